Context: an optimization exercise on an open-source flow, tuned for small area and a short achievable clock period. The choices shown serve that exercise and are no tape-out recipe.
In this exercise RTL edits were held to simulation tests only and were not proved equivalent to the original.
Order is by start time. A run may have started before the one above it ended, and the first run may already hold edits.
Some runs may be left out. An edit can pass the tests and still lose a function that they never use.

==> run.sh <==
#!/bin/bash
# synth_recipe.tcl (not shown) runs the flow's synth.tcl, then flattens the netlist and writes it again
# the make line also repeats each setting of config.mk as NAME=value (left out here)
make -C /OpenROAD-flow-scripts/flow DESIGN_CONFIG=/design/flow/config.mk WORK_HOME=/design/flow/orfs CLKGATE_MAP_FILE= SYNTH_SCRIPT=/design/flow/synth_recipe.tcl finish
==> config.mk <==
export PLATFORM = sky130hd
export DESIGN_NAME = float_alu
export DESIGN_NICKNAME = float_alu
export VERILOG_FILES = /design/flow/design.v
export SDC_FILE = /design/flow/constraint.sdc
export NUM_CORES = 4
export LEC_CHECK = 0
export CAP_MARGIN = 20
export CORE_MARGIN = 2
export CORE_UTILIZATION = 40
export SLEW_MARGIN = 20
==> constraint.sdc <==
create_clock -name core_clock -period 300.0 [get_ports {clk}]
set_input_delay 60.0000 -clock core_clock [delete_from_list [all_inputs] [get_ports {clk}]]
set_output_delay 60.0000 -clock core_clock [all_outputs]
set_load 0.01 [all_outputs]
==> design.v <==
`timescale 1ns / 1ps
module float_alu(op,a,b,clk,out);
input [31:0] a,b; 
input [2:0] op;
input clk;
output reg [31:0] out;
reg signed [7:0] exp_a,exp_b,expo;
reg signed [22:0] integ_a,integ_b,float_a,float_b,a_s,b_s,intega_s,integb_s,floata_s,floatb_s,intego,floato,intego_s,floato_s,intego_so,floato_so,mano;
reg signed [45:0] arg_a,arg_b,res_md;
reg [2:0] op_s;
reg [5:0] ia,ib,ja,jb,io,jo,fla,flb,fla_s,flb_s;
integer neg_flag,neg_flag_s;
always@(posedge clk) begin
	exp_a=a[30:23]-127;
	if(exp_a==0) begin
		integ_a=1;
		float_a=0; end
	else begin
		a_s=a[22:0];
		if(exp_a<0) begin
			exp_a=exp_a*-1;
			a_s={1'b1,a_s}>>exp_a; 
			integ_a=0;
		end
		else
			integ_a={1'b1,a_s}>>(23-exp_a);
		float_a=a_s<<exp_a; 
	end
	if(a[31]) begin
		integ_a=-integ_a;
		float_a=-float_a;
	end
	ja=23;
	for(ia=0;ia<23;ia=ia+1)
		if((float_a[ia]==1)&&(ja>ia))
			ja=ia;
	fla=23-ja;
end
always@(posedge clk) begin
	exp_b=b[30:23]-127;
	if(exp_b==0) begin
		integ_b=1;
		float_b=0; end
	else begin
		b_s=b[22:0];
		if(exp_b<0) begin
			exp_b=exp_b*-1;
			b_s={1'b1,b_s}>>exp_b; 
			integ_b=0;
		end
		else
			integ_b={1'b1,b_s}>>(23-exp_b);
		float_b=b_s<<exp_b; 
	end
	if(b[31]) begin
		integ_b=-integ_b;
		float_b=-float_b;
	end
	jb=23;
	for(ib=0;ib<23;ib=ib+1)
		if((float_b[ib]==1)&&(jb>ib))	
			jb=ib;
	flb=23-jb;
end
always@(negedge clk) begin
	intega_s=integ_a;
	floata_s=float_a;
	integb_s=integ_b;
	floatb_s=float_b;
	op_s=op;
	fla_s=fla;
	flb_s=flb;
end
always@(posedge clk) begin
case(op_s)
3'b00:begin
	{intego,floato}={intega_s,floata_s}+{integb_s,floatb_s};
	if(intego<0) begin
		{intego,floato}=-{intego,floato};
		neg_flag=1; 
		end
	else
		neg_flag=0;	
	end
3'b001:begin
	{intego,floato}={intega_s,floata_s}-{integb_s,floatb_s}; 
	end
3'b010:begin
	arg_a={intega_s,floata_s};
	arg_b={integb_s,floatb_s};
	arg_a=arg_a>>(23-fla_s);
	arg_b=arg_b>>(23-flb_s);
	res_md=arg_a*arg_b;
	res_md=res_md<<23-(fla_s+flb_s);
	{intego,floato}=res_md;
	end
3'b011:begin
	arg_a={intega_s,floata_s};
	arg_b={integb_s,floatb_s};
	arg_a=arg_a>>(23-fla_s);
	arg_b=arg_b>>(23-flb_s);
	if(arg_b==0) res_md=0;
	else res_md=arg_a/arg_b;
	res_md=res_md<<23-(fla_s-flb_s);
	{intego,floato}=res_md;
	end
3'b100:{intego,floato}={intega_s,floata_s};
3'b101:{intego,floato}=-{intega_s,floata_s};
3'b110:{intego,floato}={intega_s,floata_s}>>>integb_s;
3'b111:{intego,floato}={intega_s,floata_s}<<<integb_s;
endcase
if(intego<0) begin 
		{intego,floato}=-{intego,floato};
		neg_flag=1; 
		end
	else
		neg_flag=0;
end
always@(negedge clk) begin
	neg_flag_s=neg_flag;
	intego_s=intego;
	floato_s=floato;
end
always@(posedge clk) begin
	if({intego_s,floato_s}) begin
		if(intego_s) begin
			jo=0;
			for(io=22;io>0;io=io-1)
				if((intego_s[io]==1) && (jo<io))
					jo=io;
			expo=jo+127;
			if(jo) mano={intego_s,floato_s}>>jo;
			else
				mano=floato_s;
		end
		else begin
			io=23;
			{intego_so,floato_so}={intego_s,floato_s}<<1;
			expo=io+125;
			mano=floato_so;
		end
		out={neg_flag_s,expo,mano};
	end
	else
		out=0;
end
endmodule
==> metrics.cfg, run 1 <==
[critical_path]
required_ps = 300450
path_depth = 641
max_stage_delay_ps = 980
slowest_stage = a2111oi_1
crit_end = intego[21]$_DFF_P_
worst-r2r-cell-count = 641
critPathTopFamily = compound AO/OA/AOI/OAI gates
cpMostUsedCell = a21oi_1
path_class = flop to flop
reg2reg_setup_slack_ps = 6720
end_kind = flop
regToRegStartpoint = flb_s[4]$_DFF_N_
worstPathMaxFanout = 28
cp-startpoint = flb_s[4]$_DFF_N_
r2r-end = intego[21]$_DFF_P_
cp-start-kind = flop
crit_arrival_ps = 293730
critPathBufInv = 63

[grt]
grt_pass1_wl_mm = 1100
grt_overflow_total = 0
grt_max_degree = 70
gr-usage-all-layers_pct = 41.3
grt_pass1_vias = 152928
antenna_found_initial = 57

[die]
die_w_um = 602
fp-row-count = 219
die_h_um = 602
start_util_pct = 40.2
fp.coreArea_um2 = 356000
ios = 100
dieArea_um2 = 362000

[sta]
worst_slew_pin_slew_ps = 1370
holdWs_ps = 60040
maxSlewHeadroom_pct = 7.21
slew_viol_final = 0
final_hold_viol_count = 0
setup-violations-final = 0
fin_skew_ps = 86.8
setup_tns_ps = 0

[hold_path]
worst_hold_path_type = input port to flop
holdPathEnd = integ_a[17]$_DFF_P_
min_from = a[31]
hold_depth = 3

[layout]
layout_common_cells = nand2_1 (2,514), nor2_1 (2,002), inv_1 (1,469), ha_1 (1,455), a21oi_1 (1,344)
fin_nets = 22498
nFillCells = 37417
final_layout_size_suffix_gt1_share_pct = 9.82
area_growth_pct = 9.84
final_common_cell = nand2_1
fin_cells = 24869
postLayoutCellArea_um2 = 157000

[route]
post-route-drc-count = 0
initialDrtViolationCount = 21321
routedWlPerCell_um = 31.4
dr.pass1.iters = 7
routed_via_density = 6.56
wl_mm = 782
vias = 163052
antenna_left = 0

[placed_design]
io_buffer_count = 99
place.gp.congestion = 1.10
place_area_um2 = 153000
dpl.hpwl_mm = 622
dp.cells = 24550

[job]
drv_cap = 0

[clock_network]
clkLatencyLatePin_ps = 660
clock_sinks = 337
cts_tree = yes
h-tree-depth = 2
hold_buffers = 0
path_clk_slew_ps = 100
clock-root-buffer = clkbuf_16
clk_path_buf_depth = 3
cts_buffers = 37

[yosys]
yosys_most_used_dff = dfxtp_1
netlist.area_leader.share_pct = 12.8
synth_edf_count = 0
synthArstFlopShare_pct = 0
yosysTopAreaCell = ha_1
synth_cell_types = 115
yosys_warnings = 1
netlist_area_um2 = 143000
synthCells = 20032
yosys-top-cells-area = ha_1 (13%), fa_1 (13%), nand2_1 (6.6%)
syn_avg_cell_area_um2 = 7.13
ys_seq_elements = 337
ys_seq_area_share_pct = 4.72

[run_status]
status = no timing/DRC/antenna violations

Yosys cell counts, types with 262 or more instances:
cell type	count
a21o_1	452
nor2b_1	262
a21oi_1	1372
mux2i_1	375
nand3_1	452
o21a_1	299
nor2_1	2039
o21ai_0	1122
nor3_1	580
a31oi_1	272
clkbuf_1	856
nand2_1	2530
ha_1	1457
xor2_1	420
fa_1	909
xnor2_1	805
dfxtp_1	337
inv_1	1321
timing repair:
item | 4_1_cts | 5_1_grt
pin swaps | 8 | 32
buffers inserted | 15 | 54
setup endpoints to repair | 47 | 47
gates resized for setup | 48 | 309
cloned | 0 | 1
kinds of logic after synthesis:
logic type | count (synthesis) | synth area share [%]
AOI/OAI and AO/OA | 5508 | 25.2
xor gates and xnor gates | 1227 | 7.54
adders and majority gates | 2366 | 25.5
buffers and inverters | 2452 | 6.55
DFF | 337 | 4.72
muxes | 754 | 6.68
and+or+nand+nor | 7388 | 23.8
metal layers:
layer	up-vias	global-route usage [%]	wire length (µm)
met4	22	25.8	60100
met2	10081	61.6	325000
met3	2426	10.0	86700
met1	78960	53.3	310000
li1	71563	-	-
met5	-	0	243
state kept, by name, indices dropped and copies added (netlist names):
signal      flops
floato_s       23
flb             6
floatb_s       23
float_a        23
floato         23
intego_s       23
fla_s           6
intego         23
integ_a        23
integ_b        23
out            32
op_s            3
floata_s       23
integb_s       23
neg_flag_s      1
intega_s       23
neg_flag        1
float_b        23
flb_s           6
fla             6
stage by stage:
step                worst slack, ps  util (%)
floorplan                       189         -
global placement              -4250      42.9
detailed placement            -4670      42.9
CTS                             113      43.5
global route                   -332      44.1
finish                         6720      44.1
area by class of cell:
class	instances	area [µm²]	share of cell area, %
Multi-Input combinational cell	17244	130000	82.5
Antenna cell	28	70.1	0.0447
Sequential cell	337	6780	4.32
Clock buffer	45	1030	0.656
Inverter	1339	5030	3.21
Tap cell	4751	5940	3.79
Timing Repair Buffer	951	7720	4.92
Clock inverter	174	800	0.510
Power of run 1 is not shown: the default activity estimate is doubtful for this run.
==> inputs of run 2 (changes only) <==
==> design.v (replaced) <==
module float_alu(op,a,b,clk,out);
input [31:0] a,b;
input [2:0] op;
input clk;
output reg [31:0] out;
localparam CUT = 11;    
function [45:0] xpos;
  input [31:0] x;
  reg [7:0] e8, k; reg [22:0] m;
  begin
    m = x[22:0]; e8 = x[30:23] - 8'd127;
    if (e8 == 8'd0) xpos = 46'd1 << 23;
    else if (e8[7]) begin
      k = -e8;
      xpos = (k >= 8'd23) ? 46'd0 : {23'd0, m & ~((23'd1 << k) - 23'd1)};
    end
    else if (e8 <= 8'd23) xpos = {22'd0, 1'b1, m} << e8[4:0];
    else xpos = 46'd0;
  end
endfunction
function [5:0] ctz23;
  input [22:0] f; integer i;
  begin ctz23 = 6'd23; for (i = 22; i >= 0; i = i - 1) if (f[i]) ctz23 = i; end
endfunction
function [5:0] clz46;
  input [45:0] x; integer i;
  begin clz46 = 6'd46; for (i = 0; i <= 45; i = i + 1) if (x[i]) clz46 = 45 - i; end
endfunction
function [45:0] rev46;
  input [45:0] x; integer i;
  begin for (i = 0; i < 46; i = i + 1) rev46[i] = x[45-i]; end
endfunction
reg [31:0] ar, br; reg [2:0] opr;
always @(posedge clk) begin ar <= a; br <= b; opr <= op; end
wire [45:0] xpa = xpos(ar), xpb = xpos(br);
wire [45:0] Xa = ar[31] ? {-xpa[45:23], -xpa[22:0]} : xpa;
wire [45:0] Xb = br[31] ? {-xpb[45:23], -xpb[22:0]} : xpb;
wire [5:0] ja = ctz23(xpa[22:0]), jb = ctz23(xpb[22:0]);
wire [5:0] La = clz46(Xa), Lb = clz46(Xb);
wire is_mul = (opr == 3'd2), is_div = (opr == 3'd3);
wire [22:0] Ib = Xb[45:23];
wire [5:0] Ibs = (|Ib[22:6]) ? 6'd63 : Ib[5:0];
reg [5:0] sha; reg ra;
always @(*) begin
  ra = 1'b0; sha = 6'd0;
  case (opr)
    3'd2: begin ra = 1'b1; sha = ja; end
    3'd3: begin ra = 1'b0; sha = La; end
    3'd6: begin ra = 1'b1; sha = Ibs; end
    3'd7: begin ra = 1'b0; sha = Ibs; end
    default: ;
  endcase
end
wire [45:0] xa_in = ra ? rev46(Xa) : Xa;
wire [45:0] xa_sh = xa_in << sha;
wire [45:0] Xa_s = ra ? rev46(xa_sh) : xa_sh;
wire [5:0] shb = is_mul ? (6'd23 - ja) : Lb;
wire [45:0] xb_in = is_mul ? rev46(Xb) : Xb;
wire [45:0] xb_sh = xb_in << shb;
wire [45:0] V = is_mul ? rev46(xb_sh) : {1'b0, xb_sh[45:1]};
wire [45:0] add1 = (opr == 3'd5) ? 46'd0 : Xa_s;
wire [45:0] add2 = (opr == 3'd0) ? Xb : (opr == 3'd1) ? ~Xb : (opr == 3'd5) ? ~Xa : 46'd0;
wire addc = (opr == 3'd1) || (opr == 3'd5);
wire [45:0] SR = add1 + add2 + addc;
wire [44:0] An = Xa_s[45:1];                    
wire [46:0] Ab = {2'b00, Xa_s[44:0]};           
wire [47:0] S [0:23];
wire [47:0] C [0:23];
wire [2:0] pd [0:22];    
reg [47:0] S_r, C_r; reg [45:0] V_r; reg [23:0] Ab_r;
reg [2*CUT*2-1:0] dg_r;
reg div_r, mul_r, mval_r, dz_r; reg [2:0] op_r2; reg [45:0] SR_r;
reg [6:0] dsh_r; reg [5:0] s_r;
wire [45:0] Vrow [0:22];
wire divrow [0:22];
wire [47:0] Ain;
genvar gi;
generate
  for (gi = 22; gi >= 0; gi = gi - 1) begin : rows
    wire [47:0] sin, cin_;
    wire [45:0] vv;
    wire dv;
    wire [2:0] bb;   
    if (gi == 22) begin
      assign sin = is_div ? {5'b00000, An[44:2]} : 48'd0;   
      assign cin_ = 48'd0;
    end else if (gi == 22 - CUT) begin
      assign sin = S_r; assign cin_ = C_r;
    end else begin
      assign sin = S[gi+1]; assign cin_ = C[gi+1];
    end
    if (gi > 22 - CUT) begin
      assign vv = V; assign dv = is_div;
      assign bb = {Xa_s[2*gi+1], Xa_s[2*gi], (gi == 0) ? 1'b0 : Xa_s[2*gi-1]};
    end else begin
      assign vv = V_r; assign dv = div_r;
      assign bb = {Ab_r[2*gi+1], Ab_r[2*gi], (gi == 0) ? 1'b0 : Ab_r[2*gi-1]};
    end
    wire [1:0] nn = (gi == 22 && 1) ? (is_div ? An[1:0] : 2'b00) : 2'b00;
    srt_row r (.s(sin), .c(cin_), .v(vv), .n(nn), .div(dv), .bb(bb),
               .so(S[gi]), .co(C[gi]), .dig(pd[gi]));
  end
endgenerate
wire [6:0] dsh = {1'b0, La} - {1'b0, Lb} + 7'd45;
wire [5:0] sdiv = 6'd23 + ja - jb;
wire [6:0] jsum = {1'b0, ja} + {1'b0, jb};
integer k;
always @(posedge clk) begin
  S_r <= S[23-CUT]; C_r <= C[23-CUT]; V_r <= V; Ab_r <= Xa_s[23:0];
  for (k = 0; k < CUT; k = k + 1) begin
    dg_r[4*k +: 4] <= {pd[22-k][2], pd[22-k][1:0]};
  end
  div_r <= is_div; mul_r <= is_mul; op_r2 <= opr;
  mval_r <= (jsum >= 7'd23);
  dz_r <= (Xa == 46'd0) || (Xb == 46'd0);
  SR_r <= SR; dsh_r <= dsh; s_r <= sdiv;
end
wire [47:0] T = S[0] + C[0];
wire rneg = T[47];
reg [45:0] Pq, Mq;
integer j;
always @(*) begin
  Pq = 0; Mq = 0;
  for (j = 0; j < 23; j = j + 1) begin
    if (j > 22 - CUT) begin
      if (dg_r[4*(22-j)+2]) Mq[2*j +: 2] = dg_r[4*(22-j) +: 2];
      else Pq[2*j +: 2] = dg_r[4*(22-j) +: 2];
    end else begin
      if (pd[j][2]) Mq[2*j +: 2] = pd[j][1:0];
      else Pq[2*j +: 2] = pd[j][1:0];
    end
  end
end
wire [45:0] qv = Pq - Mq - rneg;
wire [68:0] qx = {qv[44:0], 24'd0};
wire [68:0] qs = qx >> dsh_r;
wire [45:0] dmask = ~((46'd1 << s_r) - 46'd1);
wire [45:0] divres = dz_r ? 46'd0 : (qs[45:0] & dmask);
wire [45:0] mulres = mval_r ? T[45:0] : 46'd0;
wire [45:0] R = mul_r ? mulres : div_r ? divres : SR_r;
wire nf = (op_r2 == 3'd0) ? (R == 46'h200000000000) : R[45];
wire [45:0] X = R[45] ? -R : R;
reg [4:0] jo; integer i;
always @(*) begin
  jo = 0;
  for (i = 1; i <= 22; i = i + 1) if (X[23+i]) jo = i;
end
wire [45:0] Xsh = X >> jo;
always @(posedge clk) begin
  if (X == 0) out <= 32'd0;
  else if (X[45:23] != 0) out <= {nf, 8'd127 + {3'd0, jo}, Xsh[22:0]};
  else out <= {nf, 8'd148, X[21:0], 1'b0};
end
endmodule
module srt_row(input [47:0] s, input [47:0] c, input [45:0] v, input [1:0] n,
               input div, input [2:0] bb,
               output [47:0] so, output [47:0] co, output [2:0] dig);
  wire [47:0] ys = {s[45:0], n};
  wire [47:0] yc = {c[45:0], 2'b00};
  wire [6:0] est = ys[47:41] + yc[47:41];
  wire [2:0] d3 = v[43:41];
  reg signed [6:0] m2, m1, m0, mm1;
  always @(*) begin
    case (d3)
      3'd0: begin m2 = 12; m1 = 4; m0 = -4; mm1 = -13; end
      3'd1: begin m2 = 14; m1 = 4; m0 = -6; mm1 = -15; end
      3'd2: begin m2 = 15; m1 = 4; m0 = -6; mm1 = -16; end
      3'd3: begin m2 = 16; m1 = 4; m0 = -6; mm1 = -18; end
      3'd4: begin m2 = 18; m1 = 6; m0 = -6; mm1 = -20; end
      3'd5: begin m2 = 20; m1 = 6; m0 = -8; mm1 = -20; end
      3'd6: begin m2 = 20; m1 = 8; m0 = -8; mm1 = -22; end
      default: begin m2 = 24; m1 = 8; m0 = -8; mm1 = -24; end
    endcase
  end
  wire signed [6:0] se = est;
  reg [2:0] qd;    
  always @(*) begin
    if (se >= m2) qd = 3'b010;
    else if (se >= m1) qd = 3'b001;
    else if (se >= m0) qd = 3'b000;
    else if (se >= mm1) qd = 3'b101;
    else qd = 3'b110;
  end
  reg [2:0] bd;
  always @(*) begin
    case (bb)
      3'b000, 3'b111: bd = 3'b000;
      3'b001, 3'b010: bd = 3'b101;    
      3'b011: bd = 3'b110;            
      3'b100: bd = 3'b010;            
      default: bd = 3'b001;           
    endcase
  end
  wire [2:0] e = div ? qd : bd;
  wire inv = ~e[2] & (e[1] | e[0]);           
  wire [47:0] vx = {2'b00, v};
  wire [47:0] mg = ({48{e[0]}} & vx) | ({48{e[1]}} & {vx[46:0], 1'b0});
  wire [47:0] o = mg ^ {48{inv}};
  assign so = ys ^ yc ^ o;
  wire [47:0] cy = (ys & yc) | (ys & o) | (yc & o);
  assign co = {cy[46:0], inv};
  assign dig = e;
endmodule
==> run 2 against run 1 <==
  * Final area fell by 24%
  * Synthesized cell count fell by 25%
  * Sequential share of layout area rose by 1.7 points
  * Setup slack improved by 230000 ps
  * Flip-flop and latch count rose by 19
  * Utilization fell by 2.4 points
  * Critical path type unchanged
  * Highest routed layer unchanged
==> metrics.cfg, run 2 <==
[run_status]
status = no timing/DRC/antenna violations

[hold_path]
holdPathEnd = op_r2[2]$_DFF_P_
worst_hold_path_type = flop to flop
hold_depth = 0
min_from = opr[2]$_DFF_P_

[die]
ios = 100
dieArea_um2 = 290000
start_util_pct = 40.1
die_h_um = 538
fp-row-count = 196
fp.coreArea_um2 = 284000
die_w_um = 538

[sta]
slew_viol_final = 0
rsz0062_at_grt = no
post-route-min-period_ps = 66610
maxSlewHeadroom_pct = 15.6
worst_slew_pin_slew_ps = 1260
fin_skew_ps = 65.7
setup_tns_ps = 0
fin_crit_sh_pct = 22.2
final_hold_viol_count = 0
setup-violations-final = 0
fmax_ghz = 0.0150

[grt]
met1_usage_pct = 46.7
gr-usage-all-layers_pct = 34.7
grt_overflow_total = 0
antenna_found_initial = 32
grt_max_degree = 92
grt_pass1_vias = 110913
busiest_layer = met2
grt_pass1_wl_mm = 761
use_met2_pct = 51.4
gr-usage-met3_pct = 9.22

[critical_path]
worstPathMaxFanout = 62
end_kind = flop
required_ps = 300570
worst-r2r-cell-count = 220
cpMostUsedCell = inv_1
crit_arrival_ps = 67180
reg2reg_setup_slack_ps = 233390
slowest_stage = a2111oi_0
cp-start-kind = flop
max_stage_delay_ps = 920
r2r-end = S_r[44]$_DFF_P_
regToRegStartpoint = br[23]$_DFF_P_
path_class = flop to flop

[yosys]
syn_avg_cell_area_um2 = 7.63
ys_seq_elements = 356
synth_edf_count = 0
synthArstFlopShare_pct = 0
yosysMostFrequentCell = o21ai_0
yosys_most_used_dff = dfxtp_1
netlist.area_leader.share_pct = 16.0
yosys-top-cells-area = fa_1 (16%), ha_1 (8.0%), dfxtp_1 (6.2%)
netlist_area_um2 = 114000
yosysTopAreaCell = fa_1
synth_cell_types = 193
synth_common_cells = o21ai_0 (1,197), inv_1 (1,113), nor2_1 (1,104), nand2_1 (1,037), a21oi_1 (1,024)
synthCells = 14953
yosys_warnings = 2
ys_seq_area_share_pct = 6.25

[layout]
ff_latch_area_um2 = 7180
final_common_cell = o21ai_0
area_growth_pct = 3.95
multi_input_area_um2 = 96700
reg_top3 = SR_r (46), S_r (46), V_r (46)
fin_nets = 15948
nFillCells = 29450
fin_util_pct = 41.7
layout_common_cells = o21ai_0 (1,185), inv_1 (1,109), nor2_1 (1,089), nand2_1 (1,032), a21oi_1 (1,011)
final_layout_size_suffix_gt1_share_pct = 8.48

[placed_design]
dpl.hpwl_mm = 403
place.gp.congestion = 1.08
io_buffer_count = 99

[clock_network]
path_clk_slew_ps = 70
h-tree-depth = 2
clock-root-buffer = clkbuf_16
clkLatencyLatePin_ps = 710
cts_tree = yes
hold_buffers = 0
clock_sinks = 356
cts-resized-gates = 0
cts_buffers = 48
cts_setup_buffers = 0
clk_path_buf_depth = 3

[route]
vias = 119900
wl_mm = 521
routed_via_density = 6.64
post-route-drc-count = 0
dr.pass1.iters = 7
antenna_left = 0
initialDrtViolationCount = 17258
routedWlPerCell_um = 28.8

[job]
drv_cap = 0

-- run 2: cell types whose count changed in the layout (fill, tap and decap cells not counted), sizes merged, moves of 220 or more --
cell,delta
nor3,-289
o22a,+220
nor2,-924
a21oi,-334
nand2,-1480
inv,-339
o22ai,+401
buf,-479
ha,-729
-- run 2: worst max path at each step --
stage,start,end,slack (ps),depth (start not counted)
after floorplan,out[0]$_SDFF_PP0_,out[0],239670,0
after global placement,br[23]$_DFF_P_,S_r[44]$_DFF_P_,235940,224
after detailed placement,V_r[42]$_DFF_P_,out[20]$_SDFF_PP0_,235550,245
after CTS,V_r[42]$_DFF_P_,out[20]$_SDFF_PP0_,235380,243
after global routing,V_r[42]$_DFF_P_,out[20]$_SDFF_PP0_,229810,239
final,br[23]$_DFF_P_,S_r[44]$_DFF_P_,233390,220
-- run 2: layout make-up --
type                    instances  share of cell area, %
clock buffers                  54                   1.05
multi-input cells           12197                   81.5
clock inverters                35                  0.423
well taps                    3762                   3.97
flip-flops and latches        356                   6.05
diodes                         11                 0.0232
inverters                    1162                   3.74
repair buffers                473                   3.20
-- run 2: cells by family after synthesis --
logic type | count (synthesis) | synth area share, %
xor gates and xnor gates | 911 | 7.13
adders and majority gates | 1642 | 24.0
muxes | 439 | 4.63
AOI/OAI and AO/OA | 5463 | 32.5
DFF | 356 | 6.25
buffers and inverters | 2400 | 9.55
and+or+nand+nor | 3742 | 15.9
-- run 2: worst max-delay path: cells and delay by family, from the launching register on --
kind | cells | cell delay, ps
buf+inv | 47 | 12520
fa+ha+maj | 43 | 16190
mux | 7 | 2530
compound gates | 70 | 19460
flops | 1 | 310
xor+xnor | 11 | 5100
simple gates | 42 | 9820
-- run 2: metrics by stage --
| step | cells | setup WS [ps] | cell area, µm² | hold WS [ps] |
|---|---|---|---|---|
| 2_1_floorplan | 14953 | 239670 | 114000 | 329 |
| 3_3_place_gp | 17948 | 235940 | 117000 | 529 |
| 3_5_place_dp | 17948 | 235550 | 117000 | 526 |
| 4_1_cts | 18037 | 235380 | 119000 | 532 |
| 5_1_grt | 18040 | 229810 | 119000 | 556 |
| 6_report | 18050 | 233390 | 119000 | 558 |
-- run 2: per-layer routing --
| layer | up-vias | wire length, µm |
|---|---|---|
| met2 | 7429 | 218000 |
| met4 | 42 | 28500 |
| met5 | - | 279 |
| li1 | 53003 | - |
| met1 | 58059 | 212000 |
| met3 | 1367 | 62300 |
Power of run 2 is not shown: default switching activity piles up to over one toggle a cycle in this logic, so the estimate is an artifact.
==> inputs of run 3 (changes only) <==
--- a/design.v
+++ b/design.v
@@ -3,7 +3,7 @@
 input [2:0] op;
 input clk;
 output reg [31:0] out;
-localparam CUT = 11;    
+localparam CUT = 12;    
 function [45:0] xpos;
   input [31:0] x;
   reg [7:0] e8, k; reg [22:0] m;
@@ -64,26 +64,23 @@
 wire [45:0] SR = add1 + add2 + addc;
 wire [44:0] An = Xa_s[45:1];                    
 wire [46:0] Ab = {2'b00, Xa_s[44:0]};           
-wire [47:0] S [0:23];
-wire [47:0] C [0:23];
+wire [45:0] S [0:23];
+wire [45:0] C [0:23];
 wire [2:0] pd [0:22];    
-reg [47:0] S_r, C_r; reg [45:0] V_r; reg [23:0] Ab_r;
-reg [2*CUT*2-1:0] dg_r;
+reg [45:0] S_r, C_r; reg [45:0] V_r; reg [23:0] Ab_r;
+reg [4*CUT-1:0] dg_r;
 reg div_r, mul_r, mval_r, dz_r; reg [2:0] op_r2; reg [45:0] SR_r;
 reg [6:0] dsh_r; reg [5:0] s_r;
-wire [45:0] Vrow [0:22];
-wire divrow [0:22];
-wire [47:0] Ain;
 genvar gi;
 generate
   for (gi = 22; gi >= 0; gi = gi - 1) begin : rows
-    wire [47:0] sin, cin_;
+    wire [45:0] sin, cin_;
     wire [45:0] vv;
     wire dv;
     wire [2:0] bb;   
     if (gi == 22) begin
-      assign sin = is_div ? {5'b00000, An[44:2]} : 48'd0;   
-      assign cin_ = 48'd0;
+      assign sin = is_div ? {3'b000, An[44:2]} : 46'd0;   
+      assign cin_ = 46'd0;
     end else if (gi == 22 - CUT) begin
       assign sin = S_r; assign cin_ = C_r;
     end else begin
@@ -96,9 +93,61 @@
       assign vv = V_r; assign dv = div_r;
       assign bb = {Ab_r[2*gi+1], Ab_r[2*gi], (gi == 0) ? 1'b0 : Ab_r[2*gi-1]};
     end
-    wire [1:0] nn = (gi == 22 && 1) ? (is_div ? An[1:0] : 2'b00) : 2'b00;
-    srt_row r (.s(sin), .c(cin_), .v(vv), .n(nn), .div(dv), .bb(bb),
-               .so(S[gi]), .co(C[gi]), .dig(pd[gi]));
+    wire [1:0] nn = (gi == 22) ? (is_div ? An[1:0] : 2'b00) : 2'b00;
+    wire [6:0] est = sin[45:39] + cin_[45:39];
+    wire [2:0] d3 = vv[43:41];
+    reg signed [6:0] m2, m1, m0, mm1;
+    always @(*) begin
+      case (d3)
+        3'd0: begin m2 = 12; m1 = 4; m0 = -4; mm1 = -13; end
+        3'd1: begin m2 = 14; m1 = 4; m0 = -6; mm1 = -15; end
+        3'd2: begin m2 = 15; m1 = 4; m0 = -6; mm1 = -16; end
+        3'd3: begin m2 = 16; m1 = 4; m0 = -6; mm1 = -18; end
+        3'd4: begin m2 = 18; m1 = 6; m0 = -6; mm1 = -20; end
+        3'd5: begin m2 = 20; m1 = 6; m0 = -8; mm1 = -20; end
+        3'd6: begin m2 = 20; m1 = 8; m0 = -8; mm1 = -22; end
+        default: begin m2 = 24; m1 = 8; m0 = -8; mm1 = -24; end
+      endcase
+    end
+    wire signed [6:0] se = est;
+    reg [2:0] qd;    
+    always @(*) begin
+      if (se >= m2) qd = 3'b010;
+      else if (se >= m1) qd = 3'b001;
+      else if (se >= m0) qd = 3'b000;
+      else if (se >= mm1) qd = 3'b101;
+      else qd = 3'b110;
+    end
+    reg [2:0] bd;
+    always @(*) begin
+      case (bb)
+        3'b000, 3'b111: bd = 3'b000;
+        3'b001, 3'b010: bd = 3'b101;
+        3'b011: bd = 3'b110;
+        3'b100: bd = 3'b010;
+        default: bd = 3'b001;
+      endcase
+    end
+    wire [2:0] e = dv ? qd : bd;
+    wire inv = ~e[2] & (e[1] | e[0]);
+    wire [45:0] mg = e[1] ? {vv[44:0], 1'b0} : (e[0] ? vv : 46'd0);
+    wire [45:0] o = mg ^ {46{inv}};
+    wire [45:0] ys = {sin[43:0], nn};
+    wire [45:0] yc = {cin_[43:0], 1'b0, inv};
+    wire [45:0] so, cy;
+    if (gi == 22) begin
+      assign so = ys ^ yc ^ o;
+      assign cy = (ys & yc) | (ys & o) | (yc & o);
+    end else begin
+      assign so[1:0] = {o[1], yc[0] ^ o[0]};
+      assign cy[1:0] = {1'b0, yc[0] & o[0]};
+      csa #(.W(43)) u (.a(ys[44:2]), .b(yc[44:2]), .c(o[44:2]), .s(so[44:2]), .cy(cy[44:2]));
+      assign so[45] = ys[45] ^ yc[45] ^ o[45];
+      assign cy[45] = 1'b0;
+    end
+    assign S[gi] = so;
+    assign C[gi] = {cy[44:0], 1'b0};
+    assign pd[gi] = e;
   end
 endgenerate
 wire [6:0] dsh = {1'b0, La} - {1'b0, Lb} + 7'd45;
@@ -115,8 +164,8 @@
   dz_r <= (Xa == 46'd0) || (Xb == 46'd0);
   SR_r <= SR; dsh_r <= dsh; s_r <= sdiv;
 end
-wire [47:0] T = S[0] + C[0];
-wire rneg = T[47];
+wire [45:0] T = S[0] + C[0];
+wire rneg = T[45];
 reg [45:0] Pq, Mq;
 integer j;
 always @(*) begin
@@ -152,52 +201,8 @@
   else out <= {nf, 8'd148, X[21:0], 1'b0};
 end
 endmodule
-module srt_row(input [47:0] s, input [47:0] c, input [45:0] v, input [1:0] n,
-               input div, input [2:0] bb,
-               output [47:0] so, output [47:0] co, output [2:0] dig);
-  wire [47:0] ys = {s[45:0], n};
-  wire [47:0] yc = {c[45:0], 2'b00};
-  wire [6:0] est = ys[47:41] + yc[47:41];
-  wire [2:0] d3 = v[43:41];
-  reg signed [6:0] m2, m1, m0, mm1;
-  always @(*) begin
-    case (d3)
-      3'd0: begin m2 = 12; m1 = 4; m0 = -4; mm1 = -13; end
-      3'd1: begin m2 = 14; m1 = 4; m0 = -6; mm1 = -15; end
-      3'd2: begin m2 = 15; m1 = 4; m0 = -6; mm1 = -16; end
-      3'd3: begin m2 = 16; m1 = 4; m0 = -6; mm1 = -18; end
-      3'd4: begin m2 = 18; m1 = 6; m0 = -6; mm1 = -20; end
-      3'd5: begin m2 = 20; m1 = 6; m0 = -8; mm1 = -20; end
-      3'd6: begin m2 = 20; m1 = 8; m0 = -8; mm1 = -22; end
-      default: begin m2 = 24; m1 = 8; m0 = -8; mm1 = -24; end
-    endcase
-  end
-  wire signed [6:0] se = est;
-  reg [2:0] qd;    
-  always @(*) begin
-    if (se >= m2) qd = 3'b010;
-    else if (se >= m1) qd = 3'b001;
-    else if (se >= m0) qd = 3'b000;
-    else if (se >= mm1) qd = 3'b101;
-    else qd = 3'b110;
-  end
-  reg [2:0] bd;
-  always @(*) begin
-    case (bb)
-      3'b000, 3'b111: bd = 3'b000;
-      3'b001, 3'b010: bd = 3'b101;    
-      3'b011: bd = 3'b110;            
-      3'b100: bd = 3'b010;            
-      default: bd = 3'b001;           
-    endcase
-  end
-  wire [2:0] e = div ? qd : bd;
-  wire inv = ~e[2] & (e[1] | e[0]);           
-  wire [47:0] vx = {2'b00, v};
-  wire [47:0] mg = ({48{e[0]}} & vx) | ({48{e[1]}} & {vx[46:0], 1'b0});
-  wire [47:0] o = mg ^ {48{inv}};
-  assign so = ys ^ yc ^ o;
-  wire [47:0] cy = (ys & yc) | (ys & o) | (yc & o);
-  assign co = {cy[46:0], inv};
-  assign dig = e;
+module csa #(parameter W = 8) (input [W-1:0] a, input [W-1:0] b, input [W-1:0] c,
+                               output [W-1:0] s, output [W-1:0] cy);
+  assign s = a ^ b ^ c;
+  assign cy = (a & b) | (a & c) | (b & c);
 endmodule
--- a/config.mk
+++ b/config.mk
@@ -9,3 +9,4 @@
 export CORE_MARGIN = 2
 export CORE_UTILIZATION = 40
 export SLEW_MARGIN = 20
+export SYNTH_HIERARCHICAL = 1
==> run 3 against run 2 <==
  * Still clean on timing, DRC and antenna
  * Synthesized cell count shrank 1.7%
  * Die area is 2.2% lower
  * Final cell count shrank 2.1%
  * Setup slack worse by 1500 ps
  * Utilization is 0.30 points higher
  * Critical path depth increased by 33
  * Fmax down 2.2%
  * Clock skew up 56 ps
  * Synthesized area decreased by 2.2%
  * Critical path type unchanged
  * Largest cell class unchanged
  * Highest routed layer unchanged
==> metrics.cfg, run 3 <==
[route]
wl_met2_mm = 210
met3_length_mm = 63.0
routedWlPerCell_um = 28.6
highest_layer = met5
vias = 117863
post-route-drc-count = 0
dr.pass1.iters = 10
initialDrtViolationCount = 18079
routed_via_density = 6.67
m1WireLength_mm = 206
antenna_left = 0
wl_mm = 506

[sta]
post-route-min-period_ps = 68130
fin_skew_ps = 121
fin_crit_sh_pct = 22.7
rsz0062_at_grt = no
setup_tns_ps = 0
final_hold_viol_count = 0
slew_viol_final = 0
fmax_ghz = 0.0147
worst_slew_pin_slew_ps = 1260
maxSlewHeadroom_pct = 15.8
setup-violations-final = 0

[yosys]
yosys-top-cells-area = fa_1 (17%), ha_1 (7.9%), dfxtp_1 (6.4%)
synthArstFlopShare_pct = 0
netlist.area_leader.share_pct = 17.5
yosysMostFrequentCell = nor2_1
synthCells = 14692
ys_seq_area_share_pct = 6.41
synth_cell_types = 149
synth_common_cells = nor2_1 (1,442), nand2_1 (1,347), a21oi_1 (1,187), fa_1 (974), clkbuf_1 (885)
netlist_area_um2 = 112000
yosys_warnings = 7
synth_edf_count = 0
ys_seq_elements = 357
syn_avg_cell_area_um2 = 7.59
yosysTopAreaCell = fa_1
yosys_most_used_dff = dfxtp_1

[layout]
layout_common_cells = nor2_1 (1,429), nand2_1 (1,343), a21oi_1 (1,175), fa_1 (974), o22ai_1 (772)
final_layout_size_suffix_gt1_share_pct = 7.05
fin_util_pct = 42.0
area_growth_pct = 4.23
fin_nets = 15661
reg_top3 = SR_r (46), S_r (46), V_r (46)
final_common_cell = nor2_1

[clock_network]
cts_buffers = 46
clock-root-buffer = clkbuf_16
clock_sinks = 357
cts_tree = yes
hold_buffers = 0
clkLatencyLatePin_ps = 750
clk_path_buf_depth = 3
cts-resized-gates = 0
h-tree-depth = 2
cts_setup_buffers = 0
path_clk_slew_ps = 70

[grt]
antenna_found_initial = 28
grt_pass1_wl_mm = 740
gr-usage-all-layers_pct = 34.0
grt_pass1_vias = 107892
grt_overflow_total = 0
grt_max_degree = 97

[placed_design]
place.gp.congestion = 1.08
dpl.hpwl_mm = 391
io_buffer_count = 99

[die]
die_w_um = 532
die_h_um = 532
fp.coreArea_um2 = 277000
ios = 100
start_util_pct = 40.3
dieArea_um2 = 283000
fp-row-count = 193

[critical_path]
critPathBufInv = 29
end_kind = flop
crit_arrival_ps = 68710
cp-start-kind = flop
slowest_stage = a221oi_1
worstPathMaxFanout = 92
max_stage_delay_ps = 930
path_class = flop to flop
critPathTopFamily = compound AO/OA/AOI/OAI gates
required_ps = 300580
cpMostUsedCell = a21oi_1

[run_status]
status = no timing/DRC/antenna violations

[job]
drv_cap = 0

[hold_path]
worst_hold_path_type = flop to flop

## run 3: kinds of logic (layout without fill, tap and decap cells)
kind of cell,Yosys count,count (layout),synth area share [%]
muxes,559,559,5.67
DFF,357,357,6.41
and+or+nand+nor,4224,4224,17.3
adders and majority gates,1680,1680,25.4
AOI/OAI and AO/OA,5078,5078,30.2
xor gates and xnor gates,980,980,7.76
other,1,54,0.00336
buffers and inverters,1813,1028,7.26
## run 3: final timing paths
kind,startpoint,to,slack [ps],depth (start not counted)
max reg2reg,V_r[43]$_DFF_P_,out[12]$_SDFF_PP0_,231870,253
min reg2reg,op_r2[2]$_DFF_P_,out[31]$_SDFF_PP0_,710,2
min,op_r2[2]$_DFF_P_,out[31]$_SDFF_PP0_,710,2
max,V_r[43]$_DFF_P_,out[12]$_SDFF_PP0_,231870,253
## run 3: metrics by stage
| step | setup slack, ps | hold slack (ps) | cells | area (µm²) |
|---|---|---|---|---|
| detailed placement | 232820 | 695 | 17571 | 115000 |
| finish | 231870 | 708 | 17665 | 116000 |
| floorplan | 239670 | 329 | 14734 | 112000 |
| CTS | 232480 | 719 | 17654 | 116000 |
| global route | 226810 | 739 | 17656 | 116000 |
| global placement | 232870 | 680 | 17571 | 115000 |
## run 3: area by class of cell
type | instances | area, µm²
multi-input combinational | 12564 | 97200
sequential | 357 | 7170
antenna | 11 | 27.5
tap | 3705 | 4640
clock inverter | 30 | 390
clock buffer | 53 | 1200
inverter | 448 | 1710
timing repair buffer | 497 | 3980
fill | 28478 | 161000
## run 3: routing by layer
metal,vias to the layer above,global-route usage (%)
met1,56774,46.3
met2,7595,49.5
met5,-,0
li1,52082,-
met4,24,15.1
met3,1388,9.71
## run 3: tightest hold or removal path: cells and delay by family (launching register included)
kind	cells	cell delay [ps]
simple gates	1	280
compound gates	1	50
flops	1	300
Power of run 3 is left out for the same reason.
==> inputs of run 4 (changes only) <==
--- a/design.v
+++ b/design.v
@@ -3,18 +3,19 @@
 input [2:0] op;
 input clk;
 output reg [31:0] out;
-localparam CUT = 12;    
+localparam CUT = 13;    
 function [45:0] xpos;
   input [31:0] x;
-  reg [7:0] e8, k; reg [22:0] m;
+  reg [7:0] E; reg [22:0] m, keep; reg [4:0] k;
+  integer i;
   begin
-    m = x[22:0]; e8 = x[30:23] - 8'd127;
-    if (e8 == 8'd0) xpos = 46'd1 << 23;
-    else if (e8[7]) begin
-      k = -e8;
-      xpos = (k >= 8'd23) ? 46'd0 : {23'd0, m & ~((23'd1 << k) - 23'd1)};
-    end
-    else if (e8 <= 8'd23) xpos = {22'd0, 1'b1, m} << e8[4:0];
+    m = x[22:0]; E = x[30:23]; k = ~E[4:0];
+    for (i = 0; i < 23; i = i + 1) keep[i] = (i >= k);
+    if (E[7:5] == 3'b100 && E[4:0] <= 5'd22)       
+      xpos = {21'd0, 1'b1, m, 1'b0} << E[4:0];
+    else if (E == 8'd127) xpos = 46'd1 << 23;
+    else if (E[7:5] == 3'b011 && E[4:0] >= 5'd9)   
+      xpos = {23'd0, m & keep};
     else xpos = 46'd0;
   end
 endfunction
@@ -36,7 +37,7 @@
 wire [45:0] Xa = ar[31] ? {-xpa[45:23], -xpa[22:0]} : xpa;
 wire [45:0] Xb = br[31] ? {-xpb[45:23], -xpb[22:0]} : xpb;
 wire [5:0] ja = ctz23(xpa[22:0]), jb = ctz23(xpb[22:0]);
-wire [5:0] La = clz46(Xa), Lb = clz46(Xb);
+wire [5:0] Lb = clz46(Xb);
 wire is_mul = (opr == 3'd2), is_div = (opr == 3'd3);
 wire [22:0] Ib = Xb[45:23];
 wire [5:0] Ibs = (|Ib[22:6]) ? 6'd63 : Ib[5:0];
@@ -45,7 +46,6 @@
   ra = 1'b0; sha = 6'd0;
   case (opr)
     3'd2: begin ra = 1'b1; sha = ja; end
-    3'd3: begin ra = 1'b0; sha = La; end
     3'd6: begin ra = 1'b1; sha = Ibs; end
     3'd7: begin ra = 1'b0; sha = Ibs; end
     default: ;
@@ -62,7 +62,7 @@
 wire [45:0] add2 = (opr == 3'd0) ? Xb : (opr == 3'd1) ? ~Xb : (opr == 3'd5) ? ~Xa : 46'd0;
 wire addc = (opr == 3'd1) || (opr == 3'd5);
 wire [45:0] SR = add1 + add2 + addc;
-wire [44:0] An = Xa_s[45:1];                    
+wire [44:0] An = Xa[45:1];                      
 wire [46:0] Ab = {2'b00, Xa_s[44:0]};           
 wire [45:0] S [0:23];
 wire [45:0] C [0:23];
@@ -150,7 +150,7 @@
     assign pd[gi] = e;
   end
 endgenerate
-wire [6:0] dsh = {1'b0, La} - {1'b0, Lb} + 7'd45;
+wire [6:0] dsh = 7'd45 - {1'b0, Lb};
 wire [5:0] sdiv = 6'd23 + ja - jb;
 wire [6:0] jsum = {1'b0, ja} + {1'b0, jb};
 integer k;
@@ -182,7 +182,7 @@
 end
 wire [45:0] qv = Pq - Mq - rneg;
 wire [68:0] qx = {qv[44:0], 24'd0};
-wire [68:0] qs = qx >> dsh_r;
+wire [68:0] qs = qx >> dsh_r[5:0];
 wire [45:0] dmask = ~((46'd1 << s_r) - 46'd1);
 wire [45:0] divres = dz_r ? 46'd0 : (qs[45:0] & dmask);
 wire [45:0] mulres = mval_r ? T[45:0] : 46'd0;
==> run 4 against run 3 <==
  * Highest routed layer unchanged
  * Register-to-register slack gained 700 ps
  * Critical path type unchanged
  * Still clean
  * Fmax rose by 1.0%
  * Largest cell class unchanged
  * Count of clock-buffer cells in the layout up 3
==> metrics.cfg, run 4 <==
[run_status]
status = no timing/DRC/antenna violations

[critical_path]
worstPathMaxFanout = 67
r2r-end = S_r[42]$_DFF_P_
path_class = flop to flop
required_ps = 300570
crit_arrival_ps = 67990
worst-r2r-cell-count = 225
slowest_stage = a222oi_1
cp-startpoint = br[24]$_DFF_P_
regToRegStartpoint = br[24]$_DFF_P_
cp-start-kind = flop
end_kind = flop
reg2reg_setup_slack_ps = 232580
max_stage_delay_ps = 990

[sta]
slew_viol_final = 0
fmax_ghz = 0.0148
maxSlewHeadroom_pct = 13.0
fin_skew_ps = 27.7
post-route-min-period_ps = 67430
setup-violations-final = 0
worst_slew_pin_slew_ps = 1300
rsz0062_at_grt = no
final_hold_viol_count = 0
setup_tns_ps = 0
fin_crit_sh_pct = 22.5

[route]
routedWlPerCell_um = 29.0
initialDrtViolationCount = 14919
m1WireLength_mm = 188
highest_layer = met5
antenna_left = 0
wl_met2_mm = 198
wl_mm = 466
routed_via_density = 6.62
dr.pass1.iters = 9
met3_length_mm = 49.8
vias = 106196
post-route-drc-count = 0

[die]
die_w_um = 512
start_util_pct = 40.2
fp-row-count = 186
fp.coreArea_um2 = 257000
die_h_um = 512
ios = 100
dieArea_um2 = 262000

[yosys]
synthCells = 13178
netlist_area_um2 = 103000
yosysTopAreaCell = fa_1
syn_avg_cell_area_um2 = 7.84
yosysMostFrequentCell = nor2_1
yosys_most_used_dff = dfxtp_1
synthArstFlopShare_pct = 0
yosys_warnings = 7
ys_seq_elements = 357
synth_cell_types = 120
synth_edf_count = 0
synth_common_cells = nor2_1 (1,017), a21oi_1 (991), fa_1 (972), nand2_1 (971), clkbuf_1 (964)
yosys-top-cells-area = fa_1 (19%), ha_1 (8.3%), dfxtp_1 (6.9%)
netlist.area_leader.share_pct = 18.8
ys_seq_area_share_pct = 6.92

[grt]
grt_max_degree = 91
grt_overflow_total = 0
antenna_found_initial = 19
grt_pass1_vias = 99208
gr-usage-all-layers_pct = 34.2
grt_pass1_wl_mm = 685

[layout]
multi_input_area_um2 = 91000
fin_nets = 14326
nFillCells = 26252
ff_latch_area_um2 = 7170
layout_common_cells = nor2_1 (1,001), a21oi_1 (977), fa_1 (972), nand2_1 (967), xnor2_1 (768)
final_layout_size_suffix_gt1_share_pct = 7.54
area_growth_pct = 6.27
final_common_cell = nor2_1
reg_top3 = SR_r (46), S_r (46), V_r (46)

[job]
drv_cap = 0

[clock_network]
h-tree-depth = 2
cts-resized-gates = 0
clk_path_buf_depth = 3
cts_buffers = 47
hold_buffers = 0
cts_setup_buffers = 0
clock-root-buffer = clkbuf_16
path_clk_slew_ps = 60
clkLatencyLatePin_ps = 720
clock_sinks = 357
cts_tree = yes

[placed_design]
dpl.hpwl_mm = 362
place.gp.congestion = 1.06
io_buffer_count = 99

[hold_path]
worst_hold_path_type = flop to flop
holdPathEnd = op_r2[0]$_DFF_P_
hold_depth = 0
min_from = opr[0]$_DFF_P_

run 4: cell types whose count changed after synthesis, moves of 113 or more:
cell and change:
nor2_1 -425, a21oi_1 -196, xnor2_1 +200, o22a_1 +124
o22ai_1 -250, nand2_1 -376, a31oi_1 -113
run 4: logic make-up (layout without fill, tap and decap cells):
family	after synthesis	count (layout)	share of synthesized area (%)
compound gates	4642	4642	30.0
fa+ha+maj	1660	1660	27.2
mux	449	449	4.96
other cells	2	58	0.00727
buf+inv	1557	973	5.79
simple gates	3382	3382	15.5
flops	357	357	6.92
xor+xnor	1129	1129	9.63
run 4: critical path, delay by kind of cell (launching register included):
family	cells	cell delay [ps]
xor+xnor	21	5740
simple gates	53	11480
buf+inv	27	11370
fa+ha+maj	46	16910
mux	5	1620
flops	1	310
compound gates	73	19230
run 4: metal layers:
metal / vias to the layer above / GRT usage (%)
met5: - / 0
met4: 4 / 18.6
met3: 1158 / 7.58
met2: 6124 / 51.2
met1: 51708 / 45.5
li1: 47202 / -
run 4: worst max path at each step:
stage	endpoint	slack, ps	depth (start not counted)
after global placement	S_r[44]$_DFF_P_	233650	224
after detailed placement	S_r[22]$_DFF_P_	233100	229
after floorplan	out[0]	239670	0
final	S_r[42]$_DFF_P_	232580	225
after CTS	S_r[22]$_DFF_P_	233000	228
after global routing	S_r[42]$_DFF_P_	228600	229
run 4: area by class of cell:
type	count	area share [%]
inverters	372	1.27
flip-flops and latches	357	6.54
clock buffers	56	1.16
clock inverters	31	0.412
diodes	13	0.0296
multi-input cells	11307	83.0
repair buffers	514	3.76
well taps	3384	3.86
run 4: stage by stage:
stage	hold WS, ps	cell area (µm²)	cells	util, %	setup slack [ps]
2_1_floorplan	329	103000	13221	-	239670
3_3_place_gp	498	108000	15931	42.0	233650
3_5_place_dp	492	108000	15931	42.0	233100
4_1_cts	502	110000	16018	42.7	233000
5_1_grt	500	110000	16023	42.7	228600
6_report	508	110000	16034	42.8	232580
Power of run 4 is left out for the same reason.
==> inputs of run 5 (changes only) <==
==> design.v (replaced) <==
module float_alu(op,a,b,clk,out);
input [31:0] a,b;
input [2:0] op;
input clk;
output reg [31:0] out;
localparam CUT = 12;    
function [45:0] xpos;
  input [31:0] x;
  reg [7:0] E; reg [22:0] m, keep; reg [4:0] k;
  integer i;
  begin
    m = x[22:0]; E = x[30:23]; k = ~E[4:0];
    for (i = 0; i < 23; i = i + 1) keep[i] = (i >= k);
    if (E[7:5] == 3'b100 && E[4:0] <= 5'd22)       
      xpos = {21'd0, 1'b1, m, 1'b0} << E[4:0];
    else if (E == 8'd127) xpos = 46'd1 << 23;
    else if (E[7:5] == 3'b011 && E[4:0] >= 5'd9)   
      xpos = {23'd0, m & keep};
    else xpos = 46'd0;
  end
endfunction
function [5:0] ctz23;
  input [22:0] f; integer i;
  begin ctz23 = 6'd23; for (i = 22; i >= 0; i = i - 1) if (f[i]) ctz23 = i; end
endfunction
function [5:0] clz46;
  input [45:0] x; integer i;
  begin clz46 = 6'd46; for (i = 0; i <= 45; i = i + 1) if (x[i]) clz46 = 45 - i; end
endfunction
function ge6;
  input [5:0] x; input [5:0] c;
  integer i; reg r;
  begin
    r = 1'b1;
    for (i = 0; i < 6; i = i + 1) r = c[i] ? (x[i] & r) : (x[i] | r);
    ge6 = r;
  end
endfunction
function [45:0] rev46;
  input [45:0] x; integer i;
  begin for (i = 0; i < 46; i = i + 1) rev46[i] = x[45-i]; end
endfunction
reg [31:0] ar, br; reg [2:0] opr;
always @(posedge clk) begin ar <= a; br <= b; opr <= op; end
wire [45:0] xpa = xpos(ar), xpb = xpos(br);
wire [45:0] Xa = ar[31] ? {-xpa[45:23], -xpa[22:0]} : xpa;
wire [45:0] Xb = br[31] ? {-xpb[45:23], -xpb[22:0]} : xpb;
wire [5:0] ja = ctz23(xpa[22:0]), jb = ctz23(xpb[22:0]);
wire [5:0] Lb = clz46(Xb);
wire is_mul = (opr == 3'd2), is_div = (opr == 3'd3);
wire [22:0] Ib = Xb[45:23];
wire [5:0] Ibs = (|Ib[22:6]) ? 6'd63 : Ib[5:0];
wire [5:0] sha = is_mul ? ja : (opr == 3'd6) ? Ibs : 6'd0;
wire [45:0] Xa_s = Xa >> sha;
wire [45:0] xb_src = (is_mul | is_div) ? Xb : (opr == 3'd5) ? {46{1'b1}} : 46'd1;
wire [5:0] shb = is_mul ? (6'd23 - ja) : is_div ? Lb : (opr == 3'd7) ? Ibs : 6'd0;
wire [45:0] xb_in = is_mul ? rev46(xb_src) : xb_src;
wire [45:0] xb_sh = xb_in << shb;
wire [45:0] V = is_mul ? rev46(xb_sh) : is_div ? {1'b0, xb_sh[45:1]} : xb_sh;
wire is_as = (opr == 3'd0) || (opr == 3'd1);
wire [45:0] asb = Xb ^ {46{opr[0]}};
wire [46:0] asc;
wire [45:0] SR;
assign asc[0] = opr[0];
genvar gk;
generate for (gk = 0; gk < 46; gk = gk + 1) begin : rca
  assign SR[gk] = Xa[gk] ^ asb[gk] ^ asc[gk];
  assign asc[gk+1] = (Xa[gk] & asb[gk]) | (asc[gk] & (Xa[gk] ^ asb[gk]));
end endgenerate
wire [44:0] An = Xa[45:1];                      
wire [46:0] Ab = {2'b00, Xa_s[44:0]};           
wire [45:0] S [0:23];
wire [45:0] C [0:23];
wire [2:0] pd [0:22];    
reg [45:0] S_r, C_r; reg [45:0] V_r; reg [23:0] Ab_r;
reg [4*CUT-1:0] dg_r;
reg div_r, as_r, mval_r, dz_r; reg [2:0] op_r2;
reg [6:0] dsh_r; reg [5:0] s_r;
wire [7:0] Da = 8'd1 << V[43:41];
wire [7:0] Db = 8'd1 << V_r[43:41];
genvar gi;
generate
  for (gi = 22; gi >= 0; gi = gi - 1) begin : rows
    wire [45:0] sin, cin_;
    wire [45:0] vv;
    wire dv;
    wire [2:0] bb;   
    wire [7:0] D;    
    if (gi == 22) begin
      assign sin = is_div ? {3'b000, An[44:2]} : 46'd0;   
      assign cin_ = 46'd0;
    end else if (gi == 22 - CUT) begin
      assign sin = S_r; assign cin_ = C_r;
    end else begin
      assign sin = S[gi+1]; assign cin_ = C[gi+1];
    end
    if (gi > 22 - CUT) begin
      assign vv = V; assign dv = is_div; assign D = Da;
      assign bb = {Xa_s[2*gi+1], Xa_s[2*gi], (gi == 0) ? 1'b0 : Xa_s[2*gi-1]};
    end else begin
      assign vv = V_r; assign dv = div_r; assign D = Db;
      assign bb = {Ab_r[2*gi+1], Ab_r[2*gi], (gi == 0) ? 1'b0 : Ab_r[2*gi-1]};
    end
    wire [1:0] nn = (gi == 22) ? (is_div ? An[1:0] : 2'b00) : 2'b00;
    wire [6:0] est = sin[45:39] + cin_[45:39];
    wire es = est[6];
    wire [5:0] e6 = est[5:0];
    wire [7:0] c2 = {ge6(e6, 24), ge6(e6, 20), ge6(e6, 20), ge6(e6, 18),
                     ge6(e6, 16), ge6(e6, 15), ge6(e6, 14), ge6(e6, 12)};
    wire [7:0] c1 = {ge6(e6, 8), ge6(e6, 8), ge6(e6, 6), ge6(e6, 6),
                     ge6(e6, 4), ge6(e6, 4), ge6(e6, 4), ge6(e6, 4)};
    wire [7:0] c0 = {ge6(e6, 56), ge6(e6, 56), ge6(e6, 56), ge6(e6, 58),
                     ge6(e6, 58), ge6(e6, 58), ge6(e6, 58), ge6(e6, 60)};
    wire [7:0] cm = {ge6(e6, 40), ge6(e6, 42), ge6(e6, 44), ge6(e6, 44),
                     ge6(e6, 46), ge6(e6, 48), ge6(e6, 49), ge6(e6, 51)};
    wire p2 = |(c2 & D), p1 = |(c1 & D), n0 = |(~c0 & D), n1 = |(~cm & D);
    wire [2:0] qd = es ? (n1 ? 3'b110 : n0 ? 3'b101 : 3'b000)
                       : (p2 ? 3'b010 : p1 ? 3'b001 : 3'b000);
    reg [2:0] bd;
    always @(*) begin
      case (bb)
        3'b000, 3'b111: bd = 3'b000;
        3'b001, 3'b010: bd = 3'b101;
        3'b011: bd = 3'b110;
        3'b100: bd = 3'b010;
        default: bd = 3'b001;
      endcase
    end
    wire [2:0] e, eh;    
    drv dlo (.qd(qd), .bd(bd), .dv(dv), .c(e));
    drv dhi (.qd(qd), .bd(bd), .dv(dv), .c(eh));
    wire [45:0] mg;
    assign mg[33:0] = e[1] ? {vv[32:0], 1'b0} : (e[0] ? vv[33:0] : 34'd0);
    assign mg[45:34] = eh[1] ? vv[44:33] : (eh[0] ? vv[45:34] : 12'd0);
    wire [45:0] o = mg ^ {{12{eh[2]}}, {34{e[2]}}};
    wire inv = e[2];
    wire [45:0] ys = {sin[43:0], nn};
    wire [45:0] yc = {cin_[43:0], 1'b0, inv};
    wire [45:0] so, cy;
    if (gi == 22) begin
      assign so = ys ^ yc ^ o;
      assign cy = (ys & yc) | (ys & o) | (yc & o);
    end else begin
      assign so[1:0] = {o[1], yc[0] ^ o[0]};
      assign cy[1:0] = {1'b0, yc[0] & o[0]};
      csa #(.W(43)) u (.a(ys[44:2]), .b(yc[44:2]), .c(o[44:2]), .s(so[44:2]), .cy(cy[44:2]));
      assign so[45] = ys[45] ^ yc[45] ^ o[45];
      assign cy[45] = 1'b0;
    end
    assign S[gi] = so;
    assign C[gi] = {cy[44:0], 1'b0};
    assign pd[gi] = {e[2] ? 1'b0 : (e[1] | e[0]), e[1:0]};    
  end
endgenerate
wire [6:0] dsh = 7'd45 - {1'b0, Lb};
wire [5:0] sdiv = 6'd23 + ja - jb;
wire [6:0] jsum = {1'b0, ja} + {1'b0, jb};
integer k;
always @(posedge clk) begin
  S_r <= S[23-CUT]; C_r <= C[23-CUT]; Ab_r <= Xa_s[23:0];
  V_r <= is_as ? SR : V;      
  for (k = 0; k < CUT; k = k + 1) begin
    dg_r[4*k +: 4] <= {pd[22-k][2], pd[22-k][1:0]};
  end
  div_r <= is_div; as_r <= is_as; op_r2 <= opr;
  mval_r <= ~is_mul | (jsum >= 7'd23);
  dz_r <= (Xa == 46'd0) || (Xb == 46'd0);
  dsh_r <= dsh; s_r <= sdiv;
end
wire [45:0] T = S[0] + C[0];
wire rneg = T[45];
reg [45:0] Pq, Mq;
integer j;
always @(*) begin
  Pq = 0; Mq = 0;
  for (j = 0; j < 23; j = j + 1) begin
    if (j > 22 - CUT) begin
      if (dg_r[4*(22-j)+2]) Mq[2*j +: 2] = dg_r[4*(22-j) +: 2];
      else Pq[2*j +: 2] = dg_r[4*(22-j) +: 2];
    end else begin
      if (pd[j][2]) Mq[2*j +: 2] = pd[j][1:0];
      else Pq[2*j +: 2] = pd[j][1:0];
    end
  end
end
wire [45:0] qv = Pq - Mq - rneg;
wire [68:0] qx = {qv[44:0], 24'd0};
wire [68:0] qs = qx >> dsh_r[5:0];
wire [45:0] dmask = ~((46'd1 << s_r) - 46'd1);
wire [45:0] divres = dz_r ? 46'd0 : (qs[45:0] & dmask);
wire [45:0] mulres = mval_r ? T[45:0] : 46'd0;
wire [45:0] R = as_r ? V_r : div_r ? divres : mulres;
wire nf = (op_r2 == 3'd0) ? (R == 46'h200000000000) : R[45];
wire [45:0] X = R[45] ? -R : R;
reg [4:0] jo; integer i;
always @(*) begin
  jo = 0;
  for (i = 1; i <= 22; i = i + 1) if (X[23+i]) jo = i;
end
wire [45:0] Xsh = X >> jo;
always @(posedge clk) begin
  if (X == 0) out <= 32'd0;
  else if (X[45:23] != 0) out <= {nf, 8'd127 + {3'd0, jo}, Xsh[22:0]};
  else out <= {nf, 8'd148, X[21:0], 1'b0};
end
endmodule
module csa #(parameter W = 8) (input [W-1:0] a, input [W-1:0] b, input [W-1:0] c,
                               output [W-1:0] s, output [W-1:0] cy);
  assign s = a ^ b ^ c;
  assign cy = (a & b) | (a & c) | (b & c);
endmodule
module drv(input [2:0] qd, input [2:0] bd, input dv, output [2:0] c);
  wire [2:0] e = dv ? qd : bd;    
  assign c = {~e[2] & (e[1] | e[0]), e[1:0]};
endmodule
==> run 5 against run 4 <==
  * Critical path type is now flop to output pin
  * Critical endpoint is now out[9]
  * Clock skew rose by 29 ps
  * Final area fell by 6.3%
  * Non-clock buffer count fell by 63
  * Still clean on timing, DRC and antenna
  * Critical path depth fell by 224
  * First-iteration DRC count fell by 33%
  * Synthesized cell count fell by 7.8%
  * Final cell count fell by 7.3%
  * Highest routed layer unchanged
  * Utilization fell by 0.082 points
==> metrics.cfg, run 5 <==
[run_status]
status = no timing/DRC/antenna violations

[grt]
antenna_found_initial = 31
grt_pass1_wl_mm = 668
grt_max_degree = 74
gr-usage-all-layers_pct = 36.0
grt_pass1_vias = 98179
grt_overflow_total = 0

[sta]
fin_skew_ps = 57.1
fmax_ghz = 0.0163
maxSlewHeadroom_pct = 10.5
post-route-min-period_ps = 61530
worst_slew_pin_slew_ps = 1330
final_hold_viol_count = 0
setup_tns_ps = 0
fin_crit_sh_pct = 20.5
rsz0062_at_grt = no
setup-violations-final = 0
slew_viol_final = 0
holdWs_ps = 569

[clock_network]
h-tree-depth = 2
clock_sinks = 310
path_clk_slew_ps = 60
clkLatencyLatePin_ps = 720
hold_buffers = 0
cts_buffers = 44
cts_tree = yes
cts_setup_buffers = 0
clock-root-buffer = clkbuf_16
clk_path_buf_depth = 3
cts-resized-gates = 0

[route]
post-route-drc-count = 0
routed_via_density = 6.64
wl_mm = 456
initialDrtViolationCount = 10013
antenna_left = 0
dr.pass1.iters = 7
vias = 98709
routedWlPerCell_um = 30.7

[die]
die_h_um = 497
fp-row-count = 180
start_util_pct = 40.3
ios = 100
dieArea_um2 = 247000
die_w_um = 497
fp.coreArea_um2 = 241000

[job]
drv_cap = 0

[hold_path]
worst_hold_path_type = flop to flop
hold_depth = 1
min_from = opr[1]$_DFF_P_
holdPathEnd = op_r2[1]$_DFF_P_

[yosys]
synth_compound_area_share_pct = 27.1
synth-xor-area-share_pct = 13.6
synth_top_family_by_area = compound AO/OA/AOI/OAI gates
synthArstFlopShare_pct = 0
yosys_warnings = 7
synth-adder-area-share_pct = 25.0
synth_mux_area_share_pct = 7.39
synth_cell_types = 122
synth_edf_count = 0
yosysMostFrequentCell = nand2_1
synthCells = 12147
netlist.area_leader.share_pct = 20.9
ys_seq_elements = 310
syn_avg_cell_area_um2 = 7.99
ys_seq_area_share_pct = 6.39
synth_common_cells = nand2_1 (1,216), xnor2_1 (1,205), fa_1 (1,014), a22oi_1 (902), nor2_1 (872)
yosys-top-cells-area = fa_1 (21%), xnor2_1 (11%), a22oi_1 (7.0%)
netlist_area_um2 = 97100
yosysTopAreaCell = fa_1
yosys_most_used_dff = dfxtp_1
synth_simple_gate_area_share_pct = 15.3

[layout]
ff_latch_area_um2 = 6240
fin_util_pct = 42.7
final_layout_size_suffix_gt1_share_pct = 8.03
area_growth_pct = 5.93
nFillCells = 24332
final_common_cell = nand2_1
layout_common_cells = nand2_1 (1,213), xnor2_1 (1,204), fa_1 (1,014), a22oi_1 (902), nor2_1 (861)
reg_top3 = S_r (46), V_r (46), C_r (44)
postLayoutCellArea_um2 = 103000
multi_input_area_um2 = 86500
fin_nets = 13021

[critical_path]
slowest_stage = clkdlybuf4s50_1
r2r-end = S_r[34]$_DFF_P_
required_ps = 240000
regToRegStartpoint = br[24]$_DFF_P_
max_stage_delay_ps = 540
cp-startpoint = out[9]$_SDFF_PP0_
critPathBufInv = 1
end_kind = output pin
reg2reg_setup_slack_ps = 239120
worstPathMaxFanout = 1
path_class = flop to output pin
cp-start-kind = flop
crit_arrival_ps = 1530
path_depth = 1
worst-r2r-cell-count = 207
critPathTopFamily = buffers and inverters
path_cells = clkdlybuf4s50_1

[placed_design]
io_buffer_count = 99
dpl.hpwl_mm = 364
place_area_um2 = 101000
place.gp.congestion = 1.05

-- run 5: changes by cell type in the layout (fill, tap and decap cells not counted), moves of 92 or more --
cell,before,now
nor2_1,1001,861
ha_1,687,307
xnor2_1,768,1204
o22ai_1,518,106
a221oi_1,207,32
inv_1,326,222
a21o_1,267,153
o22a_1,185,15
mux2_4,0,92
a22oi_1,340,902
nand2_1,967,1213
a21oi_1,977,678
-- run 5: routing by layer --
layer	vias up	routed length (µm)	GRT usage, %
li1	42945	-	-
met1	49363	173000	42.5
met2	4961	214000	60.4
met3	1410	32700	5.62
met4	30	36200	24.0
met5	-	207	0
-- run 5: per-module statistics from Yosys (local to each module, per instance), excerpt --
module / cells / area (µm²)
float_alu: 11017 / 75900
drv: 4 / 47.5
-- run 5: logic make-up (layout without fill, tap and decap cells) --
logic type,count (synthesis),in the layout
multiplexers,575,575
buffers and inverters,1294,767
adder cells (fa/ha/maj),1333,1333
AO/OA/AOI/OAI,3881,3881
flip-flops,310,310
AND/OR/NAND/NOR,3242,3242
XOR/XNOR,1510,1510
other,2,56
-- run 5: stage by stage --
stage	std cells	setup WS, ps
6_report	14859	238470
5_1_grt	14853	235670
3_3_place_gp	14766	239170
4_1_cts	14846	238430
3_5_place_dp	14767	239150
2_1_floorplan	12192	239670
-- run 5: cell type report --
cell class,instances,area share [%]
multi-input cells,10588,84.1
diodes,9,0.0219
inverters,237,0.869
clock inverters,30,0.358
clock buffers,49,1.09
flip-flops and latches,310,6.07
well taps,3185,3.88
repair buffers,451,3.57
-- run 5: how the worst max path moves through the flow --
stage,to,slack (ps)
2_1_floorplan,out[0],239670
6_report,out[9],238470
3_3_place_gp,out[11],239170
4_1_cts,out[26],238430
3_5_place_dp,out[26],239150
5_1_grt,S_r[34]$_DFF_P_,235670
Power of run 5 is left out for the same reason.
==> inputs of run 6 (changes only) <==
--- a/design.v
+++ b/design.v
@@ -105,15 +105,13 @@
     wire [6:0] est = sin[45:39] + cin_[45:39];
     wire es = est[6];
     wire [5:0] e6 = est[5:0];
-    wire [7:0] c2 = {ge6(e6, 24), ge6(e6, 20), ge6(e6, 20), ge6(e6, 18),
+    wire [7:0] c2 = {ge6(e6, 22), ge6(e6, 22), ge6(e6, 19), ge6(e6, 19),
                      ge6(e6, 16), ge6(e6, 15), ge6(e6, 14), ge6(e6, 12)};
-    wire [7:0] c1 = {ge6(e6, 8), ge6(e6, 8), ge6(e6, 6), ge6(e6, 6),
-                     ge6(e6, 4), ge6(e6, 4), ge6(e6, 4), ge6(e6, 4)};
-    wire [7:0] c0 = {ge6(e6, 56), ge6(e6, 56), ge6(e6, 56), ge6(e6, 58),
-                     ge6(e6, 58), ge6(e6, 58), ge6(e6, 58), ge6(e6, 60)};
-    wire [7:0] cm = {ge6(e6, 40), ge6(e6, 42), ge6(e6, 44), ge6(e6, 44),
-                     ge6(e6, 46), ge6(e6, 48), ge6(e6, 49), ge6(e6, 51)};
-    wire p2 = |(c2 & D), p1 = |(c1 & D), n0 = |(~c0 & D), n1 = |(~cm & D);
+    wire [7:0] cm = {ge6(e6, 41), ge6(e6, 41), ge6(e6, 44), ge6(e6, 44),
+                     ge6(e6, 47), ge6(e6, 48), ge6(e6, 49), ge6(e6, 51)};
+    wire p2 = |(c2 & D), n1 = ~|(cm & D);
+    wire p1 = D[7] | D[6] | D[5] | D[4] ? ge6(e6, 6) : ge6(e6, 4);
+    wire n0 = D[7] | D[6] | D[5] | D[4] ? ~ge6(e6, 57) : ~ge6(e6, 59);
     wire [2:0] qd = es ? (n1 ? 3'b110 : n0 ? 3'b101 : 3'b000)
                        : (p2 ? 3'b010 : p1 ? 3'b001 : 3'b000);
     reg [2:0] bd;
@@ -130,9 +128,9 @@
     drv dlo (.qd(qd), .bd(bd), .dv(dv), .c(e));
     drv dhi (.qd(qd), .bd(bd), .dv(dv), .c(eh));
     wire [45:0] mg;
-    assign mg[33:0] = e[1] ? {vv[32:0], 1'b0} : (e[0] ? vv[33:0] : 34'd0);
-    assign mg[45:34] = eh[1] ? vv[44:33] : (eh[0] ? vv[45:34] : 12'd0);
-    wire [45:0] o = mg ^ {{12{eh[2]}}, {34{e[2]}}};
+    assign mg[37:0] = e[1] ? {vv[36:0], 1'b0} : (e[0] ? vv[37:0] : 38'd0);
+    assign mg[45:38] = eh[1] ? vv[44:37] : (eh[0] ? vv[45:38] : 8'd0);
+    wire [45:0] o = mg ^ {{8{eh[2]}}, {38{e[2]}}};
     wire inv = e[2];
     wire [45:0] ys = {sin[43:0], nn};
     wire [45:0] yc = {cin_[43:0], 1'b0, inv};
==> run 6 against run 5 <==
  * Utilization is 0.30 points lower
  * Via count shrank 1.7%
  * Clock skew increased by 25 ps
  * Sequential share of layout area is 0.060 points higher
  * Wire length is 3.2% lower
  * Critical path type unchanged
  * Critical path depth is the same
  * First-iteration DRC count rose by 11%
  * Flip-flop and latch count unchanged
  * Count of clock-buffer cells in the layout rose by 4
  * Final area decreased by 0.98%
  * Setup slack lost 48 ps
==> metrics.cfg, run 6 <==
[sta]
setup-violations-final = 0
setup_tns_ps = 0
maxSlewHeadroom_pct = 17.8
worst_slew_pin_slew_ps = 1220
slew_viol_final = 0
post-route-min-period_ps = 61580
fmax_ghz = 0.0162
final_hold_viol_count = 0
fin_skew_ps = 82.3
rsz0062_at_grt = no
fin_crit_sh_pct = 20.5

[yosys]
synthCells = 11910
netlist.area_leader.share_pct = 21.0
syn_avg_cell_area_um2 = 8.10
yosysMostFrequentCell = xnor2_1
ys_seq_elements = 310
synth_edf_count = 0
yosysTopAreaCell = fa_1
synth_cell_types = 159
synth_common_cells = xnor2_1 (1,260), nand2_1 (1,025), fa_1 (1,014), a22oi_1 (953), nor2_1 (873)
netlist_area_um2 = 96500
yosys-top-cells-area = fa_1 (21%), xnor2_1 (11%), a22oi_1 (7.4%)
synthArstFlopShare_pct = 0
yosys_warnings = 7
yosys_most_used_dff = dfxtp_1
ys_seq_area_share_pct = 6.43

[grt]
antenna_found_initial = 10
grt_pass1_vias = 95222
grt_pass1_wl_mm = 653
grt_overflow_total = 0
gr-usage-all-layers_pct = 35.1
grt_max_degree = 80

[placed_design]
io_buffer_count = 99
dp.cells = 14487
place.gp.congestion = 1.03
dpl.hpwl_mm = 351

[hold_path]
min_from = opr[0]$_DFF_P_
holdPathEnd = op_r2[0]$_DFF_P_
worst_hold_path_type = flop to flop
hold_depth = 0

[clock_network]
clkLatencyLatePin_ps = 730
cts_tree = yes
path_clk_slew_ps = 100
hold_buffers = 0
cts_buffers = 42
clk_path_buf_depth = 3
h-tree-depth = 2
cts_setup_buffers = 0
clock-root-buffer = clkbuf_16
cts-resized-gates = 0
clock_sinks = 310

[critical_path]
r2r-end = out[8]$_SDFF_PP0_
max_stage_delay_ps = 540
end_kind = output pin
worstPathMaxFanout = 1
path_class = flop to output pin
required_ps = 240000
crit_arrival_ps = 1580
critPathBufInv = 1
critPathTopFamily = buffers and inverters
worst-r2r-cell-count = 194
slowest_stage = clkdlybuf4s50_1
reg2reg_setup_slack_ps = 242060
regToRegStartpoint = V_r[42]$_DFF_P_
cp-start-kind = flop
path_cells = clkdlybuf4s50_1

[die]
die_h_um = 495
ios = 100
dieArea_um2 = 245000
start_util_pct = 40.2
die_w_um = 495
fp.coreArea_um2 = 240000
fp-row-count = 180

[route]
dr.pass1.iters = 8
routed_via_density = 6.66
wl_mm = 442
routedWlPerCell_um = 30.3
initialDrtViolationCount = 11068
antenna_left = 0
vias = 97068
post-route-drc-count = 0

[run_status]
status = no timing/DRC/antenna violations

[layout]
layout_common_cells = xnor2_1 (1,257), nand2_1 (1,023), fa_1 (1,014), a22oi_1 (953), nor2_1 (868)
fin_cells = 14580
reg_top3 = S_r (46), V_r (46), C_r (44)
fin_nets = 12736
final_common_cell = xnor2_1
final_layout_size_suffix_gt1_share_pct = 8.60
area_growth_pct = 5.52

[job]
drv_cap = 0

## run 6: cell types whose count changed after synthesis, moves of 55 or more
| cell | delta |
|---|---|
| o21ai_0 | -66 |
| a21oi_1 | -58 |
| xnor2_1 | +55 |
| o211ai_1 | -62 |
| nand2_1 | -191 |
| mux2i_1 | -106 |
| xor2_1 | -83 |
## run 6: logic make-up after synthesis
kind of cell               Yosys count  synth area share, %
AOI/OAI and AO/OA                 3869                 27.9
xor gates and xnor gates          1489                 13.6
adders and majority gates         1344                 25.3
buffers and inverters             1315                 5.49
DFF                                310                 6.43
muxes                              432                 5.80
other                                2              0.00778
and+or+nand+nor                   3149                 15.5
## run 6: Yosys stat by module (local to each module, per instance), a selection
module	area, µm²	cells
float_alu	75400	10780
drv	47.5	4
## run 6: how the worst max path moves through the flow
stage	from	to	slack, ps	cells past startpoint
6_report	out[24]$_SDFF_PP0_	out[24]	238420	1
2_1_floorplan	out[0]$_SDFF_PP0_	out[0]	239670	0
4_1_cts	out[24]$_SDFF_PP0_	out[24]	238370	1
3_3_place_gp	out[15]$_SDFF_PP0_	out[15]	239180	1
3_5_place_dp	out[5]$_SDFF_PP0_	out[5]	239120	1
5_1_grt	out[0]$_SDFF_PP0_	out[0]	238380	1
## run 6: final cells by class
| cell class | instances | area [µm²] |
|---|---|---|
| Antenna cell | 14 | 35.0 |
| Clock buffer | 53 | 1140 |
| Clock inverter | 25 | 357 |
| Fill cell | 24223 | 138000 |
| Inverter | 239 | 900 |
| Multi-Input combinational cell | 10330 | 85700 |
| Sequential cell | 310 | 6240 |
| Tap cell | 3185 | 3990 |
| Timing Repair Buffer | 424 | 3450 |
## run 6: routing by layer
layer  vias to the layer above  part of all wire, %  GRT usage (%)
met5                         -               0.0016              0
li1                      42104                    -              -
met2                      5011                   44           55.3
met3                      1078                  8.8           7.07
met4                         2                  6.4           19.3
met1                     48873                   40           45.0
## run 6: per-stage QoR
step	hold WS (ps)	area [µm²]	setup WS, ps	utilization (%)
3_3_place_gp	497	100000	239180	41.7
2_1_floorplan	329	96700	239670	-
3_5_place_dp	498	100000	239120	41.7
6_report	540	102000	238420	42.4
5_1_grt	545	102000	238380	42.4
4_1_cts	541	102000	238370	42.3
Power of run 6 is left out for the same reason.
==> inputs of run 7 (changes only) <==
--- a/design.v
+++ b/design.v
@@ -36,6 +36,24 @@
     ge6 = r;
   end
 endfunction
+function [45:0] bkadd;
+  input [45:0] a, b; input cin;
+  reg [45:0] g, p, G, P; integer l, i;
+  begin
+    g = a & b; p = a ^ b;
+    G = g; P = p;
+    G[0] = g[0] | (p[0] & cin);
+    for (l = 0; l < 6; l = l + 1)
+      for (i = (2 << l) - 1; i < 46; i = i + (2 << l)) begin
+        G[i] = G[i] | (P[i] & G[i - (1 << l)]);
+        P[i] = P[i] & P[i - (1 << l)];
+      end
+    for (l = 4; l >= 0; l = l - 1)
+      for (i = (3 << l) - 1; i < 46; i = i + (2 << l))
+        G[i] = G[i] | (P[i] & G[i - (1 << l)]);
+    bkadd = p ^ {G[44:0], cin};
+  end
+endfunction
 function [45:0] rev46;
   input [45:0] x; integer i;
   begin for (i = 0; i < 46; i = i + 1) rev46[i] = x[45-i]; end
@@ -43,8 +61,10 @@
 reg [31:0] ar, br; reg [2:0] opr;
 always @(posedge clk) begin ar <= a; br <= b; opr <= op; end
 wire [45:0] xpa = xpos(ar), xpb = xpos(br);
-wire [45:0] Xa = ar[31] ? {-xpa[45:23], -xpa[22:0]} : xpa;
-wire [45:0] Xb = br[31] ? {-xpb[45:23], -xpb[22:0]} : xpb;
+wire [45:0] nIa = bkadd({23'd0, ~xpa[45:23]}, 46'd0, 1'b1), nFa = bkadd({23'd0, ~xpa[22:0]}, 46'd0, 1'b1);
+wire [45:0] nIb = bkadd({23'd0, ~xpb[45:23]}, 46'd0, 1'b1), nFb = bkadd({23'd0, ~xpb[22:0]}, 46'd0, 1'b1);
+wire [45:0] Xa = ar[31] ? {nIa[22:0], nFa[22:0]} : xpa;
+wire [45:0] Xb = br[31] ? {nIb[22:0], nFb[22:0]} : xpb;
 wire [5:0] ja = ctz23(xpa[22:0]), jb = ctz23(xpb[22:0]);
 wire [5:0] Lb = clz46(Xb);
 wire is_mul = (opr == 3'd2), is_div = (opr == 3'd3);
@@ -126,11 +146,19 @@
     end
     wire [2:0] e, eh;    
     drv dlo (.qd(qd), .bd(bd), .dv(dv), .c(e));
-    drv dhi (.qd(qd), .bd(bd), .dv(dv), .c(eh));
-    wire [45:0] mg;
-    assign mg[37:0] = e[1] ? {vv[36:0], 1'b0} : (e[0] ? vv[37:0] : 38'd0);
-    assign mg[45:38] = eh[1] ? vv[44:37] : (eh[0] ? vv[45:38] : 8'd0);
-    wire [45:0] o = mg ^ {{8{eh[2]}}, {38{e[2]}}};
+    if (gi <= 26 - CUT || gi == 23 - CUT) begin
+      drv dhi (.qd(qd), .bd(bd), .dv(dv), .c(eh));
+    end else begin
+      assign eh = e;    
+    end
+    localparam integer SP = (gi == 23 - CUT || gi == 0) ? 23 : 38;
+    wire [45:0] mg, vx = {vv[44:0], 1'b0};
+    genvar gb;
+    for (gb = 0; gb < 46; gb = gb + 1) begin : ob
+      wire [2:0] c = (gb >= SP) ? eh : e;
+      assign mg[gb] = (c[1] ? vx[gb] : (c[0] ? vv[gb] : 1'b0)) ^ c[2];
+    end
+    wire [45:0] o = mg;
     wire inv = e[2];
     wire [45:0] ys = {sin[43:0], nn};
     wire [45:0] yc = {cin_[43:0], 1'b0, inv};
@@ -162,10 +190,10 @@
   end
   div_r <= is_div; as_r <= is_as; op_r2 <= opr;
   mval_r <= ~is_mul | (jsum >= 7'd23);
-  dz_r <= (Xa == 46'd0) || (Xb == 46'd0);
+  dz_r <= (Xb == 46'd0);     
   dsh_r <= dsh; s_r <= sdiv;
 end
-wire [45:0] T = S[0] + C[0];
+wire [45:0] T = bkadd(S[0], C[0], 1'b0);
 wire rneg = T[45];
 reg [45:0] Pq, Mq;
 integer j;
@@ -181,7 +209,7 @@
     end
   end
 end
-wire [45:0] qv = Pq - Mq - rneg;
+wire [45:0] qv = bkadd(Pq, ~Mq, ~rneg);
 wire [68:0] qx = {qv[44:0], 24'd0};
 wire [68:0] qs = qx >> dsh_r[5:0];
 wire [45:0] dmask = ~((46'd1 << s_r) - 46'd1);
@@ -189,7 +217,8 @@
 wire [45:0] mulres = mval_r ? T[45:0] : 46'd0;
 wire [45:0] R = as_r ? V_r : div_r ? divres : mulres;
 wire nf = (op_r2 == 3'd0) ? (R == 46'h200000000000) : R[45];
-wire [45:0] X = R[45] ? -R : R;
+wire [45:0] nR = bkadd(~R, 46'd0, 1'b1);
+wire [45:0] X = R[45] ? nR : R;
 reg [4:0] jo; integer i;
 always @(*) begin
   jo = 0;
--- a/config.mk
+++ b/config.mk
@@ -5,6 +5,7 @@
 export SDC_FILE = /design/flow/constraint.sdc
 export NUM_CORES = 4
 export LEC_CHECK = 0
+export ABC_AREA = 1
 export CAP_MARGIN = 20
 export CORE_MARGIN = 2
 export CORE_UTILIZATION = 40
==> run 7 against run 6 <==
  * First-iteration DRC count is 10% higher
  * Utilization rose by 0.060 points
  * Synthesized area shrank 6.8%
  * Final area is 6.6% lower
  * Global-route usage decreased by 2.5 points
  * Via count is 3.6% lower
  * Highest routed layer unchanged
==> metrics.cfg, run 7 <==
[layout]
area_growth_pct = 5.81
fin_nets = 14369
layout_common_cells = nand2_1 (2,830), o21ai_0 (1,701), inv_1 (1,138), xor2_1 (1,105), fa_1 (1,035)
final_common_cell = nand2_1
nFillCells = 23884
final_layout_size_suffix_gt1_share_pct = 6.20
reg_top3 = S_r (46), V_r (46), C_r (44)

[route]
routed_via_density = 5.84
routedWlPerCell_um = 24.0
initialDrtViolationCount = 12225
wl_mm = 384
antenna_left = 0
vias = 93554
post-route-drc-count = 0
dr.pass1.iters = 9

[yosys]
synthCells = 13370
netlist_area_um2 = 89900
netlist.area_leader.share_pct = 23.0
synth-xor-area-share_pct = 11.8
syn_avg_cell_area_um2 = 6.73
yosysMostFrequentCell = nand2_1
synth_edf_count = 0
ys_seq_elements = 310
synth_top_family_by_area = adder cells
yosys_warnings = 7
synthArstFlopShare_pct = 0
ys_seq_area_share_pct = 6.90
synth_cell_types = 81
synth_mux_area_share_pct = 0.459
synth_compound_area_share_pct = 18.9
yosys_most_used_dff = dfxtp_1
synth_common_cells = nand2_1 (2,831), o21ai_0 (1,703), inv_1 (1,155), xor2_1 (1,105), fa_1 (1,035)
yosysTopAreaCell = fa_1
synth-adder-area-share_pct = 27.7
synth_simple_gate_area_share_pct = 24.9
yosys-top-cells-area = fa_1 (23%), nand2_1 (12%), xor2_1 (11%)

[placed_design]
place.gp.congestion = 1.05
io_buffer_count = 99
dp_slack_ps = 239170
dpl.hpwl_mm = 303

[die]
fp-row-count = 174
start_util_pct = 40.1
fp.coreArea_um2 = 224000
dieArea_um2 = 229000
die_w_um = 478
die_h_um = 478
ios = 100

[critical_path]
worstPathMaxFanout = 1
end_kind = output pin
crit_arrival_ps = 1530
reg2reg_setup_slack_ps = 238480
slowest_stage = clkdlybuf4s50_1
critPathTopFamily = buffers and inverters
path_cells = clkdlybuf4s50_1
r2r-end = C_r[39]$_DFF_P_
worst-r2r-cell-count = 311
regToRegStartpoint = br[25]$_DFF_P_
critPathBufInv = 1
max_stage_delay_ps = 530
path_depth = 1
required_ps = 240000
cp-start-kind = flop
path_class = flop to output pin

[clock_network]
clock_sinks = 310
clock-root-buffer = clkbuf_16
h-tree-depth = 2
cts_buffers = 43
path_clk_slew_ps = 60
hold_buffers = 0
cts_tree = yes
cts-resized-gates = 0
clkLatencyLatePin_ps = 700
cts_setup_buffers = 0
clk_path_buf_depth = 3

[grt]
gr-usage-all-layers_pct = 32.6
grt_overflow_total = 0
grt_pass1_wl_mm = 570
antenna_found_initial = 41
grt_pass1_vias = 87797
grt_max_degree = 90

[sta]
slew_viol_final = 0
fin_skew_ps = 60.1
fmax_ghz = 0.0163
rsz0062_at_grt = no
worst_slew_pin_slew_ps = 1320
maxSlewHeadroom_pct = 12.1
fin_crit_sh_pct = 20.5
setup_slack_ps = 238470
final_hold_viol_count = 0
setup_tns_ps = 0
post-route-min-period_ps = 61530
setup-violations-final = 0

[hold_path]
min_from = opr[0]$_DFF_P_
hold_depth = 1
holdPathEnd = op_r2[0]$_DFF_P_
worst_hold_path_type = flop to flop

[job]
drv_cap = 0

[run_status]
status = no timing/DRC/antenna violations

## run 7: worst max-delay path by stage
stage                  startpoint         endpoint  slack (ps)
2_1_floorplan   out[0]$_SDFF_PP0_           out[0]      239670
3_3_place_gp   out[27]$_SDFF_PP0_          out[27]      239180
3_5_place_dp    out[8]$_SDFF_PP0_           out[8]      239170
4_1_cts         out[8]$_SDFF_PP0_           out[8]      238420
5_1_grt            br[25]$_DFF_P_  C_r[39]$_DFF_P_      234410
6_report        out[8]$_SDFF_PP0_           out[8]      238470
## run 7: cell type report
cell class                      count  area [µm²]  share of cell area, %
Antenna cell                       63         158                  0.166
Timing Repair Buffer              381        3110                   3.27
Multi-Input combinational cell  10934       75700                   79.5
Sequential cell                   310        6210                   6.53
Clock buffer                       53        1200                   1.26
Tap cell                         2992        3740                   3.93
Clock inverter                     26         324                  0.341
Inverter                         1262        4740                   4.98
## run 7: Yosys stat by module, one instance, submodules excluded, a selection
module	cell area (µm²)	flip-flops and latches	cells inside	copies in the design
float_alu	68900	310	11968	1
drv	55.1	0	12	38
## run 7: layer usage
metal / wire [µm] / up-vias / GRT usage, %
met5: 300 / - / 0
met4: 26600 / 42 / 18.8
met3: 42300 / 1002 / 7.78
met2: 160000 / 4999 / 48.7
met1: 154000 / 44393 / 42.9
li1: - / 43118 / -
## run 7: kinds of logic after synthesis
family	Yosys count
mux	41
flops	310
fa+ha+maj	1369
other cells	2
buf+inv	2170
xor+xnor	1206
compound gates	3039
simple gates	5233
## run 7: stage by stage
step           instance area (µm²)  hold WS, ps  utilization [%]  instances
4_1_cts                      95000          668             42.3      15957
3_3_place_gp                 93400          651             41.7      15877
5_1_grt                      95100          677             42.4      16013
3_5_place_dp                 93400          662             41.7      15878
2_1_floorplan                90100          329                -      13414
6_report                     95100          674             42.4      16021
## run 7: worst reg2reg max path, delay by kind of cell, from the launching register on
kind,cells,cell delay [ps]
DFF,1,300
AOI/OAI and AO/OA,48,8830
adders and majority gates,28,11520
xor gates and xnor gates,21,5890
and+or+nand+nor,159,23300
buffers and inverters,55,11480
Power of run 7 is left out for the same reason.
==> inputs of run 8 (changes only) <==
--- a/design.v
+++ b/design.v
@@ -52,6 +52,15 @@
       for (i = (3 << l) - 1; i < 46; i = i + (2 << l))
         G[i] = G[i] | (P[i] & G[i - (1 << l)]);
     bkadd = p ^ {G[44:0], cin};
+  end
+endfunction
+function gev;
+  input [5:0] x, y;
+  integer i; reg r;
+  begin
+    r = 1'b1;
+    for (i = 0; i < 6; i = i + 1) r = (x[i] & ~y[i]) | ((x[i] | ~y[i]) & r);
+    gev = r;
   end
 endfunction
 function [45:0] rev46;
@@ -92,12 +101,22 @@
 wire [45:0] S [0:23];
 wire [45:0] C [0:23];
 wire [2:0] pd [0:22];    
-reg [45:0] S_r, C_r; reg [45:0] V_r; reg [23:0] Ab_r;
-reg [4*CUT-1:0] dg_r;
-reg div_r, as_r, mval_r, dz_r; reg [2:0] op_r2;
+reg [45:0] S_r, C_r; reg [45:0] V_r;
+reg [3*CUT-1:0] dq_r;
+reg div_r, as_r, mval_r, dz_r, op0_r;
 reg [6:0] dsh_r; reg [5:0] s_r;
-wire [7:0] Da = 8'd1 << V[43:41];
-wire [7:0] Db = 8'd1 << V_r[43:41];
+function [11:0] thr;
+  input [2:0] d3;
+  case (d3)
+    3'd0: thr = {6'd12, 6'd51}; 3'd1: thr = {6'd14, 6'd49};
+    3'd2: thr = {6'd15, 6'd48}; 3'd3: thr = {6'd16, 6'd47};
+    3'd4, 3'd5: thr = {6'd19, 6'd44};
+    default: thr = {6'd22, 6'd41};
+  endcase
+endfunction
+wire [5:0] T2a, Tma, T2b, Tmb;
+assign {T2a, Tma} = thr(V[43:41]);
+assign {T2b, Tmb} = thr(V_r[43:41]);
 genvar gi;
 generate
   for (gi = 22; gi >= 0; gi = gi - 1) begin : rows
@@ -105,7 +124,7 @@
     wire [45:0] vv;
     wire dv;
     wire [2:0] bb;   
-    wire [7:0] D;    
+    wire [5:0] T2, Tm; wire DH;    
     if (gi == 22) begin
       assign sin = is_div ? {3'b000, An[44:2]} : 46'd0;   
       assign cin_ = 46'd0;
@@ -115,23 +134,20 @@
       assign sin = S[gi+1]; assign cin_ = C[gi+1];
     end
     if (gi > 22 - CUT) begin
-      assign vv = V; assign dv = is_div; assign D = Da;
+      assign vv = V; assign dv = is_div; assign T2 = T2a; assign Tm = Tma; assign DH = V[43];
       assign bb = {Xa_s[2*gi+1], Xa_s[2*gi], (gi == 0) ? 1'b0 : Xa_s[2*gi-1]};
     end else begin
-      assign vv = V_r; assign dv = div_r; assign D = Db;
-      assign bb = {Ab_r[2*gi+1], Ab_r[2*gi], (gi == 0) ? 1'b0 : Ab_r[2*gi-1]};
+      assign vv = V_r; assign dv = div_r; assign T2 = T2b; assign Tm = Tmb; assign DH = V_r[43];
+      assign bb = {dq_r[2*gi+1], dq_r[2*gi], (gi == 0) ? 1'b0 : dq_r[2*gi-1]};
     end
     wire [1:0] nn = (gi == 22) ? (is_div ? An[1:0] : 2'b00) : 2'b00;
-    wire [6:0] est = sin[45:39] + cin_[45:39];
+    wire [45:0] esum = bkadd({39'd0, sin[45:39]}, {39'd0, cin_[45:39]}, 1'b0);
+    wire [6:0] est = esum[6:0];
     wire es = est[6];
     wire [5:0] e6 = est[5:0];
-    wire [7:0] c2 = {ge6(e6, 22), ge6(e6, 22), ge6(e6, 19), ge6(e6, 19),
-                     ge6(e6, 16), ge6(e6, 15), ge6(e6, 14), ge6(e6, 12)};
-    wire [7:0] cm = {ge6(e6, 41), ge6(e6, 41), ge6(e6, 44), ge6(e6, 44),
-                     ge6(e6, 47), ge6(e6, 48), ge6(e6, 49), ge6(e6, 51)};
-    wire p2 = |(c2 & D), n1 = ~|(cm & D);
-    wire p1 = D[7] | D[6] | D[5] | D[4] ? ge6(e6, 6) : ge6(e6, 4);
-    wire n0 = D[7] | D[6] | D[5] | D[4] ? ~ge6(e6, 57) : ~ge6(e6, 59);
+    wire p2 = gev(e6, T2), n1 = ~gev(e6, Tm);
+    wire p1 = gev(e6, {4'b0001, DH, 1'b0});           
+    wire n0 = ~gev(e6, {4'b1110, ~DH, 1'b1});         
     wire [2:0] qd = es ? (n1 ? 3'b110 : n0 ? 3'b101 : 3'b000)
                        : (p2 ? 3'b010 : p1 ? 3'b001 : 3'b000);
     reg [2:0] bd;
@@ -181,14 +197,14 @@
 wire [6:0] dsh = 7'd45 - {1'b0, Lb};
 wire [5:0] sdiv = 6'd23 + ja - jb;
 wire [6:0] jsum = {1'b0, ja} + {1'b0, jb};
+reg [3*CUT-1:0] dgp;
 integer k;
+always @(*) for (k = 0; k < CUT; k = k + 1) dgp[3*k +: 3] = pd[22-k];
 always @(posedge clk) begin
-  S_r <= S[23-CUT]; C_r <= C[23-CUT]; Ab_r <= Xa_s[23:0];
+  S_r <= S[23-CUT]; C_r <= C[23-CUT];
   V_r <= is_as ? SR : V;      
-  for (k = 0; k < CUT; k = k + 1) begin
-    dg_r[4*k +: 4] <= {pd[22-k][2], pd[22-k][1:0]};
-  end
-  div_r <= is_div; as_r <= is_as; op_r2 <= opr;
+  dq_r <= is_div ? dgp : {{(3*CUT-2*(23-CUT)){1'b0}}, Xa_s[2*(23-CUT)-1:0]};
+  div_r <= is_div; as_r <= is_as; op0_r <= (opr == 3'd0);
   mval_r <= ~is_mul | (jsum >= 7'd23);
   dz_r <= (Xb == 46'd0);     
   dsh_r <= dsh; s_r <= sdiv;
@@ -201,8 +217,8 @@
   Pq = 0; Mq = 0;
   for (j = 0; j < 23; j = j + 1) begin
     if (j > 22 - CUT) begin
-      if (dg_r[4*(22-j)+2]) Mq[2*j +: 2] = dg_r[4*(22-j) +: 2];
-      else Pq[2*j +: 2] = dg_r[4*(22-j) +: 2];
+      if (dq_r[3*(22-j)+2]) Mq[2*j +: 2] = dq_r[3*(22-j) +: 2];
+      else Pq[2*j +: 2] = dq_r[3*(22-j) +: 2];
     end else begin
       if (pd[j][2]) Mq[2*j +: 2] = pd[j][1:0];
       else Pq[2*j +: 2] = pd[j][1:0];
@@ -216,7 +232,7 @@
 wire [45:0] divres = dz_r ? 46'd0 : (qs[45:0] & dmask);
 wire [45:0] mulres = mval_r ? T[45:0] : 46'd0;
 wire [45:0] R = as_r ? V_r : div_r ? divres : mulres;
-wire nf = (op_r2 == 3'd0) ? (R == 46'h200000000000) : R[45];
+wire nf = op0_r ? (R == 46'h200000000000) : R[45];
 wire [45:0] nR = bkadd(~R, 46'd0, 1'b1);
 wire [45:0] X = R[45] ? nR : R;
 reg [4:0] jo; integer i;
--- a/config.mk
+++ b/config.mk
@@ -6,8 +6,8 @@
 export NUM_CORES = 4
 export LEC_CHECK = 0
 export ABC_AREA = 1
-export CAP_MARGIN = 20
+export CAP_MARGIN = 40
 export CORE_MARGIN = 2
 export CORE_UTILIZATION = 40
-export SLEW_MARGIN = 20
+export SLEW_MARGIN = 40
 export SYNTH_HIERARCHICAL = 1
==> run 8 against run 7 <==
  * First-iteration DRC count fell by 7.4%
  * Still clean on timing, DRC and antenna
  * Critical path type unchanged
  * Synthesized area fell by 6.2%
  * Setup slack got worse by 15 ps
==> metrics.cfg, run 8 <==
[clock_network]
clk_path_buf_depth = 3
cts_tree = yes
path_clk_slew_ps = 70
cts_setup_buffers = 0
cts-resized-gates = 0
clock_sinks = 288
clkLatencyLatePin_ps = 690
h-tree-depth = 2
cts_buffers = 39
clock-root-buffer = clkbuf_16
hold_buffers = 0

[route]
dr.pass1.iters = 7
routed_via_density = 6.10
initialDrtViolationCount = 11326
wl_met2_mm = 165
vias = 87074
antenna_left = 0
highest_layer = met5
met3_length_mm = 41.5
m1WireLength_mm = 149
post-route-drc-count = 0
routedWlPerCell_um = 27.1
wl_mm = 387

[sta]
maxSlewHeadroom_pct = 35.4
final_hold_viol_count = 0
fmax_ghz = 0.0162
fin_skew_ps = 81.1
setup_tns_ps = 0
rsz0062_at_grt = no
worst_slew_pin_slew_ps = 962
slew_viol_final = 0
fin_crit_sh_pct = 20.5
setup-violations-final = 0
post-route-min-period_ps = 61540

[grt]
antenna_found_initial = 17
grt_pass1_vias = 84474
grt_overflow_total = 0
grt_pass1_wl_mm = 564
gr-usage-all-layers_pct = 34.9
grt_max_degree = 73

[placed_design]
place.gp.congestion = 1.04
dp.cells = 14203
io_buffer_count = 99
dpl.hpwl_mm = 297

[hold_path]
worst_hold_path_type = flop to flop

[critical_path]
critPathTopFamily = buffers and inverters
worstPathMaxFanout = 1
end_kind = output pin
path_class = flop to output pin
max_stage_delay_ps = 550
slowest_stage = clkdlybuf4s50_1
critPathBufInv = 1
path_cells = clkdlybuf4s50_1
crit_arrival_ps = 1540
required_ps = 240000
cp-start-kind = flop

[layout]
reg_top3 = S_r (46), V_r (46), C_r (44)
final_layout_size_suffix_gt1_share_pct = 6.89
final_common_cell = nand2_1
fin_cells = 14282
layout_common_cells = nand2_1 (2,342), xor2_1 (1,168), fa_1 (1,079), o22ai_1 (1,008), inv_1 (983)
fin_nets = 12910
area_growth_pct = 6.09

[yosys]
netlist_area_um2 = 84300
netlist.area_leader.share_pct = 25.6
synth_cell_types = 75
ys_seq_area_share_pct = 6.84
yosysMostFrequentCell = nand2_1
yosys_warnings = 7
synthCells = 11824
yosysTopAreaCell = fa_1
syn_avg_cell_area_um2 = 7.13
synth_edf_count = 0
synthArstFlopShare_pct = 0
ys_seq_elements = 288
synth_common_cells = nand2_1 (2,346), xor2_1 (1,172), fa_1 (1,079), o22ai_1 (1,009), inv_1 (989)
yosys_most_used_dff = dfxtp_1
yosys-top-cells-area = fa_1 (26%), xor2_1 (12%), nand2_1 (10%)

[die]
die_h_um = 463
fp.coreArea_um2 = 210000
ios = 100
dieArea_um2 = 215000
fp-row-count = 168
die_w_um = 463
start_util_pct = 40.2

[job]
drv_cap = 0

[run_status]
status = no timing/DRC/antenna violations

-- run 8: worst paths after layout --
| kind | startpoint | end | slack [ps] | cells past startpoint |
|---|---|---|---|---|
| worst min register to register | op0_r$_DFF_P_ | out[31]$_SDFF_PP0_ | 870 | 3 |
| worst max-delay path | out[9]$_SDFF_PP0_ | out[9] | 238460 | 1 |
| worst max register to register | V_r[43]$_DFF_P_ | out[11]$_SDFF_PP0_ | 240600 | 305 |
| worst min-delay path | op0_r$_DFF_P_ | out[31]$_SDFF_PP0_ | 870 | 3 |
-- run 8: layer usage --
layer	global-route usage, %	up-vias
met5	0	-
met4	23.3	14
met3	8.44	1114
met2	52.7	5312
met1	44.1	42209
li1	-	38425
-- run 8: cell type report --
type                            instances  area (µm²)
Tap cell                             2805        3510
Sequential cell                       288        5770
Antenna cell                            9        22.5
Inverter                             1107        4170
Fill cell                           21654      120000
Clock buffer                           49        1070
Multi-Input combinational cell       9634       71600
Clock inverter                         17         184
Timing Repair Buffer                  373        3120
-- run 8: logic make-up after synthesis --
family	after synthesis	synth area share (%)
buffers and inverters	1946	9.02
xor gates and xnor gates	1308	13.6
muxes	39	0.464
other	2	0.00891
and+or+nand+nor	4380	22.2
AOI/OAI and AO/OA	2452	17.4
adders and majority gates	1409	30.5
DFF	288	6.84
-- run 8: through the flow --
stage	util [%]	cell area (µm²)	setup WS, ps	hold WS [ps]
2_1_floorplan	-	84500	239670	436
3_3_place_gp	41.9	87900	239180	880
3_5_place_dp	42.0	88100	239150	861
4_1_cts	42.6	89300	238430	804
5_1_grt	42.7	89500	236710	894
6_report	42.7	89500	238460	874
-- run 8: per-module statistics from Yosys (local to each module, per instance), excerpt --
| module | copies in the design | flip-flops and latches | cells |
|---|---|---|---|
| float_alu | 1 | 288 | 10422 |
| drv | 38 | 0 | 12 |
Power of run 8 is left out for the same reason.
==> inputs of run 9 (changes only) <==
--- a/design.v
+++ b/design.v
@@ -79,7 +79,7 @@
 wire is_mul = (opr == 3'd2), is_div = (opr == 3'd3);
 wire [22:0] Ib = Xb[45:23];
 wire [5:0] Ibs = (|Ib[22:6]) ? 6'd63 : Ib[5:0];
-wire [5:0] sha = is_mul ? ja : (opr == 3'd6) ? Ibs : 6'd0;
+wire [5:0] sha = is_mul ? ja : (opr == 3'd6) ? Ibs : is_div ? 6'd63 : 6'd0;
 wire [45:0] Xa_s = Xa >> sha;
 wire [45:0] xb_src = (is_mul | is_div) ? Xb : (opr == 3'd5) ? {46{1'b1}} : 46'd1;
 wire [5:0] shb = is_mul ? (6'd23 - ja) : is_div ? Lb : (opr == 3'd7) ? Ibs : 6'd0;
@@ -114,17 +114,21 @@
     default: thr = {6'd22, 6'd41};
   endcase
 endfunction
-wire [5:0] T2a, Tma, T2b, Tmb;
-assign {T2a, Tma} = thr(V[43:41]);
-assign {T2b, Tmb} = thr(V_r[43:41]);
+wire [5:0] T2a, Tma, T2b, Tmb, T1a, T0a, T1b, T0b;
+assign {T2a, Tma} = is_div ? thr(V[43:41]) : {6'd0, 6'd0};
+assign {T2b, Tmb} = div_r ? thr(V_r[43:41]) : {6'd0, 6'd0};
+assign T1a = {4'b0001, V[43], 1'b0};                        
+assign T0a = is_div ? {4'b1110, ~V[43], 1'b1} : 6'd0;       
+assign T1b = {4'b0001, V_r[43], 1'b0};
+assign T0b = div_r ? {4'b1110, ~V_r[43], 1'b1} : 6'd0;
 genvar gi;
 generate
   for (gi = 22; gi >= 0; gi = gi - 1) begin : rows
     wire [45:0] sin, cin_;
     wire [45:0] vv;
+    wire [2:0] bb;   
+    wire [5:0] T2, Tm, T1, T0;    
     wire dv;
-    wire [2:0] bb;   
-    wire [5:0] T2, Tm; wire DH;    
     if (gi == 22) begin
       assign sin = is_div ? {3'b000, An[44:2]} : 46'd0;   
       assign cin_ = 46'd0;
@@ -134,20 +138,19 @@
       assign sin = S[gi+1]; assign cin_ = C[gi+1];
     end
     if (gi > 22 - CUT) begin
-      assign vv = V; assign dv = is_div; assign T2 = T2a; assign Tm = Tma; assign DH = V[43];
+      assign vv = V; assign dv = is_div; assign T2 = T2a; assign Tm = Tma; assign T1 = T1a; assign T0 = T0a;
       assign bb = {Xa_s[2*gi+1], Xa_s[2*gi], (gi == 0) ? 1'b0 : Xa_s[2*gi-1]};
     end else begin
-      assign vv = V_r; assign dv = div_r; assign T2 = T2b; assign Tm = Tmb; assign DH = V_r[43];
-      assign bb = {dq_r[2*gi+1], dq_r[2*gi], (gi == 0) ? 1'b0 : dq_r[2*gi-1]};
+      assign vv = V_r; assign dv = div_r; assign T2 = T2b; assign Tm = Tmb; assign T1 = T1b; assign T0 = T0b;
+      assign bb = {dq_r[2*gi+1], dq_r[2*gi], (gi == 0) ? 1'b0 : dq_r[2*gi-1]} & {3{~div_r}};
     end
     wire [1:0] nn = (gi == 22) ? (is_div ? An[1:0] : 2'b00) : 2'b00;
     wire [45:0] esum = bkadd({39'd0, sin[45:39]}, {39'd0, cin_[45:39]}, 1'b0);
     wire [6:0] est = esum[6:0];
     wire es = est[6];
     wire [5:0] e6 = est[5:0];
-    wire p2 = gev(e6, T2), n1 = ~gev(e6, Tm);
-    wire p1 = gev(e6, {4'b0001, DH, 1'b0});           
-    wire n0 = ~gev(e6, {4'b1110, ~DH, 1'b1});         
+    wire p2 = gev(e6, T2) & dv, n1 = ~gev(e6, Tm);
+    wire p1 = gev(e6, T1) & dv, n0 = ~gev(e6, T0);
     wire [2:0] qd = es ? (n1 ? 3'b110 : n0 ? 3'b101 : 3'b000)
                        : (p2 ? 3'b010 : p1 ? 3'b001 : 3'b000);
     reg [2:0] bd;
@@ -161,9 +164,9 @@
       endcase
     end
     wire [2:0] e, eh;    
-    drv dlo (.qd(qd), .bd(bd), .dv(dv), .c(e));
+    drv dlo (.qd(qd), .bd(bd), .c(e));
     if (gi <= 26 - CUT || gi == 23 - CUT) begin
-      drv dhi (.qd(qd), .bd(bd), .dv(dv), .c(eh));
+      drv dhi (.qd(qd), .bd(bd), .c(eh));
     end else begin
       assign eh = e;    
     end
@@ -252,7 +255,7 @@
   assign s = a ^ b ^ c;
   assign cy = (a & b) | (a & c) | (b & c);
 endmodule
-module drv(input [2:0] qd, input [2:0] bd, input dv, output [2:0] c);
-  wire [2:0] e = dv ? qd : bd;    
+module drv(input [2:0] qd, input [2:0] bd, output [2:0] c);
+  wire [2:0] e = qd | bd;    
   assign c = {~e[2] & (e[1] | e[0]), e[1:0]};
 endmodule
--- a/config.mk
+++ b/config.mk
@@ -8,6 +8,6 @@
 export ABC_AREA = 1
 export CAP_MARGIN = 40
 export CORE_MARGIN = 2
-export CORE_UTILIZATION = 40
+export CORE_UTILIZATION = 55
 export SLEW_MARGIN = 40
 export SYNTH_HIERARCHICAL = 1
==> run 9 against run 8 <==
  * Via count up 2.7%
  * Synthesized cell count is 1.9% higher
  * Highest routed layer unchanged
  * Critical path type unchanged
  * Final area down 0.16%
  * Non-clock buffer count fell by 27
  * Global-route usage is 9.7 points higher
  * Final cell count decreased by 4.3%
  * Synthesized area rose by 1.1%
==> metrics.cfg, run 9 <==
[run_status]
status = no timing/DRC/antenna violations

[critical_path]
worst-r2r-cell-count = 295
crit_arrival_ps = 1510
path_class = flop to output pin
worstPathMaxFanout = 1
reg2reg_setup_slack_ps = 238790
slowest_stage = clkdlybuf4s50_1
required_ps = 240000
regToRegStartpoint = V_r[41]$_DFF_P_
cp-start-kind = flop
path_cells = clkdlybuf4s50_1
critPathBufInv = 1
critPathTopFamily = buffers and inverters
end_kind = output pin
r2r-end = out[8]$_SDFF_PP0_
max_stage_delay_ps = 550

[yosys]
synth_simple_gate_area_share_pct = 20.4
yosys_most_used_dff = dfxtp_1
ys_seq_elements = 288
syn_avg_cell_area_um2 = 7.08
synth-adder-area-share_pct = 29.9
ys_seq_area_share_pct = 6.76
yosysMostFrequentCell = nand2_1
yosys_warnings = 7
yosys-top-cells-area = fa_1 (25%), xor2_1 (12%), nand2_1 (9.5%)
synth_cell_types = 76
synth_top_family_by_area = adder cells
synth_mux_area_share_pct = 0.509
netlist_area_um2 = 85300
synthArstFlopShare_pct = 0
synthCells = 12052
synth-xor-area-share_pct = 13.4
synth_edf_count = 0
synth_compound_area_share_pct = 19.8
netlist.area_leader.share_pct = 25.3
yosysTopAreaCell = fa_1
synth_common_cells = nand2_1 (2,161), o21ai_0 (1,545), xor2_1 (1,178), fa_1 (1,079), inv_1 (1,020)

[sta]
setup-violations-final = 0
fin_crit_sh_pct = 20.5
fmax_ghz = 0.0163
rsz0062_at_grt = no
final_hold_viol_count = 0
maxSlewHeadroom_pct = 30.0
post-route-min-period_ps = 61510
fin_skew_ps = 48.3
setup_tns_ps = 0
slew_viol_final = 0
worst_slew_pin_slew_ps = 1050

[layout]
area_growth_pct = 4.73
nFillCells = 14669
layout_common_cells = nand2_1 (2,155), o21ai_0 (1,529), xor2_1 (1,173), fa_1 (1,079), inv_1 (993)
multi_input_area_um2 = 72400
fin_nets = 13034
final_common_cell = nand2_1
reg_top3 = S_r (46), V_r (46), C_r (44)
ff_latch_area_um2 = 5770
final_layout_size_suffix_gt1_share_pct = 5.70

[clock_network]
cts-resized-gates = 0
clkLatencyLatePin_ps = 640
clk_path_buf_depth = 3
cts_tree = yes
path_clk_slew_ps = 60
h-tree-depth = 2
cts_buffers = 39
hold_buffers = 0
cts_setup_buffers = 0
clock_sinks = 288
clock-root-buffer = clkbuf_16

[job]
drv_cap = 0

[grt]
gr-usage-all-layers_pct = 44.6
antenna_found_initial = 29
grt_pass1_wl_mm = 537
grt_overflow_total = 0
grt_max_degree = 95
grt_pass1_vias = 87381

[hold_path]
hold_depth = 3
min_from = op0_r$_DFF_P_
worst_hold_path_type = flop to flop
holdPathEnd = out[31]$_SDFF_PP0_

[die]
fp.coreArea_um2 = 154000
die_h_um = 398
ios = 100
start_util_pct = 55.4
dieArea_um2 = 158000
die_w_um = 398
fp-row-count = 144

[placed_design]
io_buffer_count = 99
place.gp.congestion = 1.05
dpl.hpwl_mm = 284

[route]
vias = 89422
antenna_left = 0
initialDrtViolationCount = 11126
routedWlPerCell_um = 26.4
post-route-drc-count = 0
routed_via_density = 6.54
wl_mm = 361
dr.pass1.iters = 16

run 9: logic make-up (layout without fill, tap and decap cells):
kind of cell / count (synthesis) / after routing
simple gates: 4067 / 4067
other cells: 2 / 59
mux: 43 / 43
fa+ha+maj: 1389 / 1389
flops: 288 / 288
compound gates: 2931 / 2931
buf+inv: 2026 / 1539
xor+xnor: 1306 / 1306
run 9: metal layers:
metal / track usage [%] / wire [µm] / up-vias / part of all wire (%)
met1: 51.6 / 127000 / 42787 / 35
met2: 71.1 / 161000 / 5955 / 45
met5: 0 / 130 / - / 0.036
met4: 36.3 / 35400 / 20 / 9.8
li1: - / - / 39119 / -
met3: 9.63 / 37500 / 1541 / 10
run 9: Yosys stat by module, one instance, submodules excluded, excerpt:
module	cell area, µm²	copies in the design	cells	flops+latches
float_alu	64800	1	10802	288
drv	40.0	38	8	0
run 9: final cells by class:
class	count	share of cell area [%]
Timing Repair Buffer	346	3.38
Inverter	1122	4.73
Multi-Input combinational cell	9782	81.0
Clock inverter	23	0.347
Tap cell	2044	2.86
Sequential cell	288	6.46
Clock buffer	48	1.18
Antenna cell	13	0.0364
run 9: worst max-delay path by stage:
stage / start / to / cells after the start
floorplan: out[0]$_SDFF_PP0_ / out[0] / 0
global placement: out[24]$_SDFF_PP0_ / out[24] / 1
detailed placement: out[25]$_SDFF_PP0_ / out[25] / 1
CTS: out[25]$_SDFF_PP0_ / out[25] / 1
global route: V_r[41]$_DFF_P_ / out[8]$_SDFF_PP0_ / 301
finish: out[25]$_SDFF_PP0_ / out[25] / 1
run 9: through the flow:
step	instance area [µm²]	util (%)	setup slack, ps	instances	hold slack [ps]
after floorplan	85400	-	239670	12096	445
after global routing	89300	58.0	235710	13655	702
after global placement	87500	56.8	239180	13567	664
after CTS	89200	57.9	238460	13652	676
after detailed placement	87800	57.0	239140	13581	655
final	89300	58.0	238490	13666	698
Power of run 9 is left out for the same reason.
==> inputs of run 10 (changes only) <==
==> design.v: back to that of run 8 <==
==> run 10 against run 9 <==
  * Worst hold slack gained 52 ps
  * Final cell count shrank 1.2%
  * Flip-flop and latch count is the same
  * Register-to-register slack gained 2100 ps
  * Synthesized cell count shrank 1.9%
  * Via count shrank 1.3%
==> metrics.cfg, run 10 <==
[run_status]
status = no timing/DRC/antenna violations

[layout]
fin_nets = 12902
final_layout_size_suffix_gt1_share_pct = 6.89
multi_input_area_um2 = 71600
final_common_cell = nand2_1
layout_common_cells = nand2_1 (2,342), xor2_1 (1,171), fa_1 (1,079), o22ai_1 (1,008), inv_1 (976)
postLayoutCellArea_um2 = 88600
ff_latch_area_um2 = 5770
reg_top3 = S_r (46), V_r (46), C_r (44)
nFillCells = 14574
area_growth_pct = 5.03

[placed_design]
place.gp.congestion = 1.13
place_area_um2 = 87200
dp_slack_ps = 239160
io_buffer_count = 99
dpl.hpwl_mm = 284

[critical_path]
end_kind = output pin
crit_arrival_ps = 1470
worstPathMaxFanout = 1
path_class = flop to output pin
cp-start-kind = flop
critPathTopFamily = buffers and inverters
slowest_stage = clkdlybuf4s50_1
required_ps = 240000
max_stage_delay_ps = 540
critPathBufInv = 1
path_cells = clkdlybuf4s50_1
path_depth = 1
worst-r2r-cell-count = 303

[yosys]
synth_mux_area_share_pct = 0.464
netlist_area_um2 = 84300
synthCells = 11824
yosys-top-cells-area = fa_1 (26%), xor2_1 (12%), nand2_1 (10%)
synth-adder-area-share_pct = 30.5
synth_simple_gate_area_share_pct = 22.2
ys_seq_elements = 288
synth_top_family_by_area = adder cells
yosysMostFrequentCell = nand2_1
yosys_warnings = 7
synthArstFlopShare_pct = 0
syn_avg_cell_area_um2 = 7.13
netlist.area_leader.share_pct = 25.6
synth_compound_area_share_pct = 17.4
synth_cell_types = 75
synth_common_cells = nand2_1 (2,346), xor2_1 (1,172), fa_1 (1,079), o22ai_1 (1,009), inv_1 (989)
synth_edf_count = 0
synth-xor-area-share_pct = 13.6
yosys_most_used_dff = dfxtp_1
yosysTopAreaCell = fa_1
ys_seq_area_share_pct = 6.84

[clock_network]
clock_sinks = 288
cts_setup_buffers = 0
path_clk_slew_ps = 60
cts_buffers = 37
clock-root-buffer = clkbuf_16
clkLatencyLatePin_ps = 660
cts-resized-gates = 0
hold_buffers = 0
cts_tree = yes
clk_path_buf_depth = 3
h-tree-depth = 2

[die]
start_util_pct = 55.4
die_w_um = 396
ios = 100
die_h_um = 396
dieArea_um2 = 156000
fp.coreArea_um2 = 152000
fp-row-count = 143

[sta]
setup_tns_ps = 0
final_hold_viol_count = 0
post-route-min-period_ps = 61470
fmax_ghz = 0.0163
maxSlewHeadroom_pct = 36.2
holdWs_ps = 750
fin_skew_ps = 65.5
slew_viol_final = 0
setup_slack_ps = 238530
worst_slew_pin_slew_ps = 950
rsz0062_at_grt = no
fin_crit_sh_pct = 20.5
setup-violations-final = 0

[grt]
grt_max_degree = 144
grt_pass1_wl_mm = 546
gr-usage-all-layers_pct = 46.0
antenna_found_initial = 11
grt_overflow_total = 0
grt_pass1_vias = 86574

[route]
post-route-drc-count = 0
routedWlPerCell_um = 27.2
routed_via_density = 6.54
dr.pass1.iters = 7
vias = 88257
antenna_left = 0
initialDrtViolationCount = 11665
wl_mm = 368

[hold_path]
hold_depth = 3
worst_hold_path_type = flop to flop

[job]
drv_cap = 0

## run 10: final timing paths
| path | startpoint | endpoint | slack (ps) |
|---|---|---|---|
| max | out[29]$_SDFF_PP0_ | out[29] | 238530 |
| min | op0_r$_DFF_P_ | out[31]$_SDFF_PP0_ | 750 |
| max reg2reg | V_r[43]$_DFF_P_ | out[12]$_SDFF_PP0_ | 240930 |
| min reg2reg | op0_r$_DFF_P_ | out[31]$_SDFF_PP0_ | 750 |
## run 10: area by class of cell
| type | instances | share of cell area [%] |
|---|---|---|
| timing repair buffer | 367 | 3.53 |
| clock inverter | 21 | 0.363 |
| tap | 2030 | 2.87 |
| clock buffer | 47 | 1.13 |
| sequential | 288 | 6.52 |
| inverter | 1107 | 4.70 |
| antenna | 8 | 0.0226 |
| multi-input combinational | 9634 | 80.9 |
## run 10: metrics by stage
step,instances,util [%]
global route,13494,58.2
floorplan,11868,-
global placement,13415,57.1
CTS,13492,58.2
finish,13502,58.2
detailed placement,13424,57.3
## run 10: per-layer routing
metal | vias up | share of wire [%] | routed length, µm | GRT usage (%)
met5 | - | 0.019 | 70 | 0
met4 | 10 | 10 | 37300 | 37.4
met3 | 1687 | 11 | 41300 | 10.6
met2 | 6015 | 43 | 160000 | 70.8
met1 | 42142 | 35 | 129000 | 55.0
li1 | 38403 | - | - | -
## run 10: tightest hold or removal path: stages, from the launching register on
cell     delay, ps
dfxtp_1        390
nand2_1        190
nand3_1         90
inv_1           70
## run 10: Yosys stat by module, one instance, submodules excluded, excerpt
module,flip-flops and latches,times used,cells,area [µm²]
float_alu,288,1,10422,63300
drv,0,38,12,55.1
## run 10: logic make-up after synthesis
logic type	Yosys count
DFF	288
AOI/OAI and AO/OA	2452
other	2
muxes	39
and+or+nand+nor	4380
buffers and inverters	1946
adders and majority gates	1409
xor gates and xnor gates	1308
Power of run 10 is left out for the same reason.
==> inputs of run 11 (changes only) <==
--- a/config.mk
+++ b/config.mk
@@ -6,8 +6,8 @@
 export NUM_CORES = 4
 export LEC_CHECK = 0
 export ABC_AREA = 1
-export CAP_MARGIN = 40
+export CAP_MARGIN = 30
 export CORE_MARGIN = 2
-export CORE_UTILIZATION = 55
-export SLEW_MARGIN = 40
+export CORE_UTILIZATION = 40
+export SLEW_MARGIN = 30
 export SYNTH_HIERARCHICAL = 1
==> run 11 against run 10 <==
  * Final area increased by 0.99%
  * Count of clock-buffer cells in the layout stayed put
  * Critical path depth unchanged
  * Highest routed layer unchanged
  * Wire length grew 5.3%
  * Via count fell by 0.88%
  * Global-route usage is 11 points lower
  * Sequential share of layout area decreased by 0.064 points
  * Largest cell class unchanged
  * Critical endpoint is now out[9]
  * Clock skew up 9.3 ps
  * Die area is 37% higher
  * Synthesized area unchanged
==> metrics.cfg, run 11 <==
[run_status]
status = no timing/DRC/antenna violations

[clock_network]
cts-resized-gates = 0
clock-root-buffer = clkbuf_16
clock_sinks = 288
h-tree-depth = 2
cts_setup_buffers = 0
path_clk_slew_ps = 70
clkLatencyLatePin_ps = 680
clk_path_buf_depth = 3
cts_tree = yes
hold_buffers = 0
cts_buffers = 39

[critical_path]
required_ps = 240000
worstPathMaxFanout = 1
path_cells = clkdlybuf4s50_1
end_kind = output pin
slowest_stage = clkdlybuf4s50_1
cp-start-kind = flop
critPathBufInv = 1
critPathTopFamily = buffers and inverters
path_class = flop to output pin
max_stage_delay_ps = 550
crit_arrival_ps = 1540

[route]
dr.pass1.iters = 7
post-route-drc-count = 0
wl_met2_mm = 166
vias = 87481
routed_via_density = 6.12
highest_layer = met5
routedWlPerCell_um = 27.1
initialDrtViolationCount = 11767
wl_mm = 387
met3_length_mm = 41.6
antenna_left = 0
m1WireLength_mm = 150

[die]
fp.coreArea_um2 = 210000
start_util_pct = 40.2
ios = 100
fp-row-count = 168
die_h_um = 463
dieArea_um2 = 215000
die_w_um = 463

[sta]
setup_tns_ps = 0
post-route-min-period_ps = 61540
fmax_ghz = 0.0163
final_hold_viol_count = 0
rsz0062_at_grt = no
fin_skew_ps = 74.8
worst_slew_pin_slew_ps = 1080
maxSlewHeadroom_pct = 27.0
setup-violations-final = 0
slew_viol_final = 0
fin_crit_sh_pct = 20.5

[yosys]
syn_avg_cell_area_um2 = 7.13
synthCells = 11824
ys_seq_area_share_pct = 6.84
ys_seq_elements = 288
yosys_warnings = 7
yosysTopAreaCell = fa_1
synthArstFlopShare_pct = 0
yosys-top-cells-area = fa_1 (26%), xor2_1 (12%), nand2_1 (10%)
yosysMostFrequentCell = nand2_1
synth_cell_types = 75
netlist_area_um2 = 84300
synth_edf_count = 0
yosys_most_used_dff = dfxtp_1
synth_common_cells = nand2_1 (2,346), xor2_1 (1,172), fa_1 (1,079), o22ai_1 (1,009), inv_1 (989)
netlist.area_leader.share_pct = 25.6

[hold_path]
worst_hold_path_type = flop to flop

[placed_design]
io_buffer_count = 99
dpl.hpwl_mm = 297
place.gp.congestion = 1.04

[layout]
area_growth_pct = 6.07
layout_common_cells = nand2_1 (2,344), xor2_1 (1,168), fa_1 (1,079), o22ai_1 (1,008), inv_1 (987)
fin_nets = 12909
final_layout_size_suffix_gt1_share_pct = 6.80
reg_top3 = S_r (46), V_r (46), C_r (44)
final_common_cell = nand2_1

[grt]
grt_overflow_total = 0
gr-usage-all-layers_pct = 35.0
grt_pass1_vias = 84662
grt_pass1_wl_mm = 566
grt_max_degree = 90
antenna_found_initial = 19

[job]
drv_cap = 0

-- run 11: cell counts after synthesis --
No cell type changed its count.
-- run 11: through the flow --
stage / cells / utilization [%] / hold WS, ps / worst slack, ps / area [µm²]
after floorplan: 11868 / - / 436 / 239670 / 84500
after global placement: 14201 / 41.9 / 880 / 239180 / 87900
after detailed placement: 14204 / 42.0 / 859 / 239150 / 88000
after CTS: 14275 / 42.6 / 811 / 238440 / 89300
after global routing: 14278 / 42.7 / 890 / 236000 / 89400
final: 14285 / 42.7 / 906 / 238460 / 89400
-- run 11: final timing paths --
check                     from                  to  slack, ps  cells past startpoint
max          out[9]$_SDFF_PP0_              out[9]     238460                      1
min              op0_r$_DFF_P_  out[31]$_SDFF_PP0_        910                      3
max reg2reg    V_r[43]$_DFF_P_   out[7]$_SDFF_PP0_     239850                    290
min reg2reg      op0_r$_DFF_P_  out[31]$_SDFF_PP0_        910                      3
-- run 11: area by class of cell --
cell class / instances / area [µm²]
Clock buffer: 47 / 1040
Inverter: 1107 / 4160
Clock inverter: 24 / 289
Antenna cell: 8 / 20.0
Sequential cell: 288 / 5770
Timing Repair Buffer: 372 / 3110
Tap cell: 2805 / 3510
Multi-Input combinational cell: 9634 / 71500
Fill cell: 21748 / 120000
-- run 11: cell families (layout without fill, tap and decap cells) --
logic type / after synthesis / after routing / synth area share (%)
AND/OR/NAND/NOR: 4380 / 4380 / 22.2
AO/OA/AOI/OAI: 2452 / 2452 / 17.4
buffers and inverters: 1946 / 1550 / 9.02
adder cells (fa/ha/maj): 1409 / 1409 / 30.5
XOR/XNOR: 1308 / 1308 / 13.6
flip-flops: 288 / 288 / 6.84
multiplexers: 39 / 39 / 0.464
other: 2 / 54 / 0.00891
-- run 11: per-layer routing --
layer | track usage (%) | vias up
met5 | 0 | -
li1 | - | 38412
met4 | 21.9 | 10
met2 | 53.3 | 5380
met3 | 8.09 | 1132
met1 | 44.5 | 42547
-- run 11: modules after synthesis, one instance, submodules excluded, excerpt --
module,flops+latches,area [µm²],times used
drv,0,55.1,38
float_alu,288,63300,1
-- run 11: worst min-delay path, cell delays in order, from the launching register on --
cell	delay, ps
dfxtp_1	430
nand2_1	120
nand3_1	210
inv_1	150
Power of run 11 is left out for the same reason.
==> inputs of run 12 (changes only) <==
--- a/config.mk
+++ b/config.mk
@@ -6,8 +6,10 @@
 export NUM_CORES = 4
 export LEC_CHECK = 0
 export ABC_AREA = 1
-export CAP_MARGIN = 30
+export CAP_MARGIN = 40
 export CORE_MARGIN = 2
 export CORE_UTILIZATION = 40
-export SLEW_MARGIN = 30
+export CTS_BUF_LIST = sky130_fd_sc_hd__clkbuf_8
+export CTS_CLUSTER_SIZE = 16
+export SLEW_MARGIN = 40
 export SYNTH_HIERARCHICAL = 1
==> run 12 against run 11 <==
  * Still clean on timing, DRC and antenna
  * Clock skew is 40 ps higher
  * Via count is 0.15% lower
  * Wire length is 0.22% lower
  * First-iteration DRC count is 1.9% lower
  * Final area hardly changed
  * Critical path depth stayed put
  * Non-clock buffer count stayed put
  * Worst hold slack worse by 63 ps
  * Setup slack worse by 190 ps
  * Utilization hardly changed
  * Synthesized cell count stayed put
  * Flip-flop and latch count stayed put
==> metrics.cfg, run 12 <==
[critical_path]
end_kind = output pin
cp-start-kind = flop
critPathBufInv = 1
worstPathMaxFanout = 1
reg2reg_setup_slack_ps = 240830
max_stage_delay_ps = 550
path_class = flop to output pin
slowest_stage = clkdlybuf4s50_1
crit_arrival_ps = 1730
critPathTopFamily = buffers and inverters
path_cells = clkdlybuf4s50_1
required_ps = 240000

[yosys]
syn_avg_cell_area_um2 = 7.13
synth_cell_types = 75
netlist.area_leader.share_pct = 25.6
netlist_area_um2 = 84300
synth_edf_count = 0
synth_common_cells = nand2_1 (2,346), xor2_1 (1,172), fa_1 (1,079), o22ai_1 (1,009), inv_1 (989)
yosys-top-cells-area = fa_1 (26%), xor2_1 (12%), nand2_1 (10%)
synthArstFlopShare_pct = 0
ys_seq_elements = 288
yosysTopAreaCell = fa_1
ys_seq_area_share_pct = 6.84
yosys_most_used_dff = dfxtp_1
yosysMostFrequentCell = nand2_1
synthCells = 11824
yosys_warnings = 7

[layout]
fin_nets = 12926
area_growth_pct = 6.10
final_common_cell = nand2_1
layout_common_cells = nand2_1 (2,342), xor2_1 (1,168), fa_1 (1,079), o22ai_1 (1,008), inv_1 (995)
final_layout_size_suffix_gt1_share_pct = 7.13
reg_top3 = S_r (46), V_r (46), C_r (44)

[route]
routed_via_density = 6.10
initialDrtViolationCount = 11548
vias = 87350
antenna_left = 0
wl_mm = 387
routedWlPerCell_um = 27.0
dr.pass1.iters = 9
post-route-drc-count = 0

[clock_network]
cts_tree = yes
clk_path_buf_depth = 3
cts_buffers = 56
path_clk_slew_ps = 70
h-tree-depth = 2
cts-resized-gates = 0
cts_setup_buffers = 0
clkLatencyLatePin_ps = 860
hold_buffers = 0
clock_sinks = 288
clock-root-buffer = clkbuf_8

[die]
fp.coreArea_um2 = 210000
ios = 100
die_h_um = 463
dieArea_um2 = 215000
die_w_um = 463
start_util_pct = 40.2
fp-row-count = 168

[sta]
final_hold_viol_count = 0
fin_skew_ps = 115
setup-violations-final = 0
post-route-min-period_ps = 61730
worst_slew_pin_slew_ps = 1080
slew_viol_final = 0
setup_tns_ps = 0
rsz0062_at_grt = no
fmax_ghz = 0.0162
fin_crit_sh_pct = 20.6
setup_slack_ps = 238270
maxSlewHeadroom_pct = 27.7

[placed_design]
place.gp.congestion = 1.04
io_buffer_count = 99
dpl.hpwl_mm = 297
dp_slack_ps = 239150

[run_status]
status = no timing/DRC/antenna violations

[grt]
grt_overflow_total = 0
antenna_found_initial = 16
grt_pass1_vias = 84540
grt_max_degree = 73
grt_pass1_wl_mm = 564
gr-usage-all-layers_pct = 34.9

[job]
drv_cap = 0

[hold_path]
worst_hold_path_type = flop to flop

run 12: cell type report:
class	count	area (µm²)
Clock buffer	67	922
Fill cell	21665	120000
Tap cell	2805	3510
Antenna cell	8	20.0
Sequential cell	288	5770
Clock inverter	38	389
Timing Repair Buffer	372	3100
Inverter	1107	4170
Multi-Input combinational cell	9634	71600
run 12: per-module statistics from Yosys (local to each module, per instance), a selection:
module     cells inside  cell area (µm²)  copies in the design
float_alu         10422            63300                     1
drv                  12             55.1                    38
run 12: cells by family (layout without fill, tap and decap cells):
kind of cell | Yosys count | in the layout | share of synthesized area, %
AOI/OAI and AO/OA | 2452 | 2452 | 17.4
buffers and inverters | 1946 | 1584 | 9.02
DFF | 288 | 288 | 6.84
adders and majority gates | 1409 | 1409 | 30.5
xor gates and xnor gates | 1308 | 1308 | 13.6
and+or+nand+nor | 4380 | 4380 | 22.2
muxes | 39 | 39 | 0.464
other | 2 | 54 | 0.00891
run 12: stage by stage:
| stage | utilization, % | cells | hold WS, ps | area (µm²) |
|---|---|---|---|---|
| 2_1_floorplan | - | 11868 | 436 | 84500 |
| 3_3_place_gp | 41.9 | 14201 | 880 | 87900 |
| 3_5_place_dp | 42.0 | 14203 | 861 | 88100 |
| 4_1_cts | 42.7 | 14308 | 759 | 89400 |
| 5_1_grt | 42.7 | 14314 | 827 | 89500 |
| 6_report | 42.7 | 14319 | 844 | 89500 |
run 12: metal layers:
metal | up-vias | GRT usage, % | part of all wire (%)
met3 | 1109 | 8.10 | 11
met4 | 10 | 23.4 | 8.1
met2 | 5340 | 52.6 | 43
met5 | - | 0 | 0.020
li1 | 38474 | - | -
met1 | 42417 | 44.3 | 39
run 12: final timing paths:
check / startpoint / end / cells past startpoint
setup / recovery: out[9]$_SDFF_PP0_ / out[9] / 1
hold / removal: op0_r$_DFF_P_ / out[31]$_SDFF_PP0_ / 3
setup reg to reg: V_r[43]$_DFF_P_ / out[7]$_SDFF_PP0_ / 305
hold reg to reg: op0_r$_DFF_P_ / out[31]$_SDFF_PP0_ / 3
Power of run 12 is left out for the same reason.

-- static timing again, ports no longer ideal --
How much do the figures lean on ideal ports? The routed layouts below were timed once more, with nothing changed but the port constraints. Step 1, drivers: a clkbuf_16 drives clk and a buf_2 each remaining input, both assumed. Step 2 times the ports against the registers' clock, not the clock port: input delays grow and output delays shrink by t, the midpoint of the rising clock arrivals with the driver on. Slacks: ideal / step 1 / step 2; pairs: ideal / step 1.
| run | t (ns) | slack for setup (ns) | hold slack, ns | latest minus earliest clock arrival (ns) | worst slew at a driven data input, ns |
|---|---|---|---|---|---|
| run 2 | 0.767 | 233.390 / 233.390 / 233.390 | 0.558 / 0.558 / 0.558 | 0.067 / 0.068 | 0.06 |
| run 3 | 0.803 | 231.872 / 231.872 / 231.872 | 0.708 / 0.708 / 0.708 | 0.123 / 0.124 | 0.12 |
| run 4 | 0.790 | 232.575 / 232.575 / 232.575 | 0.508 / 0.508 / 0.508 | 0.028 / 0.028 | 0.05 |
| run 5 | 0.789 | 238.470 / 238.377 / 239.125 | 0.569 / 0.569 / 0.569 | 0.058 / 0.058 | 0.04 |
| run 6 | 0.790 | 238.422 / 238.322 / 239.112 | 0.540 / 0.540 / 0.540 | 0.096 / 0.096 | 0.04 |
| run 7 | 0.755 | 238.473 / 238.387 / 238.483 | 0.674 / 0.674 / 0.674 | 0.060 / 0.060 | 0.04 |
| run 8 | 0.740 | 238.458 / 238.369 / 239.109 | 0.874 / 0.874 / 0.874 | 0.081 / 0.081 | 0.04 |
| run 9 | 0.706 | 238.490 / 238.411 / 238.793 | 0.698 / 0.698 / 0.698 | 0.074 / 0.073 | 0.04 |
| run 10 | 0.712 | 238.525 / 238.444 / 239.156 | 0.750 / 0.750 / 0.750 | 0.066 / 0.066 | 0.04 |
| run 11 | 0.740 | 238.463 / 238.367 / 239.107 | 0.906 / 0.906 / 0.906 | 0.075 / 0.075 | 0.04 |
| run 12 | 0.902 | 238.273 / 238.180 / 239.082 | 0.844 / 0.844 / 0.844 | 0.129 / 0.130 | 0.04 |
After both steps every run listed still meets setup and hold.
